Source: an optimization exercise on an open RTL-to-GDS flow (aim: small area and a short achievable clock period). Production flows keep margins and buffers that such runs may drop. Only simulation tests tie the RTL to the original design; equivalence was not proved. The runs stand in the order in which they began. Some may have run side by side, so a run need not build on the results above it, and the first need not be the original design. Not every run is shown, and edits may drop behaviour that the tests do not exercise. Power is estimated from default activity; no workload was simulated.

### flow/design.v
`timescale 1ns / 1ps
module FETCH #(
    parameter WIDTH = 32
) (
    input clk,
    input reset,
    input halt,
	input restore_pc,
	input [WIDTH - 1: 0] load_pc_A,
	input [WIDTH - 1: 0] load_pc_B,
	output reg [WIDTH - 1: 0] pc_out
);
	reg [WIDTH - 1: 0] pc_prev;
    always @(posedge clk) begin
        if (reset) begin
            pc_out <= 0;
			pc_prev <= pc_prev;
        end else if (halt == 0) begin
			if (restore_pc) begin
				pc_out <= pc_prev;
			end else begin
				pc_out <= load_pc_A + load_pc_B;
				pc_prev <= pc_out;
			end
		end
    end
endmodule
`timescale 1ns / 1ps
module DECODE #(
    parameter WIDTH = 32
) (
    input clk,
    input reset,
	input halt,
    input [WIDTH - 1: 0] instr,
    output reg [WIDTH - 1: 0] imm,
    output reg [2: 0] funct3,
    output reg [7: 0] funct7,
    output reg [4: 0] rs1_sel,
    output reg [4: 0] rs2_sel,
    output reg [4: 0] rd_sel,
    output reg i_type,
    output reg j_type,
    output reg b_type,
    output reg u_type,
    input [WIDTH - 1: 0] i_pc,
    output reg [WIDTH - 1: 0] o_pc,
	output reg sig_mem_rd_en,
	output reg sig_mem_wr_en
);
    parameter op_imm         =  'b0010011;
    parameter f3_addi        =  'h0;   
    parameter f3_xori        =  'h4;   
    parameter f3_ori         =  'h6;   
    parameter f3_andi        =  'h7;   
    parameter f3_slli        =  'h1;
    parameter imm_slli_11_5  =  'h00;   
    parameter f3_srli        =  'h5;
    parameter imm_srli_11_5  =  'h00;   
    parameter f3_srai        =  'h5;
    parameter imm_srai_11_5  =  'h20;   
    parameter f3_slti        =  'h2;   
    parameter f3_sltiu       =  'h3;   
    parameter op_lui         =  'b0110111;
    parameter op_auipc       =  'b0010111;
    parameter op_reg         =  'b0110011;
    parameter f3_add         =  'h0;
    parameter f7_add         =  'h00;   
    parameter f3_sub         =  'h0;
    parameter f7_sub         =  'h20;   
    parameter f3_xor         =  'h4;
    parameter f7_xor         =  'h00;   
    parameter f3_or          =  'h6;
    parameter f7_or          =  'h00;   
    parameter f3_and         =  'h7;
    parameter f7_and         =  'h00;   
    parameter f3_sll         =  'h1;
    parameter f7_sll         =  'h00;   
    parameter f3_srl         =  'h5;
    parameter f7_srl         =  'h00;   
    parameter f3_sra         =  'h5;
    parameter f7_sra         =  'h20;   
    parameter f3_slt         =  'h2;
    parameter f7_slt         =  'h00;   
    parameter f3_sltu        =  'h3;
    parameter f7_sltu        =  'h00;   
    parameter op_jal         =  'b1101111;   
    parameter op_jalr        =  'b1100111;   
    parameter f3_jalr        =  'h0;
    parameter op_branch      =  'b1100011;
    parameter f3_beq         =  'h0;   
    parameter f3_bne         =  'h1;   
    parameter f3_blt         =  'h4;   
    parameter f3_bge         =  'h5;   
    parameter f3_bltu        =  'h6;   
    parameter f3_bgeu        =  'h7;   
    parameter op_load        =  'b0000011;
    parameter f3_lb          =  'h0;   
    parameter f3_lh          =  'h1;   
    parameter f3_lw          =  'h2;   
    parameter f3_lbu         =  'h4;   
    parameter f3_lhu         =  'h5;   
    parameter op_store       =  'b0100011;
    parameter f3_sb          =  'h0;   
    parameter f3_sh          =  'h1;   
    parameter f3_sw          =  'h2;   
    parameter op_env         =  'b1110011;
    parameter f3_ecall       =  'h0;
    parameter imm_ecall      =  'h0;
    parameter f3_ebreak      =  'h0;
    parameter imm_ebreak     =  'h1;
    wire [6: 0] opcode = instr[6: 0];
	reg test;
    always @(posedge clk) begin
		if (reset) begin
			rs1_sel <= 0;
			rs2_sel <= 0;
			imm <= 0;
			rd_sel <= 0;
			funct3 <= 0;
			funct7 <= 0;
			i_type <= 0;
			j_type <= 0;
			b_type <= 0;
			u_type <= 0;
			test <= 0;
			sig_mem_rd_en <= 0;
			sig_mem_wr_en <= 0;
			o_pc <= 0;
        end else if (halt == 0) begin
			sig_mem_rd_en <= opcode == op_load;
			sig_mem_wr_en <= opcode == op_store;
			i_type <= opcode[5] == 0;
			j_type <= opcode == op_jal || opcode == op_jalr;
			b_type <= opcode == op_branch;
			u_type <= opcode == op_auipc || opcode == op_lui;
			o_pc <= i_pc;
			if (opcode == op_load || opcode == op_imm || opcode == op_jalr) begin
				imm[31: 11] <= {21{instr[31]}};
				imm[10: 5] <= instr[30: 25];
				imm[4: 1] <= instr[24: 21];
				imm[0] <= instr[20];
				rs1_sel <= instr[19: 15];
				rs2_sel <= 0;
				funct7  <= 0;
				funct3  <= instr[14: 12];
				rd_sel  <= instr[11: 7];
			end else if (opcode == op_store) begin
				imm[31: 11] <= {21{instr[31]}};
				imm[10: 5] <= instr[30: 25];
				imm[4: 1] <= instr[11: 8];
				imm[0] <= instr[7];
				rs1_sel <= instr[19: 15];
				rs2_sel <= instr[24: 20];
				funct7  <= 0;
				funct3  <= instr[14: 12];
				rd_sel  <= instr[11: 7];
			end else if (opcode == op_branch) begin
				imm[31: 12] <= {20{instr[31]}};
				imm[11] <= instr[7];
				imm[10: 5] <= instr[30: 25];
				imm[4: 1] <= instr[11: 8];
				imm[0] <= 0;
				test <= 1;
				rs1_sel <= instr[19: 15];
				rs2_sel <= instr[24: 20];
				funct3  <= instr[14: 12];
				funct7 <= 0;
				rd_sel  <= 0;
			end else if (opcode == op_jal) begin
				imm[31: 20] <= {12{instr[31]}};
				imm[19: 12] <= instr[19: 12];
				imm[11] <= instr[20];
				imm[10: 5] <= instr[30: 25];
				imm[4: 1] <= instr[24: 21];
				imm[0] <= 0;
				rs1_sel <= 0;
				rs2_sel <= 0;
				funct7 <= 0;
				funct3  <= instr[14: 12];
				rd_sel  <= instr[11: 7];
			end else if (opcode == op_auipc || opcode == op_lui) begin
				imm[31] <= instr[31];
				imm[30: 20] <= instr[30: 20];
				imm[19: 12] <= instr[19: 12];
				imm[11: 0] <= 0;
				rs1_sel <= 0;
				rs2_sel <= 0;
				funct7 <= 0;
				funct3  <= 0;
				rd_sel  <= instr[11: 7];
			end else begin
				rs1_sel <= instr[19: 15];
				rs2_sel <= instr[24: 20];
				funct7 <= instr[31: 25];
				funct3  <= instr[14: 12];
				rd_sel  <= instr[11: 7];
			end
		end
    end
endmodule
`timescale 1ns / 1ps
module EXECUTE #(
    parameter WIDTH = 32
) (
    input clk,
    input reset,
	input halt,
	input i_type,
	input j_type,
	input u_type,
    input [2: 0] funct3,
    input [7: 0] funct7,
    input [WIDTH - 1: 0] imm,
    input [WIDTH - 1: 0] rs1,
    input [WIDTH - 1: 0] rs2,
    output reg [WIDTH - 1: 0] rd,
    input [WIDTH - 1: 0] i_rd_sel,
    output reg [WIDTH - 1: 0] o_rd_sel,
	input [WIDTH - 1: 0] i_pc,
	output reg [WIDTH - 1: 0] o_pc,
	input sig_i_mem_wr_en,
	output reg sig_o_mem_wr_en,
	input sig_i_mem_rd_en,
	output reg sig_o_mem_rd_en,
	output reg [WIDTH - 1: 0] o_mem_wr_data,
	output reg [2: 0] o_mem_rw_size
);
    parameter f3_add         =  'h0;
    parameter f3_sub         =  'h0;
    parameter f3_xor         =  'h4;
    parameter f3_or          =  'h6;
    parameter f3_and         =  'h7;
    parameter f3_sll         =  'h1;
    parameter f3_srl         =  'h5;
    parameter f3_sra         =  'h5;
    parameter f3_slt         =  'h2;
    parameter f3_sltu        =  'h3;
	parameter f7_add         =  'h00;
	parameter f7_sub         =  'h20;
	parameter f7_xor         =  'h00;
	parameter f7_or          =  'h00;
	parameter f7_and         =  'h00;
	parameter f7_sll         =  'h00;
	parameter f7_srl         =  'h00;
	parameter f7_sra         =  'h20;
	parameter f7_slt         =  'h00;
	parameter f7_sltu        =  'h00;
	wire [WIDTH - 1: 0] A = 
		j_type == 1 ?
			i_pc:
		u_type && i_type ?
			o_pc:
		rs1;
	wire [WIDTH - 1: 0] B =
		j_type == 1 ?
			4:
		u_type || i_type || sig_i_mem_wr_en || sig_i_mem_rd_en ?
			imm:
		rs2;
	reg rst_0;
	reg rst_1;
	always @(posedge clk) begin
		rst_0 <= j_type;
		rst_1 <= rst_0;
		if (reset) begin
			o_pc <= 0;
		end else if (halt == 0) begin
			o_pc <= i_pc;
		end
		if (reset || rst_0 || rst_1 || halt) begin
			rd <= 0;
			o_rd_sel <= 0;
			sig_o_mem_wr_en <= 0;
			sig_o_mem_rd_en <= 0;
			o_mem_wr_data <= 0;
			o_mem_rw_size <= 0;
		end else if (halt == 0) begin
			rd	<=
				j_type ?
					B:
				sig_i_mem_wr_en || sig_i_mem_rd_en || (funct3 == f3_add && funct7 == f7_add) ? A + B:
				funct3 == f3_sub 	&& funct7 == f7_sub 	? A - B:
				funct3 == f3_xor 	&& funct7 == f7_xor 	? A ^ B:
				funct3 == f3_or 	&& funct7 == f7_or 		? A | B:
				funct3 == f3_and 	&& funct7 == f7_and 	? A & B:
				funct3 == f3_sll 	&& funct7 == f7_sll 	? A << B[4: 0]:
				funct3 == f3_srl 	&& funct7 == f7_srl 	? A >> B[4: 0]:
				funct3 == f3_sra 	&& funct7 == f7_sra 	? A >> B[4: 0]:
				funct3 == f3_slt 	&& funct7 == f7_slt 	? (A < B ? 1: 0):
				funct3 == f3_sltu 	&& funct7 == f7_sltu 	? (A < B ? 1: 0):
				0;
			o_rd_sel <= i_rd_sel;
			o_pc <= i_pc;
			sig_o_mem_wr_en <= sig_i_mem_wr_en;
			sig_o_mem_rd_en <= sig_i_mem_rd_en;
			o_mem_wr_data <= sig_i_mem_rd_en || sig_i_mem_wr_en ? rs2: 0;
			o_mem_rw_size <= sig_i_mem_rd_en || sig_i_mem_wr_en ? funct3:  0;
		end
	end
endmodule
`timescale 1ns / 1ps
module MEMORY #(
	parameter WIDTH = 8,
	parameter SIZE = 256
) (
	input wr_clk,
	input rd_clk,
	input reset,
	input halt,
	input fe_halt,
    input [4: 0] i_rd_sel,
    output reg [4: 0] o_rd_sel,
	input wr_en,
	input [2: 0] wr_size,
	input [WIDTH - 1: 0] wr_addr,
	input [WIDTH - 1: 0] wr_data,
	input rd_en,
	input [2: 0] rd_size,
	input [WIDTH - 1: 0] rd_addr,
	output reg [WIDTH - 1: 0] rd_data,
	input fe_rd_en,
	input [WIDTH - 1: 0] fe_rd_addr,
	output reg [WIDTH - 1: 0] fe_rd_data,
	output [WIDTH - 1: 0] imem_addr,
	input [WIDTH - 1: 0] imem_rdata,
	output [WIDTH - 1: 0] dmem_addr,
	output dmem_re,
	output dmem_we,
	output [WIDTH - 1: 0] dmem_wdata,
	input [WIDTH - 1: 0] dmem_rdata
);
	assign imem_addr	= fe_rd_addr;
	assign dmem_addr	= wr_addr;
	assign dmem_re		= rd_en;
	assign dmem_we		= wr_en && reset == 0 && halt == 0 && wr_size >= 2;
	assign dmem_wdata	= wr_data;
	always @(posedge rd_clk) begin
		if (reset) begin
			fe_rd_data <= 0;
		end else if (fe_halt == 0) begin
			fe_rd_data <= fe_rd_en ? imem_rdata: 0;
		end
	end
	always @(posedge rd_clk) begin
		if (reset) begin
			o_rd_sel <= 0;
			rd_data <= 0;
		end else begin
			if (halt == 0) begin
				rd_data <= rd_en ? dmem_rdata: 0;
			end
			o_rd_sel <= rd_en ? i_rd_sel: 0;
		end
	end
endmodule
`timescale 1ns / 1ps
module WRITE_BACK #(parameter WIDTH = 32) (
	input clk,
	input reset,
	input halt,
	input [4: 0] rd_ex_sel,
	input [4: 0] rd_mem_sel,
	input [4: 0] rs1_sel,
	input [4: 0] rs2_sel,
	input [WIDTH - 1: 0] rd_ex,
	input [WIDTH - 1: 0] rd_mem,
	output [WIDTH - 1: 0] rs1,
	output [WIDTH - 1: 0] rs2
);
	reg [WIDTH - 1: 0] reg_x[WIDTH - 1: 0];
	assign rs1 = rs1_sel > 0 &&
		rd_ex_sel == rs1_sel ?
			rd_ex:
		rd_mem_sel == rs1_sel ?
			rd_mem:
		reg_x[rs1_sel];
	assign rs2 = rs2_sel > 0 &&
		rd_ex_sel == rs2_sel ?
			rd_ex:
		rd_mem_sel == rs2_sel ?
			rd_mem:
		reg_x[rs2_sel];
	wire [WIDTH - 1: 0] zero	= reg_x[0];
	wire [WIDTH - 1: 0] ra		= reg_x[1];
	wire [WIDTH - 1: 0] sp		= reg_x[2];
	wire [WIDTH - 1: 0] gp		= reg_x[3];
	wire [WIDTH - 1: 0] tp		= reg_x[4];
	wire [WIDTH - 1: 0] fp		= reg_x[8];
	wire [WIDTH - 1: 0] a0		= reg_x[10];
	wire [WIDTH - 1: 0] a1		= reg_x[11];
	wire [WIDTH - 1: 0] a2		= reg_x[12];
	wire [WIDTH - 1: 0] a3		= reg_x[13];
	wire [WIDTH - 1: 0] a4		= reg_x[14];
	wire [WIDTH - 1: 0] a5		= reg_x[15];
	wire [WIDTH - 1: 0] a6		= reg_x[16];
	wire [WIDTH - 1: 0] a7		= reg_x[17];
	wire [WIDTH - 1: 0] s0		= reg_x[8];
	wire [WIDTH - 1: 0] s1		= reg_x[9];
	wire [WIDTH - 1: 0] s2		= reg_x[18];
	wire [WIDTH - 1: 0] s3		= reg_x[19];
	wire [WIDTH - 1: 0] s4		= reg_x[20];
	wire [WIDTH - 1: 0] s5		= reg_x[21];
	wire [WIDTH - 1: 0] s6		= reg_x[22];
	wire [WIDTH - 1: 0] s7		= reg_x[23];
	wire [WIDTH - 1: 0] s8		= reg_x[24];
	wire [WIDTH - 1: 0] s9		= reg_x[25];
	wire [WIDTH - 1: 0] s10		= reg_x[26];
	wire [WIDTH - 1: 0] s11		= reg_x[27];
	wire [WIDTH - 1: 0] t0		= reg_x[5];
	wire [WIDTH - 1: 0] t1		= reg_x[6];
	wire [WIDTH - 1: 0] t2		= reg_x[7];
	wire [WIDTH - 1: 0] t3		= reg_x[28];
	wire [WIDTH - 1: 0] t4		= reg_x[29];
	wire [WIDTH - 1: 0] t5		= reg_x[30];
	wire [WIDTH - 1: 0] t6		= reg_x[31];
	integer i;
	always @(posedge clk) begin
		if (reset) begin
			for (i = 0; i < WIDTH; i = i + 1) begin
				reg_x[i] <= 0;
			end
		end else if (halt == 0) begin
			if (rd_ex_sel > 0) begin
				reg_x[rd_ex_sel] <= rd_ex;
			end
			if (rd_mem_sel > 0 && rd_ex_sel != rd_mem_sel) begin
				reg_x[rd_mem_sel] <= rd_mem;
			end
		end
	end
endmodule
`timescale 1ns / 1ps
module processor #(
    parameter WIDTH = 32
) (
    input clk,
    input reset,
    output [WIDTH - 1: 0] imem_addr,
    input [WIDTH - 1: 0] imem_rdata,
    output [WIDTH - 1: 0] dmem_addr,
    output dmem_re,
    output dmem_we,
    output [WIDTH - 1: 0] dmem_wdata,
    input [WIDTH - 1: 0] dmem_rdata,
    output reg [WIDTH - 1: 0] PORT_OUT_A,
    output reg [WIDTH - 1: 0] PORT_OUT_B,
    output reg [WIDTH - 1: 0] PORT_OUT_C,
    output reg [WIDTH - 1: 0] PORT_OUT_D
);
    localparam LD_PC_DISABLE = 0;
    localparam LD_PC_PLUSEQ = 1;
    localparam LD_PC_REPLACE = 2;
    localparam LD_PC_INCREMENT = 3;
    wire FE_halt;
    wire FE_reset;
    wire [WIDTH - 1: 0] FE_load_pc_A;
    wire [WIDTH - 1: 0] FE_load_pc_B;
    wire [WIDTH - 1: 0] FE_pc;
    wire MEM_fe_rd_en;
    wire [WIDTH - 1: 0] MEM_fe_rd_addr = FE_pc;
    wire [WIDTH - 1: 0] MEM_fe_rd_data;
    wire DE_halt;
    wire [WIDTH - 1: 0] DE_instr = MEM_fe_rd_data;
    wire [WIDTH - 1: 0] DE_imm;
    wire [2: 0] DE_funct3;
    wire [7: 0] DE_funct7;
    wire [4: 0] DE_rs1_sel;
    wire [4: 0] DE_rs2_sel;
    wire [4: 0] DE_rd_sel;
    wire DE_i_type;
    wire DE_j_type;
    wire DE_b_type;
    wire DE_u_type;
    wire DE_sig_mem_rd_en;
    wire DE_sig_mem_wr_en;
    wire [WIDTH - 1: 0] DE_i_pc = FE_pc;
    wire [WIDTH - 1: 0] DE_o_pc;
    wire EX_halt;
    wire EX_i_type = DE_i_type;
    wire EX_j_type;				 
    wire EX_u_type				= DE_u_type;
    wire [2: 0] EX_funct3		= DE_funct3;
    wire [7: 0] EX_funct7		= DE_funct7;
    wire [WIDTH - 1: 0] EX_imm	= DE_imm;
    wire [WIDTH - 1: 0] EX_rs1;
    wire [WIDTH - 1: 0] EX_rs2;
    wire [WIDTH - 1: 0] EX_rd;
    wire [4: 0] EX_i_rd_sel		= DE_rd_sel;
    wire [4: 0] EX_o_rd_sel;
    wire [WIDTH - 1: 0] EX_i_pc	= DE_o_pc;
    wire [WIDTH - 1: 0] EX_o_pc;
    wire EX_sig_i_mem_wr_en		= DE_sig_mem_wr_en;
    wire EX_sig_o_mem_wr_en;
    wire EX_sig_i_mem_rd_en		= DE_sig_mem_rd_en;
    wire EX_sig_o_mem_rd_en;
    wire [WIDTH - 1: 0] EX_o_mem_wr_data;
    wire [2: 0] EX_o_mem_rw_size;
    wire MEM_halt = 0;
	wire MEM_fe_halt				= FE_halt;
    wire [4: 0] MEM_i_rd_sel		= EX_o_rd_sel;
    wire [4: 0] MEM_o_rd_sel;
    wire [2: 0] MEM_rw_size			= EX_o_mem_rw_size;
    wire MEM_wr_en 					= EX_sig_o_mem_wr_en;
    wire [WIDTH - 1: 0] MEM_wr_addr = EX_rd;
    wire [WIDTH - 1: 0] MEM_wr_data	= EX_o_mem_wr_data;
    wire MEM_rd_en					= EX_sig_o_mem_rd_en;
    wire [WIDTH - 1: 0] MEM_rd_addr = EX_rd;
    wire [WIDTH - 1: 0] MEM_rd_data;
    wire WB_halt = 0;
    wire [4: 0] WB_rd_ex_sel;
    wire [WIDTH - 1: 0] WB_rd_ex;
    wire [4: 0] WB_rd_mem_sel;
    wire [WIDTH - 1: 0] WB_rd_mem;
    wire [4: 0] WB_rs1_sel	= DE_rs1_sel;
    wire [WIDTH - 1: 0] WB_rs1;
    assign EX_rs1			= WB_rs1;
    wire [4: 0] WB_rs2_sel	= DE_rs2_sel;
    wire [WIDTH - 1: 0] WB_rs2;
    assign EX_rs2			= WB_rs2;
    wire is_branch_taken =
        DE_b_type ?
            DE_funct3 == 0 ? (EX_rs1 == EX_rs2):
            DE_funct3 == 1 ? (EX_rs1 != EX_rs2):
            DE_funct3 == 4 ? (EX_rs1 < EX_rs2):
            DE_funct3 == 5 ? (EX_rs1 >= EX_rs2):
            DE_funct3 == 6 ? (EX_rs1 < EX_rs2):
            DE_funct3 == 7 ? (EX_rs1 >= EX_rs2):
            0:
        DE_j_type;
    assign EX_j_type = is_branch_taken;
    assign FE_load_pc_B =
        is_branch_taken == 1 ?
            DE_imm:
        EX_i_rd_sel != EX_o_rd_sel && EX_sig_i_mem_rd_en == 0 && EX_sig_o_mem_rd_en == 1 && EX_o_rd_sel > 0 ?
            0:
        4;
    assign FE_load_pc_A =
        DE_j_type == 1 && DE_i_type == 1 ?
            WB_rs1:
        is_branch_taken == 1 && DE_i_type == 0 ?
            EX_o_pc:
        FE_pc;
    assign MEM_fe_rd_en = 1;
    assign WB_rd_ex_sel		= EX_o_rd_sel;
    assign WB_rd_ex			= EX_rd;
	assign WB_rd_mem_sel	= MEM_o_rd_sel;
	assign WB_rd_mem		= MEM_rd_data;
    assign FE_halt	 = (MEM_i_rd_sel == WB_rs1_sel || MEM_i_rd_sel == WB_rs2_sel) && EX_sig_o_mem_rd_en;
    assign DE_halt	 = (MEM_i_rd_sel == WB_rs1_sel || MEM_i_rd_sel == WB_rs2_sel) && EX_sig_o_mem_rd_en;
    assign EX_halt	 = (MEM_i_rd_sel == WB_rs1_sel || MEM_i_rd_sel == WB_rs2_sel) && EX_sig_o_mem_rd_en;
	reg [31: 0] rd_prev;
	reg rd_prev_en;
    always @(posedge clk) begin
        if (reset) begin
            PORT_OUT_A <= 0;
            PORT_OUT_B <= 0;
            PORT_OUT_C <= 0;
            PORT_OUT_D <= 0;
			rd_prev <= 0;
			rd_prev_en <= 0;
        end else begin
			rd_prev_en <= (MEM_i_rd_sel > 0) && (MEM_i_rd_sel == WB_rs1_sel) && MEM_rd_en;
			rd_prev <= MEM_rd_data;
            if (MEM_wr_en) begin
                case (MEM_wr_addr)
                    'h40000000:
                        PORT_OUT_A <= MEM_wr_data;
                    'h40000001:
                        PORT_OUT_B <= MEM_wr_data;
                    'h40000002:
                        PORT_OUT_C <= MEM_wr_data;
                    'h40000003:
                        PORT_OUT_D <= MEM_wr_data;
                endcase
            end
        end
    end
    FETCH #(
        .WIDTH             (WIDTH)
    ) u_FETCH (
        .clk               (clk),
        .reset             (reset),
        .halt              (FE_halt),
        .restore_pc        (1'b0),
        .load_pc_A         (FE_load_pc_A),
        .load_pc_B         (FE_load_pc_B),
        .pc_out            (FE_pc)
    );
    DECODE #(
        .WIDTH            (WIDTH)
    ) u_DECODE (
        .clk              (clk),
        .reset            (reset),
        .halt             (DE_halt),
        .instr            (DE_instr),
        .imm              (DE_imm),
        .funct3           (DE_funct3),
        .funct7           (DE_funct7),
        .rs1_sel          (DE_rs1_sel),
        .rs2_sel          (DE_rs2_sel),
        .rd_sel           (DE_rd_sel),
        .i_type           (DE_i_type),
        .j_type           (DE_j_type),
        .b_type           (DE_b_type),
        .u_type           (DE_u_type),
        .i_pc			  (DE_i_pc),
        .o_pc			  (DE_o_pc),
        .sig_mem_rd_en    (DE_sig_mem_rd_en),
        .sig_mem_wr_en    (DE_sig_mem_wr_en)
    );
    EXECUTE #(
        .WIDTH              (WIDTH)
    ) u_EXECUTE (
        .clk                (clk),
        .reset              (reset),
        .halt               (EX_halt),
        .i_type             (EX_i_type),
        .j_type             (EX_j_type),
        .u_type             (EX_u_type),
        .funct3             (EX_funct3),
        .funct7             (EX_funct7),
        .imm                (EX_imm),
        .rs1                (EX_rs1),
        .rs2                (EX_rs2),
        .rd                 (EX_rd),
        .i_rd_sel           (EX_i_rd_sel),
        .o_rd_sel           (EX_o_rd_sel),
        .i_pc           	(EX_i_pc),
        .o_pc          		(EX_o_pc),
        .sig_i_mem_wr_en    (EX_sig_i_mem_wr_en),
        .sig_o_mem_wr_en    (EX_sig_o_mem_wr_en),
        .sig_i_mem_rd_en    (EX_sig_i_mem_rd_en),
        .sig_o_mem_rd_en    (EX_sig_o_mem_rd_en),
        .o_mem_wr_data      (EX_o_mem_wr_data),
        .o_mem_rw_size      (EX_o_mem_rw_size)
    );
    MEMORY #(
        .WIDTH		(WIDTH),
        .SIZE 		(1024)
    ) u_MEMORY (
        .wr_clk		(clk),
        .rd_clk		(clk),
        .reset		(reset),
        .halt 		(MEM_halt),
        .fe_halt 	(MEM_fe_halt),
        .i_rd_sel   (MEM_i_rd_sel),
        .o_rd_sel   (MEM_o_rd_sel),
        .wr_en  	(MEM_wr_en),
        .wr_addr	(MEM_wr_addr),
        .wr_size	(MEM_rw_size),
        .wr_data	(MEM_wr_data),
        .rd_en  	(MEM_rd_en),
        .rd_addr	(MEM_rd_addr),
        .rd_size	(MEM_rw_size),
        .rd_data	(MEM_rd_data),
        .fe_rd_en  	(MEM_fe_rd_en),
        .fe_rd_addr	(MEM_fe_rd_addr),
        .fe_rd_data	(MEM_fe_rd_data),
        .imem_addr	(imem_addr),
        .imem_rdata	(imem_rdata),
        .dmem_addr	(dmem_addr),
        .dmem_re	(dmem_re),
        .dmem_we	(dmem_we),
        .dmem_wdata	(dmem_wdata),
        .dmem_rdata	(dmem_rdata)
    );
    WRITE_BACK #(
        .WIDTH      (WIDTH)
    ) u_WRITE_BACK (
        .clk        (clk),
        .reset      (reset),
        .halt       (WB_halt),
        .rd_ex_sel     (WB_rd_ex_sel),
        .rd_mem_sel     (WB_rd_mem_sel),
        .rs1_sel    (WB_rs1_sel),
        .rs2_sel    (WB_rs2_sel),
        .rd_ex         (WB_rd_ex),
        .rd_mem         (WB_rd_mem),
        .rs1        (WB_rs1),
        .rs2        (WB_rs2)
    );
endmodule
### flow/run.sh
#!/bin/bash
# synth_recipe.tcl (not shown) runs the flow's synth.tcl, then flattens the netlist and writes it again
# the make line also repeats each setting of config.mk as NAME=value (left out here)
make -C /OpenROAD-flow-scripts/flow DESIGN_CONFIG=/design/flow/config.mk WORK_HOME=/design/flow/orfs CLKGATE_MAP_FILE= SYNTH_SCRIPT=/design/flow/synth_recipe.tcl finish
### flow/config.mk
export PLATFORM = sky130hd
export DESIGN_NAME = processor
export DESIGN_NICKNAME = processor
export VERILOG_FILES = /design/flow/design.v
export SDC_FILE = /design/flow/constraint.sdc
export NUM_CORES = 4
export LEC_CHECK = 0
export CAP_MARGIN = 20
export CORE_MARGIN = 2
export CORE_UTILIZATION = 25
export PLACE_DENSITY = 0.3
export SLEW_MARGIN = 20
### flow/constraint.sdc
create_clock -name core_clock -period 11.0 [get_ports {clk}]
set_input_delay 2.2000 -clock core_clock [delete_from_list [all_inputs] [get_ports {clk}]]
set_output_delay 2.2000 -clock core_clock [all_outputs]
set_load 0.01 [all_outputs]
==> impl_metrics.tcl, run 1 <==
set metrics [dict create \
    outcome "finished clean" \
    number_of_global_route_vias_before_repair 72574 \
    worst-endpoint-arrival_ns 11.41 \
    synth.top_cells.by_area "sky130_fd_sc_hd__edfxtp_1 (35%), sky130_fd_sc_hd__mux4_2 (15%), sky130_fd_sc_hd__dfxtp_1 (10%)" \
    report.final.setup_viol 0 \
    drc_errors 0 \
    worst_clock_skew_ns 0.08770 \
    synthToLayoutAreaGrowth_pct 18.75 \
    post_synth_instance_area_um2 86940 \
    async_flop_share 0 \
    vias_per_cell 6.105 \
    period_needed_ns 10.61 \
    share_of_the_cycle_needed_by_the_critical_path_after_routing 0.9646 \
    timing.final.ws_setup_ns 0.3899 \
    synth_sequential_area_ratio 0.4553 \
    global_route.usage.total 0.3140 \
    finalNetCount 7996 \
    detail_route.first_pass.iterations 6 \
    yosys_warnings 8 \
    unrepaired_setup_endpoints_after_global_routing "false" \
    vdd.ir_drop.worst_mv 0.1104 \
    routedWlPerCell_um 45.68 \
    max_clock_freq_ghz 0.09425 \
    cts_sinks 1465 \
    clk_latency_ns 0.95 \
    leakage_power_nw 35.81 \
    synth.lib_cells_used.distinct 101 \
    share_of_the_core_filled_with_cells 0.2982 \
    ioPinCount 292 \
    yosys_register_bits 1465 \
    max_slew_margin 0.1471 \
    cp-start-kind "flip-flop" \
    power.density_cell_area_nw_per_um2 160.1 \
    route.final.wire_length_mm 572.2 \
    synth_top_cells_by_count "sky130_fd_sc_hd__edfxtp_1 (1024), sky130_fd_sc_hd__a22o_1 (1008), sky130_fd_sc_hd__nand2_1 (784)" \
    preCtsSetupSlack_ns 0.4397 \
    layout-drive-gt1-share 0.2058 \
    worstHoldPathType "flip-flop to flip-flop" \
    synth_top_area_frac 0.3537 \
    crit_path_top_delay_cell "sky130_fd_sc_hd__a221oi_1" \
    fp.dieArea_um2 352500 \
    worst_setup_hold_path_clk_slew_ns 0.06 \
    most_instantiated_library_cell_after_synthesis "sky130_fd_sc_hd__edfxtp_1" \
    critPathMaxStageDelay_ns 0.92 \
    worstPathMaxFanout 37 \
    clockRootBuffer "sky130_fd_sc_hd__clkbuf_16" \
    setup_tns_ns 0 \
    vias 76481 \
    initialDrtViolationCount 10878 \
    synth_area_leader_cell "sky130_fd_sc_hd__edfxtp_1" \
    synth_edf_count 1024 \
    dp_hpwl_mm 377.4 \
    max-clock-path-buffers 4 \
    synthesis.area_per_instance_um2 11.29 \
    max_cap_viol_count 0 \
    cpMostUsedCell "sky130_fd_sc_hd__a21oi_1" \
    antenna_found_initial 68 \
    synth-main-ff-cell "sky130_fd_sc_hd__edfxtp_1" \
    place_congestion 0.9426 \
    syn_inst_count 7698 \
    gr-total-overflow 0 \
    cp_data_required_time_ns 11.80 \
    tightest_slew_ns 1.268 \
    critical_path_endpoint_category "flip-flop" \
    numCtsBuffers 194 \
    chipHeight_um 593.7 \
    drtAntennaViolNets 0 \
    hold_violations 0 \
    placement.io_buffers 291 \
    instances_no_fill 12528 \
    placedCellCount 12150 \
    die_w_um 593.7 \
    grt_first_pass_wirelength_mm 746.2 \
    floorplan.core_area_um2 346200 \
    start_util 0.2511 \
    timing_worst_setup_path_type "flip-flop to flip-flop" \
    ctsHtreeMaxLevel 4 \
    report.final.slew_viol_count 0 \
    num_rows 216 \
    cts_tree "yes" \
    grt_max_degree 173 \
]
[flip-flops by register name, summed over array words and instances, names as in the netlist, 7 cells and up, named ones only]
register                 flops
u_FETCH.pc_out              32
u_DECODE.imm                32
PORT_OUT_C                  32
PORT_OUT_D                  32
u_DECODE.funct7              7
u_EXECUTE.o_mem_wr_data     32
u_MEMORY.fe_rd_data         32
u_DECODE.o_pc               32
u_EXECUTE.rd                32
PORT_OUT_A                  32
u_MEMORY.rd_data            32
u_EXECUTE.o_pc              32
PORT_OUT_B                  32
u_WRITE_BACK.reg_x        1024
[report_power, final]
part / switching (W) / internal (W)
sequential: 0.000213 / 0.00607
clock: 0.00284 / 0.00386
combinational: 0.00250 / 0.00106
total: 0.00555 / 0.0110
[layout by cell type, fill, tap and decap left out, types with 91 or more instances in the layout]
master / instances
sky130_fd_sc_hd__nand3_1: 92
sky130_fd_sc_hd__mux2i_1: 154
sky130_fd_sc_hd__ha_1: 159
sky130_fd_sc_hd__buf_4: 439
sky130_fd_sc_hd__a21oi_1: 578
sky130_fd_sc_hd__mux4_2: 590
sky130_fd_sc_hd__o21ai_0: 199
sky130_fd_sc_hd__clkbuf_16: 196
sky130_fd_sc_hd__nor3_1: 97
sky130_fd_sc_hd__nor2_1: 405
sky130_fd_sc_hd__dfxtp_1: 397
sky130_fd_sc_hd__inv_1: 121
sky130_fd_sc_hd__nand2_1: 779
sky130_fd_sc_hd__clkdlybuf4s50_1: 290
sky130_fd_sc_hd__a22oi_1: 91
sky130_fd_sc_hd__and2_1: 96
sky130_fd_sc_hd__a22o_1: 1008
sky130_fd_sc_hd__edfxtp_1: 1024
[what timing repair did]
action,in CTS,in global routing
setup endpoints to repair,0,3
gates resized for setup,0,3
endpoints found under the hold margin,0,0
setup buffers,0,0
hold buffers,0,0
[worst paths after layout]
path | from | end | slack [ns] | depth (start not counted)
worst max-delay path | flip-flop | u_FETCH.pc_out[31]$_SDFFE_PP0N_ | 0.39 | 34
worst min-delay path | u_EXECUTE.rst_0$_DFF_P_ | u_EXECUTE.rst_1$_DFF_P_ | 0.39 | 0
worst max register to register | flip-flop | u_FETCH.pc_out[31]$_SDFFE_PP0N_ | 0.39 | 34
worst min register to register | u_EXECUTE.rst_0$_DFF_P_ | u_EXECUTE.rst_1$_DFF_P_ | 0.39 | 0
[layout make-up]
type | count | area, um^2
timing repair buffer | 759 | 6793
clock buffer | 245 | 5309
fill | 35052 | 243000
inverter | 127 | 476.7
sequential | 1465 | 39660
tap | 4578 | 5728
multi-input combinational | 5221 | 44100
clock inverter | 113 | 1115
antenna | 20 | 50.05
[stage by stage]
| stage | total power [W] | hold slack, ns | instance area, um^2 |
|---|---|---|---|
| finish | 0.01653 | 0.3851 | 103200 |
| global placement | 0.009873 | 0.3731 | 96630 |
| CTS | 0.01657 | 0.3860 | 103200 |
| floorplan | 0.008078 | 0.3316 | 87050 |
| detailed placement | 0.009848 | 0.3775 | 96750 |
| global route | 0.01694 | 0.3927 | 103200 |
[critical path: cells and delay by family, from the launching register on]
family	cells	cell delay, ns
compound gates	20	5.89
buf+inv	3	1.19
simple gates	6	1.02
flops	1	0.82
fa+ha+maj	2	0.72
mux	2	0.65
xor+xnor	1	0.09
[routing by layer]
metal / GRT usage / wire [um] / vias up / part of all wire
met5: 0 / 116 / - / 0.00020
met4: 0.1169 / 24790 / 16 / 0.043
met3: 0.06402 / 47000 / 872 / 0.082
met2: 0.4709 / 246800 / 4466 / 0.43
met1: 0.4433 / 253500 / 41020 / 0.44
li1: - / - / 30107 / -
[cells by family after synthesis]
| logic type | count (synthesis) | share of synthesized area |
|---|---|---|
| adders and majority gates | 162 | 0.02357 |
| muxes | 769 | 0.1738 |
| buffers and inverters | 1043 | 0.04759 |
| xor gates and xnor gates | 65 | 0.006549 |
| AOI/OAI and AO/OA | 2388 | 0.2014 |
| and+or+nand+nor | 1805 | 0.09181 |
| other | 1 | 0.00004314 |
| DFF | 1465 | 0.4553 |
==> run 2: changes to the inputs <==
==> flow/design.v (replaced) <==
`timescale 1ns / 1ps
module processor #(
    parameter WIDTH = 32
) (
    input clk,
    input reset,
    output [WIDTH - 1: 0] imem_addr,
    input [WIDTH - 1: 0] imem_rdata,
    output [WIDTH - 1: 0] dmem_addr,
    output dmem_re,
    output dmem_we,
    output [WIDTH - 1: 0] dmem_wdata,
    input [WIDTH - 1: 0] dmem_rdata,
    output reg [WIDTH - 1: 0] PORT_OUT_A,
    output reg [WIDTH - 1: 0] PORT_OUT_B,
    output reg [WIDTH - 1: 0] PORT_OUT_C,
    output reg [WIDTH - 1: 0] PORT_OUT_D
);
    reg [31: 0] pc;
    reg [31: 0] fi;             
    reg [4: 0]  rs1s, rs2s, rds;
    reg [31: 0] imm;
    reg [31: 0] dpc;
    reg         d_mrd, d_mwr, d_swe;    
    reg         d_mem;                  
    reg         d_useimm;               
    reg         d_auipc;                
    reg         d_jmp;                  
    reg         d_beq, d_bne, d_blt, d_bge;
    reg         d_add, d_sub, d_xor, d_or, d_and, d_sll, d_srl, d_lt;
    reg         d_stlsel;               
    reg [31: 0] epc;
    reg         rst0, rst1;
    reg [31: 0] rd;
    reg [4: 0]  ers;
    reg         emwr, emrd, eswe;
    reg [31: 0] wdata;
    reg [31: 0] z;
    reg [31: 0] rf [1: 31];
    wire [31: 0] rf1 = (rs1s == 0) ? z : rf[rs1s];
    wire [31: 0] rf2 = (rs2s == 0) ? z : rf[rs2s];
    wire [31: 0] op1 = (rs1s != 0 && ers == rs1s) ? rd : rf1;
    wire [31: 0] op2 = (rs2s != 0 && ers == rs2s) ? rd : rf2;
    wire halt = (ers == rs1s || ers == rs2s) && emrd;
    wire eq = op1 == op2;
    wire lt = op1 < op2;
    wire taken = (d_beq & eq) | (d_bne & ~eq) | (d_blt & lt) | (d_bge & ~lt) | d_jmp;
    wire stl = (ers != rds) && d_stlsel && emrd && (ers != 0);
    wire [31: 0] A = d_auipc ? epc : op1;
    wire [31: 0] B = d_useimm ? imm : op2;
    wire [31: 0] sum = A + B;
    wire [31: 0] alu =
        d_add ? sum :
        d_sub ? A - B :
        d_xor ? A ^ B :
        d_or  ? A | B :
        d_and ? A & B :
        d_sll ? A << B[4: 0] :
        d_srl ? A >> B[4: 0] :
        d_lt  ? {31'b0, A < B} :
        32'b0;
    wire [6: 0] opc = fi[6: 0];
    wire o_load  = opc == 7'b0000011;
    wire o_imm   = opc == 7'b0010011;
    wire o_jalr  = opc == 7'b1100111;
    wire o_store = opc == 7'b0100011;
    wire o_br    = opc == 7'b1100011;
    wire o_jal   = opc == 7'b1101111;
    wire o_u     = opc == 7'b0010111 || opc == 7'b0110111;
    wire o_itype = o_load || o_imm || o_jalr;
    wire o_other = !(o_itype || o_store || o_br || o_jal || o_u);
    wire i_t     = !fi[5];
    wire [2: 0] n_f3 = o_u ? 3'd0 : fi[14: 12];
    wire [6: 0] n_f7 = o_other ? fi[31: 25] : 7'd0;
    wire n_f7z = n_f7 == 7'h00;
    wire n_f7s = n_f7 == 7'h20;
    wire n_mem = o_load || o_store;
    always @(posedge clk) begin
        if (reset) begin
            pc <= 0;
            fi <= 0;
        end else if (!halt) begin
            pc <= taken ? epc + imm : stl ? pc : pc + 4;
            fi <= imem_rdata;
        end
    end
    always @(posedge clk) begin
        if (reset) begin
            rs1s <= 0; rs2s <= 0; rds <= 0;
            imm <= 0;
            dpc <= 0;
            d_mrd <= 0; d_mwr <= 0; d_swe <= 0; d_mem <= 0;
            d_useimm <= 0; d_auipc <= 0; d_jmp <= 0;
            d_beq <= 0; d_bne <= 0; d_blt <= 0; d_bge <= 0;
            d_add <= 1; d_sub <= 0; d_xor <= 0; d_or <= 0; d_and <= 0;
            d_sll <= 0; d_srl <= 0; d_lt <= 0;
            d_stlsel <= 1;
        end else if (!halt) begin
            dpc <= pc;
            rs1s <= (o_jal || o_u) ? 5'd0 : fi[19: 15];
            rs2s <= (o_itype || o_jal || o_u) ? 5'd0 : fi[24: 20];
            rds  <= o_br ? 5'd0 : fi[11: 7];
            if (o_itype)
                imm <= {{21{fi[31]}}, fi[30: 20]};
            else if (o_store)
                imm <= {{21{fi[31]}}, fi[30: 25], fi[11: 7]};
            else if (o_br)
                imm <= {{20{fi[31]}}, fi[7], fi[30: 25], fi[11: 8], 1'b0};
            else if (o_jal)
                imm <= {{12{fi[31]}}, fi[19: 12], fi[20], fi[30: 21], 1'b0};
            else if (o_u)
                imm <= {fi[31: 12], 12'b0};
            d_mrd <= o_load;
            d_mwr <= o_store;
            d_mem <= n_mem;
            d_swe <= o_store && n_f3[2: 1] != 0;
            d_useimm <= o_u || i_t || n_mem;
            d_auipc <= o_u && i_t;
            d_jmp <= o_jal || o_jalr;
            d_beq <= o_br && n_f3 == 0;
            d_bne <= o_br && n_f3 == 1;
            d_blt <= o_br && (n_f3 == 4 || n_f3 == 6);
            d_bge <= o_br && (n_f3 == 5 || n_f3 == 7);
            d_add <= n_mem || (n_f3 == 0 && n_f7z);
            d_sub <= !n_mem && n_f3 == 0 && n_f7s;
            d_xor <= !n_mem && n_f3 == 4 && n_f7z;
            d_or  <= !n_mem && n_f3 == 6 && n_f7z;
            d_and <= !n_mem && n_f3 == 7 && n_f7z;
            d_sll <= !n_mem && n_f3 == 1 && n_f7z;
            d_srl <= !n_mem && n_f3 == 5 && (n_f7z || n_f7s);
            d_lt  <= !n_mem && (n_f3 == 2 || n_f3 == 3) && n_f7z;
            d_stlsel <= !o_load;
        end
    end
    always @(posedge clk) begin
        rst0 <= taken;
        rst1 <= rst0;
        if (reset)
            epc <= 0;
        else if (!halt)
            epc <= dpc;
        if (reset || rst0 || rst1 || halt) begin
            rd <= 0;
            ers <= 0;
            emwr <= 0;
            emrd <= 0;
            eswe <= 0;
            wdata <= 0;
        end else begin
            rd <= taken ? 32'd4 : alu;
            ers <= rds;
            emwr <= d_mwr;
            emrd <= d_mrd;
            eswe <= d_swe;
            wdata <= d_mem ? op2 : 32'd0;
        end
    end
    always @(posedge clk) begin
        if (reset)
            z <= 0;
        else
            z <= (emrd && ers == 0) ? dmem_rdata : 32'd0;
    end
    wire [31: 0] wd = reset ? 32'd0 : emrd ? dmem_rdata : rd;
    genvar gi;
    generate
        for (gi = 1; gi < 32; gi = gi + 1) begin : g_rf
            always @(posedge clk)
                if (reset || ers == gi)
                    rf[gi] <= wd;
        end
    endgenerate
    always @(posedge clk) begin
        if (reset) begin
            PORT_OUT_A <= 0;
            PORT_OUT_B <= 0;
            PORT_OUT_C <= 0;
            PORT_OUT_D <= 0;
        end else if (emwr) begin
            case (rd)
                32'h40000000: PORT_OUT_A <= wdata;
                32'h40000001: PORT_OUT_B <= wdata;
                32'h40000002: PORT_OUT_C <= wdata;
                32'h40000003: PORT_OUT_D <= wdata;
                default: ;
            endcase
        end
    end
    assign imem_addr  = pc;
    assign dmem_addr  = rd;
    assign dmem_re    = emrd;
    assign dmem_we    = eswe && !reset;
    assign dmem_wdata = wdata;
endmodule
==> run 2 against run 1 <==
Against the previous run:
- still clean
- first-iteration DRC count fell by 17%
- global-route usage rose by 1.2 points
- via count decreased by 11%
- sequential cell count down 44
- hold slack got worse by 0.017 ns
- fmax grew 11%
- worst setup slack improved by 1.0 ns
- clock-buffer cell count unchanged
- utilization increased by 0.60 points
- cell area decreased by 14%
- critical path type unchanged
- largest cell class is now sequential cells
==> impl_metrics.tcl, run 2 <==
set metrics [dict create \
    share_of_the_cycle_needed_by_the_critical_path_after_routing 0.8717 \
    yosys_warnings 34 \
    critical_path_endpoint_category "flip-flop" \
    post_synth_instance_area_um2 73520 \
    timing.reg2reg.worst_path_depth 26 \
    num_rows 199 \
    synth.lib_cells_used.distinct 112 \
    ioPinCount 292 \
    max_cap_viol_count 0 \
    synthToLayoutAreaGrowth_pct 21.38 \
    clk_latency_ns 0.90 \
    synth.top_cells.by_area "sky130_fd_sc_hd__edfxtp_1 (41%), sky130_fd_sc_hd__dfxtp_1 (12%), sky130_fd_sc_hd__a22oi_1 (4.6%)" \
    layout.area.seq_um2 38390 \
    worstPathMaxFanout 25 \
    unrepaired_setup_endpoints_after_global_routing "false" \
    initialDrtViolationCount 9047 \
    clockRootBuffer "sky130_fd_sc_hd__clkbuf_16" \
    post_dp_cell_area_um2 83210 \
    worstHoldPathType "flip-flop to flip-flop" \
    max_flop_register "rf" \
    route.final.wire_length_mm 505.9 \
    yosys_register_bits 1421 \
    detail_route.first_pass.iterations 6 \
    gr-total-overflow 0 \
    power.density_cell_area_nw_per_um2 170.0 \
    number_of_global_route_vias_before_repair 65446 \
    min_delay_path_depth 0 \
    leakage_power_nw 32.52 \
    synth_sequential_area_ratio 0.5220 \
    synth_top_area_frac 0.4052 \
    synth_area_leader_cell "sky130_fd_sc_hd__edfxtp_1" \
    drtAntennaViolNets 0 \
    outcome "finished clean" \
    max-clock-path-buffers 4 \
    timing_worst_setup_path_type "flip-flop to flip-flop" \
    hold_violations 0 \
    postCtsResizedCells 0 \
    report.final.slew_viol_count 0 \
    vias_per_cell 5.961 \
    synth_edf_count 992 \
    finalNetCount 7622 \
    finalInstanceArea_um2 89240 \
    die_w_um 546.3 \
    floorplan.core_area_um2 293300 \
    grt_first_pass_wirelength_mm 657.7 \
    timing.critical_path.from "rs2s[0]$_SDFFE_PP0N_" \
    n_fill_cell 30442 \
    max_slew_margin 0.1081 \
    cts_tree "yes" \
    layout_commonest_cell "sky130_fd_sc_hd__edfxtp_1" \
    holdWs_ns 0.3683 \
    period_needed_ns 9.589 \
    placement.io_buffers 291 \
    vias 68398 \
    antenna_found_initial 55 \
    ctsHoldBuffers 0 \
    largest_register_ffs 992 \
    place_congestion 0.9483 \
    synth-main-ff-cell "sky130_fd_sc_hd__edfxtp_1" \
    dp_hpwl_mm 356.0 \
    rr_endpoint "rd[19]$_SDFF_PP0_" \
    global_route.usage.total 0.3260 \
    async_flop_share 0 \
    worst-endpoint-arrival_ns 10.36 \
    report.final.setup_viol 0 \
    syn_inst_count 7087 \
    synth_top_cells_by_count "sky130_fd_sc_hd__edfxtp_1 (992), sky130_fd_sc_hd__nor2_1 (577), sky130_fd_sc_hd__nand2_1 (531)" \
    fp.dieArea_um2 298400 \
    multi_input_area_um2 33370 \
    worst_clock_skew_ns 0.05157 \
    final_cell_mix "sky130_fd_sc_hd__edfxtp_1 (992), sky130_fd_sc_hd__nand2_1 (529), sky130_fd_sc_hd__nor2_1 (487), sky130_fd_sc_hd__a22oi_1 (448), sky130_fd_sc_hd__and3_1 (445)" \
    reg2reg_start "rs2s[0]$_SDFFE_PP0N_" \
    cp_data_required_time_ns 11.77 \
    postCtsSetupRepairBufs 0 \
    tightest_slew_ns 1.327 \
    start_util 0.2507 \
    cp-start-kind "flip-flop" \
    routedWlPerCell_um 44.09 \
    layout-drive-gt1-share 0.1256 \
    most_instantiated_library_cell_after_synthesis "sky130_fd_sc_hd__edfxtp_1" \
    vdd.ir_drop.worst_mv 0.1077 \
    ctsHtreeMaxLevel 4 \
    holdCritStartpoint "rst0$_DFF_P_" \
    drc_errors 0 \
    worst_hold_end "rst1$_DFF_P_" \
    grt_max_degree 99 \
    max_clock_freq_ghz 0.1043 \
    r2r_setup_slack_ns 1.41 \
    synthesis.area_per_instance_um2 10.37 \
    cts_sinks 1421 \
    numCtsBuffers 182 \
    worst_setup_hold_path_clk_slew_ns 0.06 \
    chipHeight_um 546.3 \
    share_of_the_core_filled_with_cells 0.3042 \
    setup_tns_ns 0 \
]
-- run 2: kinds of logic (layout without fill, tap and decap cells) --
family,after synthesis,count (layout),share of synthesized area
AOI/OAI and AO/OA,1905,1905,0.1828
other,0,17,0
muxes,291,291,0.04411
adders and majority gates,164,164,0.02822
buffers and inverters,713,1164,0.03943
xor gates and xnor gates,90,90,0.01072
DFF,1421,1421,0.5220
and+or+nand+nor,2503,2503,0.1728
-- run 2: where the power goes --
part	total, W	internal (W)	switching (W)
sequential	0.00637	0.00607	0.000297
combinational	0.00261	0.000715	0.00189
clock	0.00620	0.00359	0.00260
total	0.0152	0.0104	0.00479
-- run 2: layout make-up --
type | instances | area share
Sequential cell | 1421 | 0.4302
Multi-Input combinational cell | 4953 | 0.3740
Timing Repair Buffer | 664 | 0.06677
Clock buffer | 245 | 0.05666
Tap cell | 3919 | 0.05495
Clock inverter | 85 | 0.009787
Inverter | 170 | 0.007151
Antenna cell | 17 | 0.0004767
-- run 2: worst max-delay path by stage --
| stage | slack (ns) | endpoint | cells past startpoint |
|---|---|---|---|
| floorplan | 4.90 | rd[29]$_SDFF_PP0_ | 27 |
| global placement | 1.46 | rd[18]$_SDFF_PP0_ | 27 |
| detailed placement | 1.48 | rd[28]$_SDFF_PP0_ | 26 |
| CTS | 1.43 | rd[28]$_SDFF_PP0_ | 26 |
| global route | 1.16 | rd[0]$_SDFF_PP0_ | 28 |
| finish | 1.41 | rd[19]$_SDFF_PP0_ | 26 |
-- run 2: layer usage --
| metal | track usage | share of wire | vias to the layer above | wire length [um] |
|---|---|---|---|---|
| met5 | 0 | 0.00026 | - | 134 |
| met4 | 0.1960 | 0.072 | 22 | 36230 |
| met3 | 0.05293 | 0.067 | 1101 | 33760 |
| met2 | 0.5335 | 0.46 | 4148 | 234500 |
| met1 | 0.4026 | 0.40 | 35195 | 201200 |
| li1 | - | - | 27932 | - |
-- run 2: worst max-delay path: stages, from the launching register on --
cell and delay (ns):
sky130_fd_sc_hd__dfxtp_1 0.37, sky130_fd_sc_hd__buf_4 0.33, sky130_fd_sc_hd__nand2b_1 0.79, sky130_fd_sc_hd__nor2_4 0.36
sky130_fd_sc_hd__buf_4 0.35, sky130_fd_sc_hd__a221o_1 0.38, sky130_fd_sc_hd__a221oi_1 0.28, sky130_fd_sc_hd__nand4_1 0.17
sky130_fd_sc_hd__nor3_1 0.93, sky130_fd_sc_hd__a211oi_1 0.19, sky130_fd_sc_hd__a21oi_1 0.16, sky130_fd_sc_hd__o21ai_0 0.10
sky130_fd_sc_hd__inv_1 0.15, sky130_fd_sc_hd__ha_1 0.16, sky130_fd_sc_hd__nand4_1 0.09, sky130_fd_sc_hd__or2_2 0.34
sky130_fd_sc_hd__or4_1 0.58, sky130_fd_sc_hd__or4_1 0.60, sky130_fd_sc_hd__nor3_1 0.28, sky130_fd_sc_hd__mux2i_1 0.22
sky130_fd_sc_hd__nand2b_1 0.11, sky130_fd_sc_hd__a211oi_4 0.66, sky130_fd_sc_hd__and2_1 0.77, sky130_fd_sc_hd__nand2_1 0.33
sky130_fd_sc_hd__a2111oi_0 0.41, sky130_fd_sc_hd__o21ai_0 0.19, sky130_fd_sc_hd__o211ai_1 0.16
-- run 2: stage by stage --
stage,instances,total power [W],setup WS (ns)
after floorplan,7087,0.007561,4.899
final,11474,0.01517,1.411
after global placement,11123,0.009065,1.463
after detailed placement,11126,0.009017,1.480
after global routing,11459,0.01556,1.164
after CTS,11456,0.01522,1.425
==> run 3: changes to the inputs <==
--- a/flow/design.v
+++ b/flow/design.v
@@ -22,6 +22,7 @@
     reg [31: 0] imm;
     reg [31: 0] dpc;
+    reg [31: 0] op1, op2;               
+    reg [31: 0] opb;                    
     reg         d_mrd, d_mwr, d_swe;    
-    reg         d_mem;                  
     reg         d_useimm;               
     reg         d_auipc;                
@@ -29,6 +30,5 @@
     reg         d_beq, d_bne, d_blt, d_bge;
     reg         d_add, d_sub, d_xor, d_or, d_and, d_sll, d_srl, d_lt;
-    reg         d_stlsel;               
-    reg [31: 0] epc;
+    reg [31: 0] tgt;            
     reg         rst0, rst1;
     reg [31: 0] rd;
@@ -36,20 +36,16 @@
     reg         emwr, emrd, eswe;
     reg [31: 0] wdata;
-    reg [31: 0] z;
     reg [31: 0] rf [1: 31];
-    wire [31: 0] rf1 = (rs1s == 0) ? z : rf[rs1s];
-    wire [31: 0] rf2 = (rs2s == 0) ? z : rf[rs2s];
-    wire [31: 0] op1 = (rs1s != 0 && ers == rs1s) ? rd : rf1;
-    wire [31: 0] op2 = (rs2s != 0 && ers == rs2s) ? rd : rf2;
     wire halt = (ers == rs1s || ers == rs2s) && emrd;
+    wire kill = reset || rst0 || rst1 || halt;
     wire eq = op1 == op2;
     wire lt = op1 < op2;
     wire taken = (d_beq & eq) | (d_bne & ~eq) | (d_blt & lt) | (d_bge & ~lt) | d_jmp;
-    wire stl = (ers != rds) && d_stlsel && emrd && (ers != 0);
-    wire [31: 0] A = d_auipc ? epc : op1;
-    wire [31: 0] B = d_useimm ? imm : op2;
-    wire [31: 0] sum = A + B;
+    wire stl = (ers != rds) && !d_mrd && emrd && (ers != 0);
+    wire [31: 0] A = op1;
+    wire [31: 0] B = opb;
     wire [31: 0] alu =
-        d_add ? sum :
+        d_auipc ? tgt :
+        d_add ? A + B :
         d_sub ? A - B :
         d_xor ? A ^ B :
@@ -60,4 +56,5 @@
         d_lt  ? {31'b0, A < B} :
         32'b0;
+    wire [31: 0] rd_n = taken ? 32'd4 : alu;
     wire [6: 0] opc = fi[6: 0];
     wire o_load  = opc == 7'b0000011;
@@ -76,4 +73,34 @@
     wire n_f7s = n_f7 == 7'h20;
     wire n_mem = o_load || o_store;
+    wire useimm_n = o_u || i_t || n_mem;
+    wire [4: 0] n_rs1s = (o_jal || o_u) ? 5'd0 : fi[19: 15];
+    wire [4: 0] n_rs2s = (o_itype || o_jal || o_u) ? 5'd0 : fi[24: 20];
+    wire [4: 0] n_rds  = o_br ? 5'd0 : fi[11: 7];
+    wire [31: 0] imm_n =
+        o_itype ? {{21{fi[31]}}, fi[30: 20]} :
+        o_store ? {{21{fi[31]}}, fi[30: 25], fi[11: 7]} :
+        o_br    ? {{20{fi[31]}}, fi[7], fi[30: 25], fi[11: 8], 1'b0} :
+        o_jal   ? {{12{fi[31]}}, fi[19: 12], fi[20], fi[30: 21], 1'b0} :
+        o_u     ? {fi[31: 12], 12'b0} :
+        imm;
+    wire [4: 0] ers_n = kill ? 5'd0 : rds;
+    wire [4: 0] s1n = halt ? rs1s : n_rs1s;
+    wire [4: 0] s2n = halt ? rs2s : n_rs2s;
+    wire fwd1 = s1n != 0 && ers_n == s1n;
+    wire fwd2 = s2n != 0 && ers_n == s2n;
+    wire hit1 = ers == s1n;
+    wire hit2 = ers == s2n;
+    wire [31: 0] rf1 = halt ? (rs1s == 0 ? 32'd0 : op1) : (n_rs1s == 0 ? 32'd0 : rf[fi[19: 15]]);
+    wire [31: 0] rf2 = halt ? (rs2s == 0 ? 32'd0 : op2) : (n_rs2s == 0 ? 32'd0 : rf[fi[24: 20]]);
+    wire [31: 0] op1_n =
+        fwd1 ? rd_n :
+        (hit1 && emrd) ? dmem_rdata :
+        (hit1 && s1n != 0) ? rd :
+        rf1;
+    wire [31: 0] op2_n =
+        fwd2 ? rd_n :
+        (hit2 && emrd) ? dmem_rdata :
+        (hit2 && s2n != 0) ? rd :
+        rf2;
     always @(posedge clk) begin
         if (reset) begin
@@ -81,7 +108,12 @@
             fi <= 0;
         end else if (!halt) begin
-            pc <= taken ? epc + imm : stl ? pc : pc + 4;
+            pc <= taken ? tgt : stl ? pc : pc + 4;
             fi <= imem_rdata;
         end
+    end
+    always @(posedge clk) begin
+        op1 <= op1_n;
+        op2 <= op2_n;
+        opb <= halt ? (d_useimm ? imm : op2_n) : (useimm_n ? imm_n : op2_n);
     end
     always @(posedge clk) begin
@@ -90,30 +122,21 @@
             imm <= 0;
             dpc <= 0;
-            d_mrd <= 0; d_mwr <= 0; d_swe <= 0; d_mem <= 0;
+            tgt <= 0;
+            d_mrd <= 0; d_mwr <= 0; d_swe <= 0;
             d_useimm <= 0; d_auipc <= 0; d_jmp <= 0;
             d_beq <= 0; d_bne <= 0; d_blt <= 0; d_bge <= 0;
             d_add <= 1; d_sub <= 0; d_xor <= 0; d_or <= 0; d_and <= 0;
             d_sll <= 0; d_srl <= 0; d_lt <= 0;
-            d_stlsel <= 1;
         end else if (!halt) begin
             dpc <= pc;
-            rs1s <= (o_jal || o_u) ? 5'd0 : fi[19: 15];
-            rs2s <= (o_itype || o_jal || o_u) ? 5'd0 : fi[24: 20];
-            rds  <= o_br ? 5'd0 : fi[11: 7];
-            if (o_itype)
-                imm <= {{21{fi[31]}}, fi[30: 20]};
-            else if (o_store)
-                imm <= {{21{fi[31]}}, fi[30: 25], fi[11: 7]};
-            else if (o_br)
-                imm <= {{20{fi[31]}}, fi[7], fi[30: 25], fi[11: 8], 1'b0};
-            else if (o_jal)
-                imm <= {{12{fi[31]}}, fi[19: 12], fi[20], fi[30: 21], 1'b0};
-            else if (o_u)
-                imm <= {fi[31: 12], 12'b0};
+            tgt <= dpc + imm_n;
+            rs1s <= n_rs1s;
+            rs2s <= n_rs2s;
+            rds  <= n_rds;
+            imm <= imm_n;
             d_mrd <= o_load;
             d_mwr <= o_store;
-            d_mem <= n_mem;
             d_swe <= o_store && n_f3[2: 1] != 0;
-            d_useimm <= o_u || i_t || n_mem;
+            d_useimm <= useimm_n;
             d_auipc <= o_u && i_t;
             d_jmp <= o_jal || o_jalr;
@@ -130,5 +153,4 @@
             d_srl <= !n_mem && n_f3 == 5 && (n_f7z || n_f7s);
             d_lt  <= !n_mem && (n_f3 == 2 || n_f3 == 3) && n_f7z;
-            d_stlsel <= !o_load;
         end
     end
@@ -136,31 +158,18 @@
         rst0 <= taken;
         rst1 <= rst0;
-        if (reset)
-            epc <= 0;
-        else if (!halt)
-            epc <= dpc;
-        if (reset || rst0 || rst1 || halt) begin
-            rd <= 0;
-            ers <= 0;
+        rd <= rd_n;
+        wdata <= op2;
+        ers <= ers_n;
+        if (kill) begin
             emwr <= 0;
             emrd <= 0;
             eswe <= 0;
-            wdata <= 0;
         end else begin
-            rd <= taken ? 32'd4 : alu;
-            ers <= rds;
             emwr <= d_mwr;
             emrd <= d_mrd;
             eswe <= d_swe;
-            wdata <= d_mem ? op2 : 32'd0;
-        end
-    end
-    always @(posedge clk) begin
-        if (reset)
-            z <= 0;
-        else
-            z <= (emrd && ers == 0) ? dmem_rdata : 32'd0;
-    end
-    wire [31: 0] wd = reset ? 32'd0 : emrd ? dmem_rdata : rd;
+        end
+    end
+    wire [31: 0] wdr = reset ? 32'd0 : emrd ? dmem_rdata : rd;
     genvar gi;
     generate
@@ -168,5 +177,5 @@
             always @(posedge clk)
                 if (reset || ers == gi)
-                    rf[gi] <= wd;
+                    rf[gi] <= wdr;
         end
     endgenerate
--- a/flow/config.mk
+++ b/flow/config.mk
@@ -8,5 +8,6 @@
 export CAP_MARGIN = 20
 export CORE_MARGIN = 2
-export CORE_UTILIZATION = 25
-export PLACE_DENSITY = 0.3
+export CORE_UTILIZATION = 35
+export PLACE_DENSITY = 0.45
+export SETUP_SLACK_MARGIN = 5
 export SLEW_MARGIN = 20
==> run 3 against run 2 <==
Against the previous run:
- still clean on timing, DRC and antenna
- utilization up 11 points
- area after synthesis is 0.96% higher
- fmax up 69%
- global-route usage rose by 4.3 points
- clock skew rose by 0.015 ns
- sequential share of layout area rose by 2.8 points
- register-to-register slack better by 3.9 ns
- hold slack better by 0.037 ns
- combinational power grew 33%
- clock power decreased by 6.8%
- critical path type unchanged
- largest cell class unchanged
==> impl_metrics.tcl, run 3 <==
set metrics [dict create \
    max_flop_register "rf" \
    power.density_cell_area_nw_per_um2 191.4 \
    critPathMaxStageDelay_ns 1.00 \
    timing.final.ws_setup_ns 5.339 \
    vdd.ir_drop.worst_mv 0.1770 \
    critical_path_endpoint_category "flip-flop" \
    worstHoldPathType "flip-flop to flip-flop" \
    synthesis.area_per_instance_um2 10.68 \
    preCtsSetupSlack_ns 5.327 \
    layout.area.seq_um2 39950 \
    synth-main-ff-cell "sky130_fd_sc_hd__edfxtp_1" \
    worst_clock_skew_ns 0.06694 \
    vias_per_cell 6.703 \
    initialDrtViolationCount 12072 \
    num_rows 169 \
    grt_max_degree 107 \
    clk_latency_ns 0.86 \
    crit_buf_inv 3 \
    synth_edf_count 1024 \
    cts_tree "yes" \
    share_of_the_core_filled_with_cells 0.4121 \
    largest_register_ffs 992 \
    period_needed_ns 5.661 \
    share_of_the_cycle_needed_by_the_critical_path_after_routing 0.5147 \
    ctsHtreeMaxLevel 4 \
    yosys_register_bits 1483 \
    cp_data_required_time_ns 11.69 \
    report.final.slew_viol_count 0 \
    async_flop_share 0 \
    layout-drive-gt1-share 0.1148 \
    outcome "finished clean" \
    worst-endpoint-arrival_ns 6.35 \
    chipHeight_um 464.5 \
    gr-total-overflow 0 \
    global_route.usage.total 0.3695 \
    unrepaired_setup_endpoints_after_global_routing "false" \
    die_w_um 464.5 \
    worst_setup_hold_path_clk_slew_ns 0.07 \
    routedWlPerCell_um 40.82 \
    tightest_slew_ns 1.283 \
    number_of_global_route_vias_before_repair 63500 \
    numCtsBuffers 166 \
    crit_chain "buf_4, clkinv_1, ha_1, o21ai_0, o21ai_0, a221o_1, o21ai_0, xor2_1, nor2_1, o311ai_0, buf_4, nand2_1, o21ai_1, o21ai_0, and2_1" \
    place_congestion 0.9859 \
    yosys_warnings 34 \
    synth_area_leader_cell "sky130_fd_sc_hd__edfxtp_1" \
    synth.lib_cells_used.distinct 108 \
    dp_hpwl_mm 259.0 \
    max_cap_viol_count 0 \
    placement.io_buffers 291 \
    synth.top_cells.by_area "sky130_fd_sc_hd__edfxtp_1 (41%), sky130_fd_sc_hd__dfxtp_1 (12%), sky130_fd_sc_hd__a22oi_1 (6.4%)" \
    critical-path-top-delay-family "compound AO/OA/AOI/OAI gates" \
    max_slew_margin 0.1365 \
    timing_worst_setup_path_type "flip-flop to flip-flop" \
    vias 67942 \
    cp-start-kind "flip-flop" \
    cpMostUsedCell "sky130_fd_sc_hd__o21ai_0" \
    fp.dieArea_um2 215800 \
    ctsHoldBuffers 0 \
    hold_violations 0 \
    synthToLayoutAreaGrowth_pct 17.41 \
    layout_commonest_cell "sky130_fd_sc_hd__edfxtp_1" \
    max-clock-path-buffers 3 \
    drtAntennaViolNets 0 \
    route.final.wire_length_mm 413.7 \
    n_fill_cell 20385 \
    floorplan.core_area_um2 211500 \
    syn_inst_count 6953 \
    setup_tns_ns 0 \
    grt_first_pass_wirelength_mm 554.3 \
    drc_errors 0 \
    post-layout-total-power_w 0.01668 \
    cts_sinks 1483 \
    finalNetCount 7393 \
    max_clock_freq_ghz 0.1766 \
    antenna_found_initial 24 \
    synth_top_area_frac 0.4143 \
    multi_input_area_um2 32360 \
    report.final.setup_viol 0 \
    leakage_power_nw 30.86 \
    start_util 0.3510 \
    holdWs_ns 0.4053 \
    synth_top_cells_by_count "sky130_fd_sc_hd__edfxtp_1 (1024), sky130_fd_sc_hd__nand2_1 (697), sky130_fd_sc_hd__a22oi_1 (629)" \
    detail_route.first_pass.iterations 10 \
    worstPathMaxFanout 29 \
    synth_sequential_area_ratio 0.5381 \
    crit_path_top_delay_cell "sky130_fd_sc_hd__o311ai_0" \
    most_instantiated_library_cell_after_synthesis "sky130_fd_sc_hd__edfxtp_1" \
    clockRootBuffer "sky130_fd_sc_hd__clkbuf_16" \
    final_cell_mix "sky130_fd_sc_hd__edfxtp_1 (1024), sky130_fd_sc_hd__nand2_1 (694), sky130_fd_sc_hd__a22oi_1 (629), sky130_fd_sc_hd__nor2_1 (503), sky130_fd_sc_hd__dfxtp_1 (454)" \
    post_synth_instance_area_um2 74230 \
    ioPinCount 292 \
]
## run 3: cell count changes after synthesis, moves of 45 or more
cell                        change
sky130_fd_sc_hd__a222oi_1      +50
sky130_fd_sc_hd__nor3_1        +45
sky130_fd_sc_hd__and3_1       -412
sky130_fd_sc_hd__mux2i_1       -56
sky130_fd_sc_hd__a2111oi_0     -98
sky130_fd_sc_hd__nand2_1      +166
sky130_fd_sc_hd__a221oi_1      +68
sky130_fd_sc_hd__a22oi_1      +181
sky130_fd_sc_hd__nand3_1      -164
sky130_fd_sc_hd__a22o_1        +90
## run 3: final cells by class
type	count	area share
clock inverters	88	0.01212
flip-flops and latches	1483	0.4584
inverters	188	0.008098
well taps	2821	0.04050
diodes	15	0.0004307
repair buffers	562	0.05701
multi-input cells	4762	0.3713
clock buffers	217	0.05209
## run 3: routing by layer
metal / share of wire / up-vias / wire length, um / GRT usage
met5: 0.00013 / - / 55 / 0
met4: 0.077 / 8 / 31660 / 0.2380
met3: 0.11 / 1324 / 44630 / 0.08630
met2: 0.44 / 5265 / 183600 / 0.5692
met1: 0.37 / 33950 / 153800 / 0.4649
li1: - / 27395 / - / -
## run 3: logic make-up after synthesis
group,Yosys count,share of synthesized area
xor gates and xnor gates,87,0.01047
adders and majority gates,164,0.02795
AOI/OAI and AO/OA,2226,0.2143
buffers and inverters,708,0.03838
DFF,1483,0.5381
and+or+nand+nor,1991,0.1219
muxes,294,0.04895
## run 3: final timing paths
check | start | endpoint | slack (ns) | depth (start not counted)
setup / recovery | opb[4]$_DFF_P_ | opb[14]$_DFF_P_ | 5.34 | 15
hold / removal | rst0$_DFF_P_ | rst1$_DFF_P_ | 0.41 | 0
setup reg to reg | opb[4]$_DFF_P_ | opb[14]$_DFF_P_ | 5.34 | 15
hold reg to reg | rst0$_DFF_P_ | rst1$_DFF_P_ | 0.41 | 0
## run 3: power breakdown
part	switching [W]	leakage, nW	total (W)	internal [W]
clock	0.00248	2.71	0.00578	0.00331
sequential	0.000695	14.3	0.00744	0.00674
combinational	0.00236	13.8	0.00346	0.00110
total	0.00553	30.9	0.0167	0.0112
## run 3: per-stage QoR
step,instance area (um^2),instances
finish,87150,10136
global route,87130,10129
CTS,87020,10118
detailed placement,81420,9813
global placement,81390,9812
floorplan,74230,6953
## run 3: timing repair
item                       CTS  global route
gates resized for setup      0             4
buffers inserted             0             0
setup endpoints to repair    0             5
==> run 4: changes to the inputs <==
==> flow/flow/run.sh (new file) <==
#!/bin/bash
# Own layout flow: the standard flow (standard.sh), with two changes:
#  - synthesis maps the logic with an area-oriented ABC script (flow/area.abc)
#    instead of ORFS's speed script; every other synthesis step, and so every
#    register, is the standard synthesis's;
#  - extra make settings from flow/knobs.txt (one VAR=value per line).
# Each tool's output is in ORFS's own logs under orfs/logs; make's output is
# in flow.log here.
set -euo pipefail
W=$PWD
mkdir -p my
sed "/synth_preamble.tcl/a set abc_args [lreplace \$abc_args 1 1 $W/flow/area.abc]" \
    "$FLOW_HOME/scripts/synth.tcl" > my/synth_orfs.tcl
grep -q "flow/area.abc" my/synth_orfs.tcl
sed "s#\$::env(SCRIPTS_DIR)/synth.tcl#$W/my/synth_orfs.tcl#" synth_recipe.tcl > my/synth.tcl
grep -q "my/synth_orfs.tcl" my/synth.tcl
sed "s#SYNTH_SCRIPT=[^ ]*#SYNTH_SCRIPT=$W/my/synth.tcl#" standard.sh > my/standard.sh
grep -q "my/synth.tcl" my/standard.sh
KNOBS=()
if [[ -f flow/knobs.txt ]]; then
    while read -r k; do [[ -n "$k" ]] && KNOBS+=("$k"); done < flow/knobs.txt
fi
bash my/standard.sh "${KNOBS[@]}" finish > flow.log 2>&1
test -s out/final.def
==> flow/flow/area.abc (new file) <==
&get -n; &st; &dch -f; &nf -a -R 1000; &put
==> flow/flow/knobs.txt (new file) <==
BUFFER_PORTS_ARGS=-buffer_cell sky130_fd_sc_hd__buf_2
MATCH_CELL_FOOTPRINT=0
SETUP_SLACK_MARGIN=6
==> flow/standard.sh (new file) <==
#!/bin/bash
# synth_recipe.tcl (not shown) runs the flow's synth.tcl, then flattens the netlist and writes it again
# the make line also repeats each setting of config.mk as NAME=value (left out here)
make -C /OpenROAD-flow-scripts/flow DESIGN_CONFIG=/design/flow/config.mk WORK_HOME=/design/flow/orfs CLKGATE_MAP_FILE= SYNTH_SCRIPT=/design/flow/synth_recipe.tcl "${@:-finish}"
--- a/flow/config.mk
+++ b/flow/config.mk
@@ -10,4 +10,3 @@
 export CORE_UTILIZATION = 35
 export PLACE_DENSITY = 0.45
-export SETUP_SLACK_MARGIN = 5
 export SLEW_MARGIN = 20
removed: flow/run.sh
==> run 4 against run 3 <==
Against the previous run:
- routed wire length decreased by 15%
- cell count decreased by 3.1%
- sequential cell count unchanged
- die area decreased by 7.0%
- still clean
- highest routed layer unchanged
- critical endpoint is now dmem_we
- cell area decreased by 4.5%
- non-clock buffer count increased by 33
==> impl_metrics.tcl, run 4 <==
set metrics [dict create \
    place_congestion 0.9568 \
    clk_latency_ns 0.84 \
    max_slew_margin 0.1532 \
    critical_path.endpoint "dmem_we" \
    clockRootBuffer "sky130_fd_sc_hd__clkbuf_16" \
    dp_hpwl_mm 226.6 \
    drtAntennaViolNets 0 \
    post_synth_instance_area_um2 69020 \
    worst_setup_hold_path_clk_slew_ns 0.06 \
    worstPathMaxFanout 15 \
    max-clock-path-buffers 3 \
    setup_tns_ns 0 \
    synthesis.area_per_instance_um2 11.01 \
    routedWlPerCell_um 35.77 \
    share_of_the_cycle_needed_by_the_critical_path_after_routing 0.4504 \
    most_instantiated_library_cell_after_synthesis "sky130_fd_sc_hd__edfxtp_1" \
    max_cap_viol_count 0 \
    synth_top_area_frac 0.4455 \
    timing_worst_setup_path_type "input pin to primary output" \
    ioPinCount 292 \
    rr_endpoint "op1[10]$_DFFE_PP_" \
    vias 62931 \
    cts_sinks 1483 \
    vdd.ir_drop.worst_mv 0.1240 \
    leakage_power_nw 29.48 \
    detail_route.first_pass.iterations 10 \
    ctsHtreeMaxLevel 4 \
    cp_data_required_time_ns 8.80 \
    report.final.slew_viol_count 0 \
    vias_per_cell 6.406 \
    placement.io_buffers 291 \
    preCtsSetupSlack_ns 4.382 \
    num_rows 163 \
    async_flop_share 0 \
    cts_tree "yes" \
    worst_clock_skew_ns 0.02548 \
    hold_violations 0 \
    synth_sequential_area_ratio 0.5786 \
    synth.lib_cells_used.distinct 59 \
    start_util 0.3511 \
    antenna_found_initial 24 \
    n_fill_cell 19030 \
    tightest_slew_ns 1.257 \
    gr-total-overflow 0 \
    synth_edf_count 1024 \
    power.density_cell_area_nw_per_um2 197.6 \
    report.final.setup_viol 0 \
    timing.final.ws_setup_ns 6.045 \
    largest_register_ffs 992 \
    yosys_register_bits 1483 \
    syn_inst_count 6267 \
    max_flop_register "rf" \
    grt_max_degree 150 \
    synth_area_leader_cell "sky130_fd_sc_hd__edfxtp_1" \
    route.final.wire_length_mm 351.4 \
    critical_path_endpoint_category "primary output" \
    final_cell_mix "sky130_fd_sc_hd__edfxtp_1 (1024), sky130_fd_sc_hd__nand2_1 (757), sky130_fd_sc_hd__a21oi_1 (706), sky130_fd_sc_hd__nor2_1 (446), sky130_fd_sc_hd__dfxtp_1 (439)" \
    drc_errors 0 \
    chipHeight_um 448.1 \
    outcome "finished clean" \
    yosys_warnings 34 \
    synthToLayoutAreaGrowth_pct 20.53 \
    max_clock_freq_ghz 0.2018 \
    floorplan.core_area_um2 196600 \
    global_route.usage.total 0.3398 \
    worstHoldPathType "flip-flop to flip-flop" \
    initialDrtViolationCount 9678 \
    synth_top_cells_by_count "sky130_fd_sc_hd__edfxtp_1 (1024), sky130_fd_sc_hd__nand2_1 (765), sky130_fd_sc_hd__a21oi_1 (731)" \
    timing.reg2reg.worst_path_depth 10 \
    reg2reg_start "fi[16]$_SDFFE_PP0N_" \
    fp.dieArea_um2 200800 \
    worst-endpoint-arrival_ns 2.75 \
    synth.top_cells.by_area "sky130_fd_sc_hd__edfxtp_1 (45%), sky130_fd_sc_hd__dfxtp_1 (13%), sky130_fd_sc_hd__a21oi_1 (5.3%)" \
    layout-drive-gt1-share 0.1523 \
    numCtsBuffers 168 \
    number_of_global_route_vias_before_repair 59012 \
    die_w_um 448.1 \
    crit_path_top_delay_cell "sky130_fd_sc_hd__nor2b_1" \
    finalNetCount 7267 \
    cp-start-kind "input pin" \
    crit_chain "buf_8, nor2b_1, buf_2" \
    grt_first_pass_wirelength_mm 479.5 \
    layout.area.seq_um2 39980 \
    period_needed_ns 4.955 \
    unrepaired_setup_endpoints_after_global_routing "true" \
    r2r_setup_slack_ns 6.10 \
    multi_input_area_um2 29880 \
    timing.critical_path.from "reset" \
    synth-main-ff-cell "sky130_fd_sc_hd__edfxtp_1" \
    critPathMaxStageDelay_ns 0.18 \
    layout_commonest_cell "sky130_fd_sc_hd__edfxtp_1" \
]
[run 4: worst min-delay path by stage]
stage | cells past startpoint | from | slack, ns | end
after floorplan | 0 | op2[0]$_DFF_P_ | 0.35 | wdata[0]$_DFF_P_
after global placement | 0 | op2[13]$_DFF_P_ | 0.40 | wdata[13]$_DFF_P_
after detailed placement | 0 | op2[13]$_DFF_P_ | 0.40 | wdata[13]$_DFF_P_
after CTS | 0 | op2[13]$_DFF_P_ | 0.39 | wdata[13]$_DFF_P_
after global routing | 0 | op2[13]$_DFF_P_ | 0.41 | wdata[13]$_DFF_P_
final | 0 | op2[14]$_DFF_P_ | 0.41 | wdata[14]$_DFF_P_
[run 4: per-layer routing]
metal / wire length (um) / global-route usage
met5: 57 / 0
met4: 25880 / 0.2195
met3: 32130 / 0.07023
met2: 159700 / 0.5341
met1: 133600 / 0.4247
[run 4: what timing repair did]
action                                  CTS  global route
hold buffers                              0             0
endpoints found under the setup margin  196            90
cloned                                    6             1
setup buffers                            54            35
pin swaps                                17            20
gates resized for setup                  80            92
[run 4: kinds of logic after synthesis]
group | count (synthesis) | synth area share
xor+xnor | 127 | 0.01612
flops | 1483 | 0.5786
mux | 114 | 0.01689
simple gates | 1889 | 0.1214
compound gates | 2302 | 0.2267
buf+inv | 188 | 0.01022
fa+ha+maj | 164 | 0.03006
[run 4: critical path: cells and delay by family]
family | cells | cell delay, ns
buf+inv | 2 | 0.31
simple gates | 1 | 0.18
[run 4: area by class of cell]
class	instances	area share
diodes	9	0.0002707
clock buffers	233	0.05544
clock inverters	75	0.007730
inverters	188	0.008798
multi-input cells	4599	0.3591
flip-flops and latches	1483	0.4805
well taps	2640	0.03970
repair buffers	595	0.04822
repair inverters	2	0.0001805
[run 4: where the power goes]
| group | total [W] | leakage [nW] | internal, W | switching (W) |
|---|---|---|---|---|
| registers | 0.00756 | 14.3 | 0.00684 | 0.000724 |
| clock network | 0.00551 | 2.56 | 0.00308 | 0.00243 |
| logic | 0.00336 | 12.6 | 0.00100 | 0.00236 |
[run 4: stage by stage]
step	utilization	hold WS, ns	area (um^2)	std cells	power, W
after global placement	0.3881	0.3960	76290	9409	0.01066
after detailed placement	0.3883	0.4001	76350	9411	0.01065
final	0.4232	0.4054	83190	9824	0.01644
after global routing	0.4231	0.4057	83190	9823	0.01692
after floorplan	-	0.3550	69140	6267	0.008952
after CTS	0.4195	0.3942	82480	9779	0.01626
==> run 5: changes to the inputs <==
--- a/flow/design.v
+++ b/flow/design.v
@@ -30,4 +30,5 @@
     reg         d_beq, d_bne, d_blt, d_bge;
     reg         d_add, d_sub, d_xor, d_or, d_and, d_sll, d_srl, d_lt;
+    reg         d_inv;                  
     reg [31: 0] tgt;            
     reg         rst0, rst1;
@@ -39,21 +40,33 @@
     wire halt = (ers == rs1s || ers == rs2s) && emrd;
     wire kill = reset || rst0 || rst1 || halt;
-    wire eq = op1 == op2;
-    wire lt = op1 < op2;
-    wire taken = (d_beq & eq) | (d_bne & ~eq) | (d_blt & lt) | (d_bge & ~lt) | d_jmp;
-    wire stl = (ers != rds) && !d_mrd && emrd && (ers != 0);
     wire [31: 0] A = op1;
     wire [31: 0] B = opb;
+    wire [33: 0] sum_x = {1'b0, A, 1'b1} + {1'b0, B, d_inv};
+    wire [32: 0] sum = sum_x[33: 1];
+    wire         a_lt_b = !sum[32];
+    wire [31: 0] sh_in;
+    wire [31: 0] sh_out = sh_in >> B[4: 0];
+    wire [31: 0] sh_rev;
+    genvar gr;
+    generate
+        for (gr = 0; gr < 32; gr = gr + 1) begin : g_rev
+            assign sh_in[gr] = d_sll ? A[31 - gr] : A[gr];
+            assign sh_rev[gr] = sh_out[31 - gr];
+        end
+    endgenerate
     wire [31: 0] alu =
         d_auipc ? tgt :
-        d_add ? A + B :
-        d_sub ? A - B :
+        (d_add | d_sub) ? sum[31: 0] :
         d_xor ? A ^ B :
         d_or  ? A | B :
         d_and ? A & B :
-        d_sll ? A << B[4: 0] :
-        d_srl ? A >> B[4: 0] :
-        d_lt  ? {31'b0, A < B} :
+        d_sll ? sh_rev :
+        d_srl ? sh_out :
+        d_lt  ? {31'b0, a_lt_b} :
         32'b0;
+    wire eq = &(op1 ^ opb);
+    wire lt = a_lt_b;
+    wire taken = (d_beq & eq) | (d_bne & ~eq) | (d_blt & lt) | (d_bge & ~lt) | d_jmp;
+    wire stl = (ers != rds) && !d_mrd && emrd && (ers != 0);
     wire [31: 0] rd_n = taken ? 32'd4 : alu;
     wire [6: 0] opc = fi[6: 0];
@@ -74,4 +87,7 @@
     wire n_mem = o_load || o_store;
     wire useimm_n = o_u || i_t || n_mem;
+    wire sub_n = !n_mem && n_f3 == 0 && n_f7s;
+    wire lt_n  = !n_mem && (n_f3 == 2 || n_f3 == 3) && n_f7z;
+    wire inv_n = sub_n || lt_n || o_br;
     wire [4: 0] n_rs1s = (o_jal || o_u) ? 5'd0 : fi[19: 15];
     wire [4: 0] n_rs2s = (o_itype || o_jal || o_u) ? 5'd0 : fi[24: 20];
@@ -115,5 +131,6 @@
         op1 <= op1_n;
         op2 <= op2_n;
-        opb <= halt ? (d_useimm ? imm : op2_n) : (useimm_n ? imm_n : op2_n);
+        opb <= halt ? (d_useimm ? imm : op2_n) ^ {32{d_inv}}
+                    : (useimm_n ? imm_n : op2_n) ^ {32{inv_n}};
     end
     always @(posedge clk) begin
@@ -127,5 +144,5 @@
             d_beq <= 0; d_bne <= 0; d_blt <= 0; d_bge <= 0;
             d_add <= 1; d_sub <= 0; d_xor <= 0; d_or <= 0; d_and <= 0;
-            d_sll <= 0; d_srl <= 0; d_lt <= 0;
+            d_sll <= 0; d_srl <= 0; d_lt <= 0; d_inv <= 0;
         end else if (!halt) begin
             dpc <= pc;
@@ -146,5 +163,5 @@
             d_bge <= o_br && (n_f3 == 5 || n_f3 == 7);
             d_add <= n_mem || (n_f3 == 0 && n_f7z);
-            d_sub <= !n_mem && n_f3 == 0 && n_f7s;
+            d_sub <= sub_n;
             d_xor <= !n_mem && n_f3 == 4 && n_f7z;
             d_or  <= !n_mem && n_f3 == 6 && n_f7z;
@@ -152,5 +169,6 @@
             d_sll <= !n_mem && n_f3 == 1 && n_f7z;
             d_srl <= !n_mem && n_f3 == 5 && (n_f7z || n_f7s);
-            d_lt  <= !n_mem && (n_f3 == 2 || n_f3 == 3) && n_f7z;
+            d_lt  <= lt_n;
+            d_inv <= inv_n;
         end
     end
==> run 5 against run 4 <==
Against the previous run:
- power is 3.4% lower
- sequential cell count increased by 1
- critical endpoint unchanged
- still clean
- sequential power about the same
- hold slack got worse by 0.037 ns
- die area down 3.1%
- largest cell class unchanged
- largest power group unchanged
==> impl_metrics.tcl, run 5 <==
set metrics [dict create \
    outcome "finished clean" \
    cts_sinks 1484 \
    post_dp_cell_area_um2 74040 \
    async_flop_share 0 \
    synthToLayoutAreaGrowth_pct 21.38 \
    detail_route.first_pass.iterations 7 \
    vias_per_cell 6.211 \
    leakage_power_nw 28.81 \
    die_w_um 441.1 \
    synth_top_area_frac 0.4599 \
    max_cap_viol_count 0 \
    worst_clock_skew_ns 0.05074 \
    most_instantiated_library_cell_after_synthesis "sky130_fd_sc_hd__edfxtp_1" \
    finalNetCount 6886 \
    max_clock_freq_ghz 0.2002 \
    vdd.ir_drop.worst_mv 0.1485 \
    post_synth_instance_area_um2 66860 \
    cp_data_required_time_ns 8.80 \
    period_needed_ns 4.994 \
    max_slew_margin 0.1474 \
    max-clock-path-buffers 3 \
    fp.dieArea_um2 194500 \
    power.density_cell_area_nw_per_um2 195.6 \
    synth_top_cells_by_count "sky130_fd_sc_hd__edfxtp_1 (1024), sky130_fd_sc_hd__nand2_1 (835), sky130_fd_sc_hd__a21oi_1 (635)" \
    synth.top_cells.by_area "sky130_fd_sc_hd__edfxtp_1 (46%), sky130_fd_sc_hd__dfxtp_1 (14%), sky130_fd_sc_hd__a21oi_1 (4.8%)" \
    drtAntennaViolNets 0 \
    preCtsSetupSlack_ns 4.974 \
    ctsHoldBuffers 0 \
    synth_sequential_area_ratio 0.5977 \
    syn_inst_count 5977 \
    unrepaired_setup_endpoints_after_global_routing "true" \
    num_rows 160 \
    cp-start-kind "input pin" \
    timing.reg2reg.worst_path_depth 29 \
    layout_commonest_cell "sky130_fd_sc_hd__edfxtp_1" \
    clockRootBuffer "sky130_fd_sc_hd__clkbuf_16" \
    number_of_global_route_vias_before_repair 54469 \
    hold_violations 0 \
    timing.final.ws_setup_ns 6.006 \
    critical-path-top-delay-family "buffers and inverters" \
    tightest_slew_ns 1.266 \
    yosys_register_bits 1484 \
    place_congestion 0.9180 \
    worst_setup_hold_path_clk_slew_ns 0.06 \
    ioPinCount 292 \
    cts_tree "yes" \
    synth-main-ff-cell "sky130_fd_sc_hd__edfxtp_1" \
    timing_worst_setup_path_type "input pin to primary output" \
    n_fill_cell 18080 \
    crit_chain "buf_12, nor2b_4, buf_2" \
    crit_path_top_delay_cell "sky130_fd_sc_hd__nor2b_4" \
    start_util 0.3519 \
    largest_register_ffs 992 \
    grt_first_pass_wirelength_mm 430.0 \
    route.final.wire_length_mm 313.3 \
    initialDrtViolationCount 8698 \
    gr-total-overflow 0 \
    ctsHtreeMaxLevel 4 \
    final_cell_mix "sky130_fd_sc_hd__edfxtp_1 (1024), sky130_fd_sc_hd__nand2_1 (826), sky130_fd_sc_hd__a21oi_1 (607), sky130_fd_sc_hd__dfxtp_1 (439), sky130_fd_sc_hd__nor2_1 (423)" \
    max_flop_register "rf" \
    layout-drive-gt1-share 0.1618 \
    vias 58359 \
    report.final.setup_viol 0 \
    yosys_warnings 34 \
    setup_tns_ns 0 \
    chipHeight_um 441.1 \
    global_route.usage.total 0.3109 \
    finalInstanceArea_um2 81150 \
    worstPathMaxFanout 45 \
    dp_hpwl_mm 202.3 \
    synth.lib_cells_used.distinct 55 \
    floorplan.core_area_um2 190000 \
    drc_errors 0 \
    worstHoldPathType "flip-flop to flip-flop" \
    critical_path_endpoint_category "primary output" \
    crit_buf_inv 2 \
    placement.io_buffers 291 \
    report.final.slew_viol_count 0 \
    routedWlPerCell_um 33.34 \
    path_depth 3 \
    numCtsBuffers 169 \
    synth_area_leader_cell "sky130_fd_sc_hd__edfxtp_1" \
    worst-endpoint-arrival_ns 2.79 \
    clk_latency_ns 0.84 \
    grt_max_degree 133 \
    synth_edf_count 1024 \
    synthesis.area_per_instance_um2 11.19 \
    min_delay_path_depth 0 \
    antenna_found_initial 30 \
    critPathMaxStageDelay_ns 0.19 \
    share_of_the_cycle_needed_by_the_critical_path_after_routing 0.4540 \
]
-- run 5: changes by cell type after synthesis, sizes merged, moves of 37 or more --
cell    before  now
a21oi      731  635
a222oi     297  236
a22oi      298  364
clkinv     188  133
ha         161   96
nand2      765  835
nand3      140  101
o22ai       51   14
xor2        32   73
-- run 5: per-stage QoR --
step	util	power (W)	hold WS, ns	instances
2_1_floorplan	-	0.008630	0.3306	5977
3_3_place_gp	0.3895	0.01005	0.3544	8972
3_5_place_dp	0.3897	0.01006	0.3660	8973
4_1_cts	0.4234	0.01585	0.3518	9336
5_1_grt	0.4271	0.01638	0.3575	9388
6_report	0.4272	0.01587	0.3686	9396
-- run 5: cell type report --
type / count / area [um^2] / area share
timing repair buffer: 569 / 3791 / 0.04672
antenna: 23 / 57.56 / 0.0007092
tap: 2511 / 3142 / 0.03871
clock inverter: 76 / 784.5 / 0.009667
inverter: 133 / 525.5 / 0.006475
multi-input combinational: 4364 / 28010 / 0.3452
timing repair inverter: 1 / 5.005 / 0.00006167
clock buffer: 235 / 4828 / 0.05950
sequential: 1484 / 40010 / 0.4930
-- run 5: path summary, 6_finish.rpt --
check	end	from	slack (ns)
max	dmem_we	reset	6.01
min	wdata[3]$_DFF_P_	op2[3]$_DFF_P_	0.37
max reg2reg	tgt[30]$_SDFFE_PP0N_	fi[2]$_SDFFE_PP0N_	6.01
min reg2reg	wdata[3]$_DFF_P_	op2[3]$_DFF_P_	0.37
-- run 5: what timing repair did --
| action | in CTS | in global routing |
|---|---|---|
| setup endpoints to repair | 120 | 67 |
| cloned | 6 | 1 |
| gates resized for setup | 85 | 87 |
| pin swaps | 34 | 41 |
| setup buffers | 46 | 35 |
-- run 5: power breakdown --
part	switching, W	internal [W]	leakage (nW)
clock network	0.00245	0.00330	2.75
registers	0.000697	0.00687	14.3
logic	0.00181	0.000750	11.8
total	0.00496	0.0109	28.8
-- run 5: kinds of logic (layout without fill, tap and decap cells) --
logic type                 after synthesis  count (layout)  synth area share
AOI/OAI and AO/OA                     2131            2131            0.2165
xor gates and xnor gates               173             173           0.02266
adders and majority gates               98              98           0.01856
buffers and inverters                  133            1014          0.007467
DFF                                   1484            1484            0.5977
muxes                                  116             116           0.01787
other                                    0              23                 0
and+or+nand+nor                       1842            1846            0.1192
-- run 5: per-layer routing --
metal | track usage | routed length [um]
met3 | 0.05429 | 26030
met5 | 0 | 41
met4 | 0.1645 | 17400
met2 | 0.4998 | 146400
met1 | 0.3995 | 123400
==> run 6: changes to the inputs <==
--- a/flow/config.mk
+++ b/flow/config.mk
@@ -8,5 +8,8 @@
 export CAP_MARGIN = 20
 export CORE_MARGIN = 2
-export CORE_UTILIZATION = 35
-export PLACE_DENSITY = 0.45
+export CORE_UTILIZATION = 40
+export CTS_BUF_LIST = sky130_fd_sc_hd__clkbuf_8
+export CTS_CLUSTER_DIAMETER = 50
+export CTS_CLUSTER_SIZE = 16
+export PLACE_DENSITY = 0.5
 export SLEW_MARGIN = 20
==> run 6 against run 5 <==
Against the previous run:
- still clean on timing, DRC and antenna
- sequential share of layout area up 1.3 points
- area after synthesis stayed put
- highest routed layer unchanged
- register-to-register slack better by 0.09 ns
- critical endpoint unchanged
- via count is 0.95% higher
- die area is 12% lower
==> impl_metrics.tcl, run 6 <==
set metrics [dict create \
    clockRootBuffer "sky130_fd_sc_hd__clkbuf_8" \
    max_cap_viol_count 0 \
    final_cell_mix "sky130_fd_sc_hd__edfxtp_1 (1024), sky130_fd_sc_hd__nand2_1 (825), sky130_fd_sc_hd__a21oi_1 (603), sky130_fd_sc_hd__dfxtp_1 (437), sky130_fd_sc_hd__nor2_1 (424)" \
    max_clock_freq_ghz 0.2002 \
    unrepaired_setup_endpoints_after_global_routing "true" \
    yosys_warnings 34 \
    ioPinCount 292 \
    clk_latency_ns 0.97 \
    routedWlPerCell_um 34.15 \
    vias 58913 \
    ctsHoldBuffers 0 \
    r2r_setup_slack_ns 6.10 \
    finalNetCount 6896 \
    worstHoldPathType "flip-flop to flip-flop" \
    critPathMaxStageDelay_ns 0.20 \
    cts_tree "yes" \
    vdd.ir_drop.worst_mv 0.1384 \
    die_w_um 412.8 \
    post_dp_cell_area_um2 73740 \
    worst-endpoint-arrival_ns 2.80 \
    synthToLayoutAreaGrowth_pct 18.33 \
    report.final.setup_viol 0 \
    synth.top_cells.by_area "sky130_fd_sc_hd__edfxtp_1 (46%), sky130_fd_sc_hd__dfxtp_1 (14%), sky130_fd_sc_hd__a21oi_1 (4.8%)" \
    synthesis.area_per_instance_um2 11.19 \
    max-clock-path-buffers 3 \
    antenna_found_initial 24 \
    n_fill_cell 15492 \
    synth_sequential_area_ratio 0.5977 \
    worstPathMaxFanout 48 \
    critical_path_endpoint_category "primary output" \
    worst_clock_skew_ns 0.05433 \
    power.density_cell_area_nw_per_um2 181.2 \
    leakage_power_nw 27.99 \
    share_of_the_cycle_needed_by_the_critical_path_after_routing 0.4541 \
    cp-start-kind "input pin" \
    place_congestion 0.9865 \
    detail_route.first_pass.iterations 10 \
    placement.io_buffers 291 \
    drc_errors 0 \
    critical_path.endpoint "dmem_we" \
    timing_worst_setup_path_type "input pin to primary output" \
    max_slew_margin 0.2191 \
    report.final.slew_viol_count 0 \
    async_flop_share 0 \
    gr-total-overflow 0 \
    most_instantiated_library_cell_after_synthesis "sky130_fd_sc_hd__edfxtp_1" \
    rr_endpoint "tgt[27]$_SDFFE_PP0N_" \
    layout_commonest_cell "sky130_fd_sc_hd__edfxtp_1" \
    crit_chain "buf_12, nor2b_4, buf_2" \
    number_of_global_route_vias_before_repair 54622 \
    timing.reg2reg.worst_path_depth 30 \
    share_of_the_core_filled_with_cells 0.4747 \
    chipHeight_um 412.8 \
    start_util 0.4012 \
    period_needed_ns 4.995 \
    fp.dieArea_um2 170400 \
    cts_sinks 1484 \
    post_synth_instance_area_um2 66860 \
    vias_per_cell 6.487 \
    grt_max_degree 168 \
    crit_path_top_delay_cell "sky130_fd_sc_hd__nor2b_4" \
    post-layout-total-power_w 0.01434 \
    route.final.wire_length_mm 310.1 \
    cp_data_required_time_ns 8.80 \
    synth_area_leader_cell "sky130_fd_sc_hd__edfxtp_1" \
    hold_violations 0 \
    setup_tns_ns 0 \
    synth_top_cells_by_count "sky130_fd_sc_hd__edfxtp_1 (1024), sky130_fd_sc_hd__nand2_1 (835), sky130_fd_sc_hd__a21oi_1 (635)" \
    global_route.usage.total 0.3524 \
    outcome "finished clean" \
    worst_setup_hold_path_clk_slew_ns 0.11 \
    dp_hpwl_mm 198.9 \
    yosys_register_bits 1484 \
    grt_first_pass_wirelength_mm 427.6 \
    timing.critical_path.from "reset" \
    drtAntennaViolNets 0 \
    ctsHtreeMaxLevel 4 \
    max_flop_register "rf" \
    syn_inst_count 5977 \
    synth_edf_count 1024 \
    layout-drive-gt1-share 0.1722 \
    initialDrtViolationCount 9617 \
    synth-main-ff-cell "sky130_fd_sc_hd__edfxtp_1" \
    largest_register_ffs 992 \
    finalInstanceArea_um2 79110 \
    synth_top_area_frac 0.4599 \
    tightest_slew_ns 1.171 \
    num_rows 150 \
    floorplan.core_area_um2 166700 \
    synth.lib_cells_used.distinct 55 \
    numCtsBuffers 158 \
    reg2reg_start "fi[0]$_SDFFE_PP0N_" \
]
==> run 6: cell families after synthesis <==
kind of cell | count (synthesis) | synth area share
flops | 1484 | 0.5977
compound gates | 2131 | 0.2165
fa+ha+maj | 98 | 0.01856
mux | 116 | 0.01787
buf+inv | 133 | 0.007467
xor+xnor | 173 | 0.02266
simple gates | 1842 | 0.1192
==> run 6: area by class of cell <==
class,count,area (um^2),share of cell area
clock inverter,128,1416,0.01790
timing repair buffer,590,3934,0.04972
timing repair inverter,1,5.005,0.00006326
tap,2204,2758,0.03486
clock buffer,165,2271,0.02871
inverter,133,521.8,0.006595
antenna,13,32.53,0.0004112
sequential,1484,40010,0.5058
multi-input combinational,4364,28160,0.3559
==> run 6: where the power goes <==
part	switching, W	internal (W)	total, W
clock network	0.00235	0.00190	0.00424
registers	0.000680	0.00685	0.00753
logic	0.00181	0.000744	0.00256
==> run 6: worst max-delay path: cells and delay by family <==
family	cells	cell delay (ns)
buffers and inverters	2	0.31
and+or+nand+nor	1	0.20
==> run 6: timing repair <==
action,in CTS,in global routing
buffers inserted,51,46
gates resized for setup,77,105
gates cloned,6,2
setup endpoints to repair,98,51
pin swaps,29,62
==> run 6: worst min path at each step <==
stage	slack [ns]	startpoint	cells after the start	end
final	0.39	op2[2]$_DFF_P_	0	wdata[2]$_DFF_P_
after global routing	0.38	op2[11]$_DFF_P_	0	wdata[11]$_DFF_P_
after CTS	0.37	op2[2]$_DFF_P_	0	wdata[2]$_DFF_P_
after detailed placement	0.37	op2[2]$_DFF_P_	0	wdata[2]$_DFF_P_
after global placement	0.37	op2[0]$_DFF_P_	0	wdata[0]$_DFF_P_
after floorplan	0.33	op2[15]$_DFF_P_	0	wdata[15]$_DFF_P_
==> run 6: metrics by stage <==
step | hold WS [ns] | instances | setup slack [ns]
after CTS | 0.3721 | 9019 | 5.922
after global placement | 0.3744 | 8667 | 4.875
after detailed placement | 0.3652 | 8669 | 4.725
final | 0.3891 | 9082 | 6.005
after floorplan | 0.3306 | 5977 | 5.187
after global routing | 0.3811 | 9074 | 5.808
==> run 6: metal layers <==
layer  global-route usage  routed length, um  vias to the layer above
li1                     -                  -                    25377
met1               0.4617             121400                    29277
met2               0.5484             139700                     3539
met3              0.07441              30370                      706
met4               0.1855              18510                       14
met5                    0                 91                        -
==> run 7: changes to the inputs <==
--- a/flow/design.v
+++ b/flow/design.v
@@ -198,19 +198,11 @@
         end
     endgenerate
-    always @(posedge clk) begin
-        if (reset) begin
-            PORT_OUT_A <= 0;
-            PORT_OUT_B <= 0;
-            PORT_OUT_C <= 0;
-            PORT_OUT_D <= 0;
-        end else if (emwr) begin
-            case (rd)
-                32'h40000000: PORT_OUT_A <= wdata;
-                32'h40000001: PORT_OUT_B <= wdata;
-                32'h40000002: PORT_OUT_C <= wdata;
-                32'h40000003: PORT_OUT_D <= wdata;
-                default: ;
-            endcase
-        end
+    wire [31: 0] pw = reset ? 32'd0 : wdata;
+    wire pm = emwr && rd[31: 2] == 30'h10000000;
+    always @(posedge clk) begin
+        if (reset || (pm && rd[1: 0] == 2'd0)) PORT_OUT_A <= pw;
+        if (reset || (pm && rd[1: 0] == 2'd1)) PORT_OUT_B <= pw;
+        if (reset || (pm && rd[1: 0] == 2'd2)) PORT_OUT_C <= pw;
+        if (reset || (pm && rd[1: 0] == 2'd3)) PORT_OUT_D <= pw;
     end
     assign imem_addr  = pc;
==> run 7 against run 6 <==
Against the previous run:
- still clean
- hold slack about the same
- register-to-register slack got worse by 0.02 ns
- clock skew rose by 0.029 ns
- sequential cell count unchanged
- non-clock buffer count decreased by 13
- fmax increased by 0.48%
- critical path type unchanged
- critical endpoint unchanged
- largest power group unchanged
==> impl_metrics.tcl, run 7 <==
set metrics [dict create \
    outcome "finished clean" \
    net-switching-power_w 0.004863 \
    vias 56331 \
    switching_fraction 0.3364 \
    dp_hpwl_mm 192.8 \
    synth_top_area_frac 0.5199 \
    seq_power_share 0.531 \
    synth.top_cells.by_area "sky130_fd_sc_hd__edfxtp_1 (52%), sky130_fd_sc_hd__dfxtp_1 (10%), sky130_fd_sc_hd__a21oi_1 (4.1%)" \
    clockRootBuffer "sky130_fd_sc_hd__clkbuf_8" \
    synth_sequential_area_ratio 0.6198 \
    num_rows 149 \
    max_clock_freq_ghz 0.2012 \
    hold_violations 0 \
    min_delay_path_depth 0 \
    timing_worst_setup_path_type "input pin to primary output" \
    drtAntennaViolNets 0 \
    layout_commonest_cell "sky130_fd_sc_hd__edfxtp_1" \
    max_flop_register "rf" \
    vdd.ir_drop.worst_mv 0.1450 \
    fp.dieArea_um2 169600 \
    worst_clock_skew_ns 0.08290 \
    grt_first_pass_wirelength_mm 404.7 \
    grt_max_degree 108 \
    cp_data_required_time_ns 8.80 \
    combinationalPowerShare 0.189 \
    antenna_found_initial 17 \
    max_slew_margin 0.2072 \
    report.final.setup_viol 0 \
    route.final.wire_length_mm 292.2 \
    unrepaired_setup_endpoints_after_global_routing "true" \
    cpMostUsedCell "sky130_fd_sc_hd__buf_16" \
    max_cap_viol_count 0 \
    die_w_um 411.9 \
    async_flop_share 0 \
    report.final.slew_viol_count 0 \
    numCtsBuffers 156 \
    crit_path_top_delay_cell "sky130_fd_sc_hd__buf_16" \
    finalNetCount 6515 \
    synth.lib_cells_used.distinct 57 \
    worst_setup_hold_path_clk_slew_ns 0.09 \
    crit_chain "buf_16, buf_16, nor2b_4, buf_2" \
    holdWs_ns 0.3892 \
    post-layout-total-power_w 0.01446 \
    clk_latency_ns 0.99 \
    critical_path_endpoint_category "primary output" \
    number_of_global_route_vias_before_repair 51631 \
    placement.io_buffers 291 \
    worst-endpoint-arrival_ns 2.77 \
    max-clock-path-buffers 3 \
    cts_sinks 1484 \
    cp-start-kind "input pin" \
    layout-drive-gt1-share 0.1752 \
    worstHoldPathType "flip-flop to flip-flop" \
    power.density_cell_area_nw_per_um2 184.2 \
    yosys_warnings 34 \
    largest_register_ffs 992 \
    period_needed_ns 4.971 \
    share_of_the_cycle_needed_by_the_critical_path_after_routing 0.4519 \
    ctsHtreeMaxLevel 4 \
    synthesis.area_per_instance_um2 11.86 \
    synthToLayoutAreaGrowth_pct 17.93 \
    p_int_w 0.009594 \
    floorplan.core_area_um2 165200 \
    synth_edf_count 1152 \
    synth_area_leader_cell "sky130_fd_sc_hd__edfxtp_1" \
    leakage_power_nw 27.71 \
    routedWlPerCell_um 33.66 \
    detail_route.first_pass.iterations 10 \
    cts_tree "yes" \
    timing.reg2reg.worst_path_depth 21 \
    setup_tns_ns 0 \
    syn_inst_count 5612 \
    tightest_slew_ns 1.189 \
    most_instantiated_library_cell_after_synthesis "sky130_fd_sc_hd__edfxtp_1" \
    ioPinCount 292 \
    critPathMaxStageDelay_ns 0.17 \
    drc_errors 0 \
    synth-main-ff-cell "sky130_fd_sc_hd__edfxtp_1" \
    global_route.usage.total 0.3327 \
    share_of_the_core_filled_with_cells 0.4751 \
    initialDrtViolationCount 9546 \
    vias_per_cell 6.488 \
    place_congestion 0.9580 \
    chipHeight_um 411.9 \
    synth_top_cells_by_count "sky130_fd_sc_hd__edfxtp_1 (1152), sky130_fd_sc_hd__a21oi_1 (542), sky130_fd_sc_hd__nand2_1 (500)" \
    clkPwrFrac 0.280 \
    worstPathMaxFanout 11 \
    start_util 0.4028 \
    gr-total-overflow 0 \
    post_synth_instance_area_um2 66540 \
    yosys_register_bits 1484 \
    final_cell_mix "sky130_fd_sc_hd__edfxtp_1 (1152), sky130_fd_sc_hd__a21oi_1 (514), sky130_fd_sc_hd__nand2_1 (490), sky130_fd_sc_hd__nor2_1 (419), sky130_fd_sc_hd__a22oi_1 (344)" \
]
[run 7: worst max-delay path, delay by kind of cell]
| kind | cells | cell delay [ns] |
|---|---|---|
| buffers and inverters | 3 | 0.45 |
| AND/OR/NAND/NOR | 1 | 0.08 |
[run 7: cell type report]
cell class | count | area [um^2]
well taps | 2189 | 2739
clock buffers | 164 | 2257
flip-flops and latches | 1484 | 41290
fillers | 15293 | 86700
diodes | 15 | 37.54
repair buffers | 577 | 3939
clock inverters | 122 | 1211
inverters | 143 | 565.5
multi-input cells | 3989 | 26430
[run 7: final timing paths]
kind                                        from               end  slack (ns)
worst max-delay path                       reset           dmem_we        6.03
worst max register to register  op1[0]$_DFFE_PP_   opb[21]$_DFF_P_        6.08
worst min-delay path              op2[8]$_DFF_P_  wdata[8]$_DFF_P_        0.39
worst min register to register    op2[8]$_DFF_P_  wdata[8]$_DFF_P_        0.39
[run 7: timing repair]
| action | CTS | global route |
|---|---|---|
| pin swaps | 15 | 47 |
| hold endpoints to repair | 0 | 0 |
| setup buffers | 38 | 62 |
| hold buffers | 0 | 0 |
| resized for setup | 115 | 98 |
| setup endpoints to repair | 189 | 107 |
| gates cloned | 8 | 2 |
[run 7: cell families after synthesis]
kind of cell               share of synthesized area
muxes                                        0.01469
DFF                                           0.6198
buffers and inverters                       0.008067
and+or+nand+nor                               0.1029
AOI/OAI and AO/OA                             0.2142
adders and majority gates                    0.01865
xor gates and xnor gates                     0.02172
[run 7: power by group through the flow]
| stage | sequential [W] | clock (W) | combinational, W |
|---|---|---|---|
| 4_1_cts | 0.00766 | 0.00410 | 0.00258 |
| 6_report | 0.00768 | 0.00404 | 0.00274 |
| 3_5_place_dp | 0.00781 | 0 | 0.00247 |
| 3_3_place_gp | 0.00780 | 0 | 0.00246 |
| 5_1_grt | 0.00772 | 0.00430 | 0.00290 |
| 2_1_floorplan | 0.00754 | 0 | 0.00130 |
[run 7: per-stage QoR]
stage | worst slack (ns) | area [um^2] | cells
final | 6.029 | 78470 | 8683
after global routing | 5.868 | 78440 | 8670
after CTS | 6.003 | 77490 | 8604
after detailed placement | 4.538 | 73140 | 8272
after global placement | 4.600 | 73090 | 8272
after floorplan | 5.751 | 66750 | 5612
[run 7: per-layer routing]
layer / global-route usage / vias to the layer above / share of wire
li1: - / 24275 / -
met1: 0.4600 / 28076 / 0.40
met2: 0.5135 / 3431 / 0.45
met3: 0.05579 / 541 / 0.096
met4: 0.1483 / 8 / 0.050
met5: 0 / - / 0.00016
==> run 8: changes to the inputs <==
--- a/flow/design.v
+++ b/flow/design.v
@@ -31,5 +31,5 @@
     reg         d_add, d_sub, d_xor, d_or, d_and, d_sll, d_srl, d_lt;
     reg         d_inv;                  
-    reg [31: 0] tgt;            
+    reg [31: 0] epc;            
     reg         rst0, rst1;
     reg [31: 0] rd;
@@ -40,4 +40,5 @@
     wire halt = (ers == rs1s || ers == rs2s) && emrd;
     wire kill = reset || rst0 || rst1 || halt;
+    wire [31: 0] tgt = epc + imm;
     wire [31: 0] A = op1;
     wire [31: 0] B = opb;
@@ -139,5 +140,5 @@
             imm <= 0;
             dpc <= 0;
-            tgt <= 0;
+            epc <= 0;
             d_mrd <= 0; d_mwr <= 0; d_swe <= 0;
             d_useimm <= 0; d_auipc <= 0; d_jmp <= 0;
@@ -147,5 +148,5 @@
         end else if (!halt) begin
             dpc <= pc;
-            tgt <= dpc + imm_n;
+            epc <= dpc;
             rs1s <= n_rs1s;
             rs2s <= n_rs2s;
==> flow/flow/knobs.txt (replaced) <==
BUFFER_PORTS_ARGS=-buffer_cell sky130_fd_sc_hd__buf_2
MATCH_CELL_FOOTPRINT=0
SETUP_SLACK_MARGIN=6.3
CTS_ARGS=-sink_clustering_enable -repair_clock_nets -sink_clustering_size 16 -sink_clustering_max_diameter 50 -buf_list sky130_fd_sc_hd__clkbuf_8 -dont_use_dummy_load
==> run 8 against run 7 <==
Against the previous run:
- clock power shrank 22%
- combinational power is essentially flat
- register-to-register slack gained 0.16 ns
- hold slack lost 0.022 ns
- cell count shrank 1.3%
- global-route usage grew 1.6 points
- critical endpoint unchanged
- largest power group unchanged
==> impl_metrics.tcl, run 8 <==
set metrics [dict create \
    outcome "finished clean" \
    max_flop_register "rf" \
    drc_errors 0 \
    syn_inst_count 5629 \
    start_util 0.4038 \
    cp_data_required_time_ns 8.80 \
    power.density_cell_area_nw_per_um2 175.1 \
    synth-main-ff-cell "sky130_fd_sc_hd__edfxtp_1" \
    post_dp_cell_area_um2 73330 \
    clkPwrFrac 0.233 \
    setup_tns_ns 0 \
    worst-endpoint-arrival_ns 2.80 \
    max_cap_viol_count 0 \
    synth_adder_area_share 0.01859 \
    grt_first_pass_wirelength_mm 419.1 \
    period_needed_ns 5.004 \
    fp.dieArea_um2 170200 \
    final_cell_mix "sky130_fd_sc_hd__edfxtp_1 (1152), sky130_fd_sc_hd__nand2_1 (610), sky130_fd_sc_hd__a21oi_1 (502), sky130_fd_sc_hd__nor2_1 (366), sky130_fd_sc_hd__a22oi_1 (341)" \
    fraction_of_the_mapped_netlist_area_in_simple_logic_gates 0.1067 \
    vias 57275 \
    cts_tree "yes" \
    holdWs_ns 0.3673 \
    tightest_slew_ns 1.222 \
    placement.io_buffers 291 \
    max-clock-path-buffers 3 \
    floorplan.core_area_um2 165400 \
    antenna_found_initial 29 \
    r2r_setup_slack_ns 6.24 \
    timing.reg2reg.worst_path_depth 14 \
    synth_edf_count 1152 \
    synth.top_cells.by_area "sky130_fd_sc_hd__edfxtp_1 (52%), sky130_fd_sc_hd__dfxtp_1 (10%), sky130_fd_sc_hd__a21oi_1 (4.0%)" \
    unrepaired_setup_endpoints_after_global_routing "true" \
    worst_hold_end "wdata[3]$_DFF_P_" \
    worst_setup_hold_path_clk_slew_ns 0.09 \
    min_delay_path_depth 0 \
    synthesis.area_per_instance_um2 11.86 \
    num_rows 149 \
    globalRouteMet3Util 0.07103 \
    cp-start-kind "input pin" \
    finalNetCount 6529 \
    switching_fraction 0.3292 \
    ioPinCount 292 \
    net-switching-power_w 0.004462 \
    chipHeight_um 412.6 \
    n_fill_cell 15259 \
    ctsHtreeMaxLevel 4 \
    largest_register_ffs 992 \
    routedWlPerCell_um 35.87 \
    worstHoldPathType "flip-flop to flip-flop" \
    die_w_um 412.6 \
    synth_top_cells_by_count "sky130_fd_sc_hd__edfxtp_1 (1152), sky130_fd_sc_hd__nand2_1 (620), sky130_fd_sc_hd__a21oi_1 (531)" \
    initialDrtViolationCount 9132 \
    worstPathMaxFanout 3 \
    report.final.slew_viol_count 0 \
    leakage_power_nw 27.10 \
    use_met2 0.5429 \
    async_flop_share 0 \
    layout_commonest_cell "sky130_fd_sc_hd__edfxtp_1" \
    numCtsBuffers 158 \
    post_synth_instance_area_um2 66770 \
    number_of_global_route_vias_before_repair 53540 \
    synth_top_family_by_area "compound AO/OA/AOI/OAI gates" \
    grt_max_degree 88 \
    yosys_register_bits 1484 \
    rr_endpoint "op1[27]$_DFFE_PP_" \
    post_synth_xor_area_fraction 0.02073 \
    worst_clock_skew_ns 0.1020 \
    synth_top_area_frac 0.5181 \
    route.final.wire_length_mm 307.3 \
    cts_sinks 1484 \
    seq_power_share 0.564 \
    share_of_the_cycle_needed_by_the_critical_path_after_routing 0.4549 \
    combinationalPowerShare 0.203 \
    synth_area_leader_cell "sky130_fd_sc_hd__edfxtp_1" \
    timing_worst_setup_path_type "input pin to primary output" \
    reg2reg_start "fi[15]$_SDFFE_PP0N_" \
    max_slew_margin 0.1797 \
    synth_mux_area_frac 0.02009 \
    drtAntennaViolNets 0 \
    vias_per_cell 6.686 \
    synth_sequential_area_ratio 0.6176 \
    finalInstanceArea_um2 77410 \
    max_clock_freq_ghz 0.1999 \
    clockRootBuffer "sky130_fd_sc_hd__clkbuf_8" \
    met1_resource_use_gr 0.4458 \
    synth.lib_cells_used.distinct 54 \
    synthToLayoutAreaGrowth_pct 15.93 \
    critical_path_endpoint_category "primary output" \
    layout-drive-gt1-share 0.1642 \
    p_int_w 0.009093 \
    hold_violations 0 \
    vdd.ir_drop.worst_mv 0.1500 \
    ctsHoldBuffers 0 \
    report.final.setup_viol 0 \
    place_congestion 0.9765 \
    holdCritStartpoint "op2[3]$_DFF_P_" \
    detail_route.first_pass.iterations 10 \
    synth_compound_area_frac 0.2096 \
    global_route.usage.total 0.3488 \
    clk_latency_ns 1.01 \
    dp_hpwl_mm 194.8 \
    busiest_layer "met2" \
    yosys_warnings 34 \
    gr-total-overflow 0 \
    most_instantiated_library_cell_after_synthesis "sky130_fd_sc_hd__edfxtp_1" \
]
[run 8: changes by cell type in the layout (fill, tap and decap cells not counted), sizes merged, moves of 33 or more]
cell / delta
mux2i: +33
a211oi: -42
inv: -44
o21ai: -45
nor2: -55
nand2: +121
clkinv: -67
[run 8: routing by layer]
layer / routed length, um / vias to the layer above
li1: - / 24189
met1: 116200 / 28468
met2: 138400 / 3787
met3: 30800 / 811
met4: 21690 / 20
met5: 171 / -
[run 8: critical path, stage by stage]
cell                      delay [ns]
sky130_fd_sc_hd__buf_16         0.13
sky130_fd_sc_hd__buf_16         0.14
sky130_fd_sc_hd__nor2b_4        0.17
sky130_fd_sc_hd__buf_6          0.13
[run 8: kinds of logic (layout without fill, tap and decap cells)]
kind of cell,after synthesis,after routing
AOI/OAI and AO/OA,2037,2037
and+or+nand+nor,1603,1612
DFF,1484,1484
xor gates and xnor gates,158,158
muxes,131,131
buffers and inverters,118,843
adders and majority gates,98,98
other,0,15
[run 8: power by group through the flow]
stage	clock [W]	sequential, W	combinational, W
final	0.00316	0.00764	0.00276
after global routing	0.00339	0.00768	0.00290
after CTS	0.00320	0.00762	0.00254
after detailed placement	0	0.00776	0.00246
after global placement	0	0.00776	0.00245
after floorplan	0	0.00751	0.00125
[run 8: layout make-up]
class | instances | area [um^2] | area share
sequential | 1484 | 41310 | 0.5337
multi-input combinational | 4036 | 26790 | 0.3461
timing repair buffer | 566 | 3877 | 0.05009
tap | 2189 | 2739 | 0.03538
clock buffer | 158 | 2175 | 0.02809
inverter | 118 | 469.2 | 0.006061
antenna | 15 | 37.54 | 0.0004849
timing repair inverter | 1 | 7.507 | 0.00009698
[run 8: worst max path at each step]
stage / startpoint / end / slack [ns] / cells past startpoint
detailed placement: opb[3]$_DFF_P_ / opb[29]$_DFF_P_ / 4.84 / 22
CTS: reset / dmem_we / 6.02 / 4
finish: reset / dmem_we / 6.00 / 4
global route: reset / dmem_we / 6.03 / 4
floorplan: reset / opb[30]$_DFF_P_ / 5.51 / 11
global placement: opb[3]$_DFF_P_ / opb[29]$_DFF_P_ / 4.87 / 22
[run 8: what timing repair did]
| action | in CTS | in global routing |
|---|---|---|
| pin swaps | 7 | 34 |
| endpoints found under the hold margin | 0 | 0 |
| endpoints found under the setup margin | 178 | 98 |
| resized for setup | 101 | 163 |
| gates cloned | 12 | 5 |
| buffers inserted | 32 | 51 |
[run 8: metrics by stage]
step	util	setup WS, ns	total power (W)	instances
after floorplan	-	5.506	0.008763	5629
after global placement	0.4430	4.866	0.01021	8292
after detailed placement	0.4435	4.842	0.01022	8294
after CTS	0.4615	6.022	0.01337	8496
after global routing	0.4680	6.025	0.01397	8560
final	0.4681	5.997	0.01356	8567
==> run 9: changes to the inputs <==
--- a/flow/design.v
+++ b/flow/design.v
@@ -31,5 +31,5 @@
     reg         d_add, d_sub, d_xor, d_or, d_and, d_sll, d_srl, d_lt;
     reg         d_inv;                  
-    reg [31: 0] epc;            
+    reg [31: 0] tgt;            
     reg         rst0, rst1;
     reg [31: 0] rd;
@@ -40,5 +40,4 @@
     wire halt = (ers == rs1s || ers == rs2s) && emrd;
     wire kill = reset || rst0 || rst1 || halt;
-    wire [31: 0] tgt = epc + imm;
     wire [31: 0] A = op1;
     wire [31: 0] B = opb;
@@ -140,5 +139,5 @@
             imm <= 0;
             dpc <= 0;
-            epc <= 0;
+            tgt <= 0;
             d_mrd <= 0; d_mwr <= 0; d_swe <= 0;
             d_useimm <= 0; d_auipc <= 0; d_jmp <= 0;
@@ -148,5 +147,5 @@
         end else if (!halt) begin
             dpc <= pc;
-            epc <= dpc;
+            tgt <= dpc + imm_n;
             rs1s <= n_rs1s;
             rs2s <= n_rs2s;
==> flow/flow/knobs.txt (replaced) <==
BUFFER_PORTS_ARGS=-buffer_cell sky130_fd_sc_hd__buf_2
MATCH_CELL_FOOTPRINT=0
SETUP_SLACK_MARGIN=6.3
==> run 9 against run 8 <==
Against the previous run:
- power is 8.0% higher
- global-route usage is 0.96 points lower
- first-iteration DRC count is 4.7% lower
- clock power is about 30% higher
- routed wire length is 3.0% lower
- sequential power hardly changed
- highest routed layer unchanged
- sequential share of layout area is 1.4 points lower
- utilization is 1.3 points higher
- critical path depth is 25 higher
- combinational power is 4% higher
- clock skew is 0.014 ns lower
- cell count is 1.9% higher
==> impl_metrics.tcl, run 9 <==
set metrics [dict create \
    outcome "finished clean" \
    final_cell_mix "sky130_fd_sc_hd__edfxtp_1 (1152), sky130_fd_sc_hd__a21oi_1 (492), sky130_fd_sc_hd__nand2_1 (488), sky130_fd_sc_hd__nor2_1 (420), sky130_fd_sc_hd__a22oi_1 (339)" \
    syn_inst_count 5612 \
    ctsHtreeMaxLevel 4 \
    worst_setup_hold_path_clk_slew_ns 0.09 \
    unrepaired_setup_endpoints_after_global_routing "true" \
    most_instantiated_library_cell_after_synthesis "sky130_fd_sc_hd__edfxtp_1" \
    worst_clock_skew_ns 0.08765 \
    synthesis.area_per_instance_um2 11.86 \
    number_of_global_route_vias_before_repair 52908 \
    synth_edf_count 1152 \
    synth-main-ff-cell "sky130_fd_sc_hd__edfxtp_1" \
    share_of_the_cycle_needed_by_the_critical_path_after_routing 0.4389 \
    vias 56960 \
    worstPathMaxFanout 5 \
    synth_adder_area_share 0.01865 \
    initialDrtViolationCount 8703 \
    drtAntennaViolNets 0 \
    detail_route.first_pass.iterations 11 \
    yosys_register_bits 1484 \
    ioPinCount 292 \
    max_slew_margin 0.2187 \
    post-layout-total-power_w 0.01464 \
    layout_commonest_cell "sky130_fd_sc_hd__edfxtp_1" \
    vdd.ir_drop.worst_mv 0.1521 \
    crit_buf_inv 2 \
    floorplan.core_area_um2 165200 \
    setup_tns_ns 0 \
    critical-path-top-delay-family "compound AO/OA/AOI/OAI gates" \
    power.density_cell_area_nw_per_um2 184.2 \
    num_rows 149 \
    fp.dieArea_um2 169600 \
    synth_area_leader_cell "sky130_fd_sc_hd__edfxtp_1" \
    cp_data_required_time_ns 11.84 \
    placement.io_buffers 291 \
    synth_top_cells_by_count "sky130_fd_sc_hd__edfxtp_1 (1152), sky130_fd_sc_hd__a21oi_1 (542), sky130_fd_sc_hd__nand2_1 (500)" \
    preCtsSetupSlack_ns 4.749 \
    drc_errors 0 \
    route.final.wire_length_mm 298.0 \
    worst-endpoint-arrival_ns 5.67 \
    leakage_power_nw 28.05 \
    grt_first_pass_wirelength_mm 411.6 \
    post_synth_xor_area_fraction 0.02172 \
    cp-start-kind "flip-flop" \
    routedWlPerCell_um 34.12 \
    synth.lib_cells_used.distinct 57 \
    max_clock_freq_ghz 0.2071 \
    tightest_slew_ns 1.172 \
    timing.final.ws_setup_ns 6.172 \
    grt_max_degree 92 \
    max_flop_register "rf" \
    global_route.usage.total 0.3392 \
    antenna_found_initial 17 \
    die_w_um 411.9 \
    yosys_warnings 34 \
    fraction_of_the_mapped_netlist_area_in_simple_logic_gates 0.1029 \
    dp_hpwl_mm 192.9 \
    cts_tree "yes" \
    largest_register_ffs 992 \
    numCtsBuffers 158 \
    post_synth_instance_area_um2 66540 \
    timing_worst_setup_path_type "flip-flop to flip-flop" \
    synth_top_family_by_area "compound AO/OA/AOI/OAI gates" \
    layout-drive-gt1-share 0.1960 \
    synthToLayoutAreaGrowth_pct 19.38 \
    clockRootBuffer "sky130_fd_sc_hd__clkbuf_8" \
    cts_sinks 1484 \
    chipHeight_um 411.9 \
    vias_per_cell 6.523 \
    finalNetCount 6565 \
    gr-total-overflow 0 \
    synth_sequential_area_ratio 0.6198 \
    crit_path_top_delay_cell "sky130_fd_sc_hd__or3b_4" \
    report.final.setup_viol 0 \
    place_congestion 1.005 \
    critical_path_endpoint_category "flip-flop" \
    report.final.slew_viol_count 0 \
    worstHoldPathType "flip-flop to flip-flop" \
    synth_mux_area_frac 0.01469 \
    max-clock-path-buffers 3 \
    critPathMaxStageDelay_ns 0.42 \
    async_flop_share 0 \
    synth_compound_area_frac 0.2142 \
    ctsHoldBuffers 0 \
    synth_top_area_frac 0.5199 \
    max_cap_viol_count 0 \
    clk_latency_ns 0.98 \
    synth.top_cells.by_area "sky130_fd_sc_hd__edfxtp_1 (52%), sky130_fd_sc_hd__dfxtp_1 (10%), sky130_fd_sc_hd__a21oi_1 (4.1%)" \
    start_util 0.4028 \
    hold_violations 0 \
    period_needed_ns 4.828 \
]
==> run 9: cell types whose count changed after synthesis, moves of 13 or more <==
cell,delta
sky130_fd_sc_hd__nor2_1,+55
sky130_fd_sc_hd__nand2_1,-120
sky130_fd_sc_hd__o21ai_0,+45
sky130_fd_sc_hd__nand3_1,+13
sky130_fd_sc_hd__clkinv_1,+25
sky130_fd_sc_hd__nor3_1,-14
sky130_fd_sc_hd__o21bai_1,-30
sky130_fd_sc_hd__mux2i_1,-33
sky130_fd_sc_hd__a211oi_1,+42
==> run 9: per-layer routing <==
| layer | global-route usage | vias to the layer above | routed length [um] |
|---|---|---|---|
| li1 | - | 24393 | - |
| met1 | 0.4554 | 28353 | 118000 |
| met2 | 0.5200 | 3458 | 133200 |
| met3 | 0.06908 | 748 | 28710 |
| met4 | 0.1734 | 8 | 18000 |
| met5 | 0 | - | 49 |
==> run 9: power breakdown <==
group	internal, W	total [W]	switching [W]
logic	0.000867	0.00287	0.00201
registers	0.00700	0.00765	0.000647
clock network	0.00185	0.00411	0.00226
==> run 9: layout make-up <==
type / count / area [um^2]
clock buffer: 169 / 2326
timing repair buffer: 622 / 4359
tap: 2189 / 2739
multi-input combinational: 3991 / 26880
inverter: 143 / 565.5
antenna: 13 / 32.53
timing repair inverter: 1 / 7.507
fill: 15169 / 85740
sequential: 1484 / 41300
clock inverter: 120 / 1221
==> run 9: worst paths after layout <==
check,startpoint,endpoint,slack (ns),cells after the start
worst max-delay path,fi[1]$_SDFFE_PP0N_,tgt[31]$_SDFFE_PP0N_,6.17,29
worst min-delay path,op2[5]$_DFF_P_,wdata[5]$_DFF_P_,0.32,0
worst max register to register,fi[1]$_SDFFE_PP0N_,tgt[31]$_SDFFE_PP0N_,6.17,29
worst min register to register,op2[5]$_DFF_P_,wdata[5]$_DFF_P_,0.32,0
==> run 9: cells by family after synthesis <==
group                      after synthesis
DFF                                   1484
buffers and inverters                  143
adders and majority gates               98
xor gates and xnor gates               165
and+or+nand+nor                       1532
AOI/OAI and AO/OA                     2095
muxes                                   95
==> run 9: what timing repair did <==
action	CTS	global route
gates cloned	9	6
endpoints found under the hold margin	0	0
endpoints found under the setup margin	195	75
pin swaps	48	62
buffers inserted	92	52
resized for setup	184	177
==> run 9: per-stage QoR <==
stage               std cells  utilization  instance area [um^2]  hold WS (ns)
floorplan                5612            -                 66790        0.3306
global placement         8270       0.4425                 73100        0.3553
detailed placement       8271       0.4428                 73140        0.3640
CTS                      8661       0.4735                 78220        0.3146
global route             8724       0.4808                 79410        0.3297
finish                   8732       0.4809                 79430        0.3246

[static timing again, ports no longer ideal]
How much do the figures lean on ideal ports? The routed layouts below were timed once more, with nothing changed but the port constraints. Step 1, drivers: a clkbuf_16 drives clk and a buf_2 each remaining input, both assumed. Step 2 also shifts input and output timing later by t, the mid clock arrival at the registers, as if the neighbouring blocks saw the same clock. a / b / c = ideal / step 1 / step 2; a / b = the first two.
| run | t, ns | setup WS [ns] | hold slack, ns | worst setup path at the end |
|---|---|---|---|---|
| run 1 | 1.010 | 0.390 / 0.390 / 0.390 | 0.385 / 0.385 / 0.385 | register to register |
| run 2 | 0.970 | 1.411 / 1.411 / 1.411 | 0.368 / 0.368 / 0.368 | register to register |
| run 3 | 0.918 | 5.339 / 5.315 / 5.315 | 0.405 / 0.405 / 0.405 | input to output |
| run 4 | 0.919 | 6.045 / 5.998 / 5.349 | 0.405 / 0.405 / 0.405 | input to register |
| run 5 | 0.902 | 6.006 / 5.960 / 5.297 | 0.369 / 0.369 / 0.369 | input to register |
| run 6 | 1.029 | 6.005 / 5.956 / 5.266 | 0.389 / 0.389 / 0.389 | input to register |
| run 7 | 1.027 | 6.029 / 5.792 / 5.415 | 0.389 / 0.389 / 0.389 | input to register |
| run 8 | 1.029 | 5.997 / 5.718 / 5.110 | 0.367 / 0.367 / 0.367 | input to register |
| run 9 | 1.024 | 6.172 / 6.071 / 5.446 | 0.325 / 0.325 / 0.325 | input to register |
After both steps setup and hold are still met in every run listed. The setup slack of run 8, which loses most, moves by -0.279 ns with the drivers and by -0.887 ns with both steps.
